This is an optimization exercise on Yosys and OpenROAD, whose aim is a short achievable clock period and few clock cycles, not a production implementation.
Only simulation tests tie the RTL to the original design; equivalence was not proved.
Order is by start time. A run may have started before the one above it ended, and the first run may already hold edits.
Not every run is shown, and edits may drop behaviour that the tests do not exercise.

==> design.v <==
module reuleaux(input logic clk, input logic rst_n, input logic [2:0] colour,
                input logic [7:0] centre_x, input logic [6:0] centre_y, input logic [7:0] diameter,
                input logic start, output logic done,
                output logic [7:0] vga_x, output logic [6:0] vga_y,
                output logic [2:0] vga_colour, output logic vga_plot);
     localparam int F = 8;    
     logic [7:0] p_cx, p_d;
     logic [6:0] p_cy;
     logic [7:0] c_x1, c_x2, c_x3;
     logic [6:0] c_y1;
     logic [7:0] ox, oy;
     logic signed [10:0] crit;
     logic stepping;
     logic clearing, ld, busy;
     logic [7:0] clr_x;
     logic [6:0] clr_y;
     logic [7:0]  q_ox [F];
     logic [7:0]  q_oy [F];
     logic [23:0] q_m  [F];
     logic [3:0] q_n;
     logic [7:0] n_x1, n_x2;
     logic [6:0] n_y1;
     logic [23:0] m_first;
     reuleaux_vis u_vf (.cx1(n_x1), .cx2(n_x2), .cx3(p_cx), .cy1(n_y1), .ox(p_d), .oy(8'd0), .m(m_first));
     always_comb begin
          n_x1 = p_cx + 8'((9'(p_d) + 9'd1) >> 1);
          n_x2 = p_cx - (p_d >> 1);
          n_y1 = p_cy + 7'(p_d * 7'd74);
     end
     logic act, adv, push;
     logic [23:0] m_step;
     reuleaux_vis u_vs (.cx1(c_x1), .cx2(c_x2), .cx3(c_x3), .cy1(c_y1), .ox(ox), .oy(oy), .m(m_step));
     logic [7:0] oy_n, ox_n;
     logic signed [10:0] crit_n;
     always_comb begin
          act = stepping && (oy <= ox);
          adv = act && (q_n < F);
          oy_n = oy + 8'd1;
          if (crit <= 0) begin
               ox_n = ox;
               crit_n = crit + 11'(2 * oy_n) + 11'sd1;
          end else begin
               ox_n = ox - 8'd1;
               crit_n = crit + 11'(2 * oy_n) - 11'(2 * ox_n) + 11'sd1;
          end
     end
     logic [23:0] low, rest;
     logic pop, q_any;
     logic [23:0] push_m;
     logic [7:0] push_ox, push_oy;
     logic [7:0] e_x, e_y;
     logic [23:0][7:0] ex, ey;
     reuleaux_cands u_ec (.cx1(c_x1), .cx2(c_x2), .cx3(c_x3), .cy1(c_y1), .ox(q_ox[0]), .oy(q_oy[0]), .px(ex), .py(ey));
     always_comb begin
          q_any = (q_n != 0);
          low = q_m[0] & (~q_m[0] + 24'd1);
          rest = q_m[0] & ~low;
          pop = q_any && (rest == 24'd0);
          if (ld) begin
               push = (m_first != 24'd0); push_m = m_first; push_ox = p_d; push_oy = 8'd0;
          end else begin
               push = adv && (m_step != 24'd0); push_m = m_step; push_ox = ox; push_oy = oy;
          end
          e_x = 8'd0; e_y = 8'd0;
          for (int b = 0; b < 24; b++) begin
               e_x = e_x | (ex[b] & {8{low[b]}});
               e_y = e_y | (ey[b] & {8{low[b]}});
          end
     end
     always_ff @(posedge clk) begin
          if (clearing) begin
               p_cx <= 8'd80; p_cy <= 7'd60; p_d <= 8'd80;
          end else if (done) begin
               p_cx <= centre_x; p_cy <= centre_y; p_d <= diameter;
          end
     end
     always_ff @(posedge clk) begin
          if (ld) begin
               c_x1 <= n_x1; c_x2 <= n_x2; c_x3 <= p_cx; c_y1 <= n_y1;
               ox <= (p_d == 8'd0) ? 8'd255 : p_d;
               oy <= 8'd1;
               crit <= (p_d == 8'd0) ? -11'sd506 : 11'sd4 - 11'(p_d);
          end else if (adv) begin
               ox <= ox_n; oy <= oy_n; crit <= crit_n;
          end
     end
     logic [3:0] widx;
     always_comb widx = pop ? q_n - 1'b1 : q_n;
     always_ff @(posedge clk) begin
          for (int i = 0; i < F; i++) begin
               if (push && widx == i) begin
                    q_ox[i] <= push_ox; q_oy[i] <= push_oy; q_m[i] <= push_m;
               end else if (pop) begin
                    if (i < F - 1) begin
                         q_ox[i] <= q_ox[i+1]; q_oy[i] <= q_oy[i+1]; q_m[i] <= q_m[i+1];
                    end
               end else if (i == 0 && q_any) begin
                    q_m[0] <= rest;
               end
          end
     end
     always_ff @(posedge clk) begin
          vga_colour <= clearing ? 3'd0 : colour;
          if (clearing) begin
               vga_x <= clr_x; vga_y <= clr_y;
          end else begin
               vga_x <= e_x; vga_y <= e_y[6:0];
          end
     end
     always_ff @(posedge clk) begin
          if (!rst_n) begin
               done <= 1'b0;
               vga_plot <= 1'b0;
               clearing <= 1'b1;
               clr_x <= 8'd0;
               clr_y <= 7'd0;
               ld <= 1'b0;
               busy <= 1'b0;
               stepping <= 1'b0;
               q_n <= '0;
          end else begin
               vga_plot <= clearing || q_any;
               q_n <= q_n + push - pop;
               if (clearing) begin
                    if (clr_y == 7'd119) begin
                         clr_y <= 7'd0;
                         clr_x <= clr_x + 8'd1;
                         if (clr_x == 8'd159) begin
                              clearing <= 1'b0;
                              ld <= 1'b1;
                              busy <= 1'b1;
                         end
                    end else begin
                         clr_y <= clr_y + 7'd1;
                    end
               end
               if (done && start) begin
                    done <= 1'b0;
                    ld <= 1'b1;
                    busy <= 1'b1;
               end
               if (ld) begin
                    ld <= 1'b0;
                    stepping <= 1'b1;
               end else if (stepping && !act) begin
                    stepping <= 1'b0;
               end
               if (busy && !ld && !act && q_n == 0) begin
                    busy <= 1'b0;
                    done <= 1'b1;
               end
          end
     end
endmodule
module reuleaux_cands(input logic [7:0] cx1, input logic [7:0] cx2, input logic [7:0] cx3,
                      input logic [6:0] cy1, input logic [7:0] ox, input logic [7:0] oy,
                      output logic [23:0][7:0] px, output logic [23:0][7:0] py);
     logic [2:0][7:0] cx, cy;
     always_comb begin
          cx[0] = cx1; cx[1] = cx2; cx[2] = cx3;
          cy[0] = {1'b0, cy1}; cy[1] = {1'b0, cy1}; cy[2] = 8'd23;
          for (int k = 0; k < 3; k++) begin
               px[8*k+0] = cx[k] + ox; py[8*k+0] = cy[k] + oy;
               px[8*k+1] = cx[k] + oy; py[8*k+1] = cy[k] + ox;
               px[8*k+2] = cx[k] - oy; py[8*k+2] = cy[k] + ox;
               px[8*k+3] = cx[k] - ox; py[8*k+3] = cy[k] + oy;
               px[8*k+4] = cx[k] - ox; py[8*k+4] = cy[k] - oy;
               px[8*k+5] = cx[k] - oy; py[8*k+5] = cy[k] - ox;
               px[8*k+6] = cx[k] + oy; py[8*k+6] = cy[k] - ox;
               px[8*k+7] = cx[k] + ox; py[8*k+7] = cy[k] - oy;
          end
     end
endmodule
module reuleaux_vis(input logic [7:0] cx1, input logic [7:0] cx2, input logic [7:0] cx3,
                    input logic [6:0] cy1, input logic [7:0] ox, input logic [7:0] oy,
                    output logic [23:0] m);
     logic [23:0][7:0] px, py;
     logic [23:0] v;
     logic [7:0] dup;
     reuleaux_cands u_c (.cx1(cx1), .cx2(cx2), .cx3(cx3), .cy1(cy1), .ox(ox), .oy(oy), .px(px), .py(py));
     always_comb begin
          for (int o = 0; o < 8; o++) begin
               v[o]    = px[o] < 8'd160 && py[o] < 8'd120 && px[o] <= cx3 && px[o] >= cx2
                         && py[o] <= {1'b0, cy1} && py[o] >= 8'd23;
               v[8+o]  = px[8+o] < 8'd160 && py[8+o] < 8'd120 && px[8+o] <= cx1 && px[8+o] >= cx3
                         && py[8+o] <= {1'b0, cy1} && py[8+o] >= 8'd23;
               v[16+o] = px[16+o] < 8'd160 && py[16+o] < 8'd120 && px[16+o] <= cx1 && px[16+o] >= cx2
                         && py[16+o] >= {1'b0, cy1};
          end
          dup = 8'd0;
          if (oy == 8'd0) dup = dup | 8'b1101_0100;
          if (ox == oy)   dup = dup | 8'b1010_1010;
          m = v & ~{dup, dup, dup};
     end
endmodule
==> run.sh <==
#!/bin/bash
# synth_recipe.tcl (not shown) runs the flow's synth.tcl, then flattens the netlist and writes it again
# the make line also repeats each setting of config.mk as NAME=value (left out here)
make -C /OpenROAD-flow-scripts/flow DESIGN_CONFIG=/design/flow/config.mk WORK_HOME=/design/flow/orfs CLKGATE_MAP_FILE= SYNTH_SCRIPT=/design/flow/synth_recipe.tcl finish
==> config.mk <==
export PLATFORM = sky130hd
export DESIGN_NAME = reuleaux
export DESIGN_NICKNAME = reuleaux
export VERILOG_FILES = /design/flow/design.v
export SDC_FILE = /design/flow/constraint.sdc
export NUM_CORES = 4
export LEC_CHECK = 0
export CAP_MARGIN = 20
export CORE_MARGIN = 2
export CORE_UTILIZATION = 40
export SLEW_MARGIN = 20
==> constraint.sdc <==
create_clock -name core_clock -period 18.0 [get_ports {clk}]
set_input_delay 3.6000 -clock core_clock [delete_from_list [all_inputs] [get_ports {clk}]]
set_output_delay 3.6000 -clock core_clock [all_outputs]
set_load 0.01 [all_outputs]
==> impl_metrics.py, run 1 <==
metrics = {
    "placement": {
        "port_buffers": 48,
        "dpl.cell_count": 5993,
        "place_congestion": 0.994,
        "hpwlAfterDp_um": 109000,
    },
    "timing": {
        "tightest_slew_ns": 1.24,
        "fmax_mhz": 124,
        "period_needed_ns": 8.06,
        "max_slew_margin_pct": 17.3,
        "rsz0062_at_grt": "false",
        "finalHoldViolCount": 0,
        "setup_violations": 0,
        "finalClockSkew_ns": 0.0259,
        "tns_ns": 0,
        "period_share_pct": 44.8,
        "maxSlewViolCount": 0,
    },
    "synthesis": {
        "synth_seq_area_share_pct": 27.8,
        "syn_area_um2": 45200,
        "syn_inst": 4503,
        "synthArstFlopShare_pct": 0,
        "syn_avg_cell_area_um2": 10.0,
        "synth-edff-count": 370,
        "synth_ff_type": "edfxtp_1",
        "synth_warnings": 9,
        "ys_ff_latch": 444,
        "synth_nets": 5328,
        "ys_types": 106,
    },
    "clock_tree": {
        "cts-hold-fix-buffers": 0,
        "clk_latency_ns": 0.62,
        "cts_buffers": 49,
        "cts-htree-levels": 2,
        "clk_pin_slew_ns": 0.06,
        "ctsResizeCount": 0,
        "postCtsSetupBuffers": 0,
        "cts_max_path_buffers": 3,
        "cts-root-buf": "clkbuf_16",
        "clkSinkCount": 444,
        "cts_tree": "built",
    },
    "layout": {
        "nNetsFinal": 5369,
        "final_common_cell": "ha_1",
        "fin_cells": 6084,
        "final_cell_mix": "750 x ha_1, 370 x edfxtp_1, 320 x a21oi_1, 290 x inv_1, 281 x nor2_1",
        "syn2layout_area_growth_pct": 8.56,
        "final_util_pct": 43.7,
        "drive_gt1_share_pct": 11.1,
    },
    "critical_path": {
        "startpoint": "p_d[1]",
        "crit_path_max_incr_delay_ns": 0.88,
        "crit_required_ns": 18.23,
        "critPathArrivalTime_ns": 8.30,
        "cpMostUsedCell": "ha_1",
        "critical_path_class": "register to register",
        "reg2reg_from": "p_d[1]",
        "slowest_stage": "or2_1",
        "critPathCaptureType": "register",
        "crit_path_start_kind": "register",
        "worstPathMaxFanout": 42,
    },
    "global_routing": {
        "grt_max_degree": 80,
        "grt_pass1_vias": 33900,
        "track_usage_pct": 23.6,
        "antenna_found_initial": 0,
        "grt_pass1_wl_um": 211000,
        "grt_overflow_total": 0,
    },
    "drt": {
        "drc": 0,
        "viasPerCell": 5.83,
        "drtIter0Drc": 3233,
        "drt-wirelength-per-cell_um": 23.2,
        "wl_um": 141000,
        "antenna_left": 0,
        "num_vias": 35500,
        "first_pass_iters": 6,
    },
    "floorplanning": {
        "die_y_um": 340,
        "die-area_um2": 116000,
        "die_w_um": 340,
        "io_pins": 49,
        "initial_core_util_pct": 40.3,
        "rows": 123,
        "core-area_um2": 112000,
    },
    "status": {
        "status": "finished clean",
    },
    "hold_path": {
        "worstHoldStart": "p_cy[4]",
        "holdCritPathClass": "register to register",
    },
    "run": {
        "maxCapViolCount": 0,
    },
}
==> per-layer routing <==
layer	share of wire (%)	track usage, %	vias to the layer above	routed length [µm]
li1	-	-	17000	-
met1	47	33.9	17200	66900
met2	44	37.0	1074	61600
met3	5.4	2.24	220	7650
met4	3.5	8.07	0	4940
met5	0	0	-	0
==> logic make-up after synthesis <==
logic type      after synthesis  share of synthesized area (%)
compound gates             1226                           18.4
xor+xnor                    259                           5.05
fa+ha+maj                   799                           22.9
buf+inv                     431                           4.14
flops                       444                           27.8
mux                         309                           9.85
simple gates               1035                           11.9
==> critical path: cells and delay by family, from the launching register on <==
| family | cells | cell delay (ns) |
|---|---|---|
| xor+xnor | 2 | 0.92 |
| fa+ha+maj | 5 | 1.69 |
| flops | 1 | 0.56 |
| simple gates | 5 | 1.68 |
| buf+inv | 5 | 1.26 |
| compound gates | 10 | 1.51 |
==> stage by stage <==
stage               hold slack, ns  setup slack [ns]  instance area [µm²]
floorplan                    0.449             11.01                45200
global placement             0.478             10.21                47400
detailed placement           0.486             10.08                47400
CTS                          0.505             10.06                49100
global route                 0.540              9.50                49100
finish                       0.502              9.94                49100
==> cells in the mapped netlist, drive strengths merged, types with 55 or more instances <==
cell      n  area [µm²]
nand2   188         706
xor2     69         604
o21a     66         495
nor3     69         384
nor2    281        1050
nand2b   77         482
ha      750        9380
nand3    55         275
mux2    281        4170
edfxtp  370       11100
inv     291        1090
dfxtp    74        1480
o21bai   64         480
a21oi   320        1600
buf      65         499
o21ai   224        1200
nor2b    78         488
xnor2   189        1660
clkbuf   72         270
a21o     93         699
==> final timing paths <==
| kind | end | slack [ns] | cells past startpoint |
|---|---|---|---|
| min reg2reg | p_cy[4] | 0.50 | 2 |
| max | q_m[0][18] | 9.94 | 27 |
| max reg2reg | q_m[0][18] | 9.94 | 27 |
| min | p_cy[4] | 0.50 | 2 |
==> layout make-up <==
class	instances	area [µm²]
clock inverter	29	318
multi-input combinational	3628	30800
fill	10700	63200
antenna	1	2.50
timing repair buffer	127	1070
clock buffer	61	1330
inverter	294	1100
sequential	444	12600
tap	1500	1880
==> sequential cells by signal, summed over array words and instances (netlist names), 11 cells and up <==
signal / count
q_m: 192
crit: 11
q_oy: 64
q_ox: 64
Testbench counts, summed over its fixed seeds: cycles 25,345.
Power of run 1 is not shown: the default activity estimate is doubtful for this run.
==> run 2, diff against run 1 <==
==> design.v (replaced) <==
module reuleaux(input logic clk, input logic rst_n, input logic [2:0] colour,
                input logic [7:0] centre_x, input logic [6:0] centre_y, input logic [7:0] diameter,
                input logic start, output logic done,
                output logic [7:0] vga_x, output logic [6:0] vga_y,
                output logic [2:0] vga_colour, output logic vga_plot);
     localparam int F = 8;    
     logic [7:0] p_cx, p_d;
     logic [6:0] p_cy;
     logic [7:0] b_x1, b_x2, b_x3, b_y1;
     logic [7:0] ox, oy;
     logic signed [10:0] crit, c_a, c_b;
     logic stepping;
     logic [2:0][3:0][7:0] cx_r;
     logic [1:0][3:0][7:0] cy_r;
     logic clearing, ld, busy;
     logic [7:0] clr_x;
     logic [6:0] clr_y;
     logic [23:0] h_m;
     logic [7:0]  h_ox, h_oy;
     logic [23:0] f_m  [F];
     logic [7:0]  f_ox [F];
     logic [7:0]  f_oy [F];
     logic [2:0]  f_rd, f_wr;
     logic [3:0]  f_n;
     logic [7:0] n_x1, n_x2;
     logic [6:0] n_y1;
     always_comb begin
          n_x1 = p_cx + 8'((9'(p_d) + 9'd1) >> 1);
          n_x2 = p_cx - (p_d >> 1);
          n_y1 = p_cy + 7'(p_d * 7'd74);
     end
     logic act, adv, push, dec;
     logic [23:0] vis, m_step;
     logic [7:0] dup;
     always_comb begin
          act = stepping && (oy <= ox);
          adv = act && (f_n != 4'(F));
          dec = (crit > 0);
          for (int k = 0; k < 3; k++) begin
               logic [7:0] xs [8];
               logic [7:0] ys [8];
               logic [7:0] lo, hi;
               logic r;
               r = (k == 2);
               xs[0] = cx_r[k][0]; ys[0] = cy_r[r][0];
               xs[1] = cx_r[k][2]; ys[1] = cy_r[r][2];
               xs[2] = cx_r[k][3]; ys[2] = cy_r[r][2];
               xs[3] = cx_r[k][1]; ys[3] = cy_r[r][0];
               xs[4] = cx_r[k][1]; ys[4] = cy_r[r][1];
               xs[5] = cx_r[k][3]; ys[5] = cy_r[r][3];
               xs[6] = cx_r[k][2]; ys[6] = cy_r[r][3];
               xs[7] = cx_r[k][0]; ys[7] = cy_r[r][1];
               lo = (k == 1) ? b_x3 : b_x2;
               hi = (k == 0) ? b_x3 : b_x1;
               for (int o = 0; o < 8; o++) begin
                    if (k == 2)
                         vis[8*k+o] = xs[o] < 8'd160 && ys[o] < 8'd120 && xs[o] >= lo && xs[o] <= hi
                                      && ys[o] >= b_y1;
                    else
                         vis[8*k+o] = xs[o] < 8'd160 && ys[o] < 8'd120 && xs[o] >= lo && xs[o] <= hi
                                      && ys[o] <= b_y1 && ys[o] >= 8'd23;
               end
          end
          dup = 8'd0;
          if (oy == 8'd0) dup = dup | 8'b1101_0100;
          if (ox == oy)   dup = dup | 8'b1010_1010;
          m_step = vis & ~{dup, dup, dup};
          push = adv && (m_step != 24'd0);
     end
     always_ff @(posedge clk) begin
          if (ld) begin
               b_x1 <= n_x1; b_x2 <= n_x2; b_x3 <= p_cx; b_y1 <= {1'b0, n_y1};
               ox <= p_d;
               oy <= 8'd0;
               crit <= 11'sd1 - 11'(p_d);
               c_a <= 11'sd3;
               c_b <= (p_d == 8'd0) ? -11'sd507 : 11'sd5 - 11'(2 * p_d);
               cx_r[0] <= {n_x1, n_x1, n_x2, n_x1 + p_d};
               cx_r[1] <= {n_x2, n_x2, n_x2 - p_d, n_x1};
               cx_r[2] <= {p_cx, p_cx, p_cx - p_d, p_cx + p_d};
               cy_r[0] <= {{1'b0, n_y1} - p_d, {1'b0, n_y1} + p_d, {1'b0, n_y1}, {1'b0, n_y1}};
               cy_r[1] <= {8'd23 - p_d, 8'd23 + p_d, 8'd23, 8'd23};
          end else if (adv) begin
               ox <= ox - 8'(dec);
               oy <= oy + 8'd1;
               crit <= crit + (dec ? c_b : c_a);
               c_a <= c_a + 11'sd2;
               c_b <= c_b + (dec ? 11'sd4 : 11'sd2);
               for (int k = 0; k < 3; k++) begin
                    cx_r[k][0] <= cx_r[k][0] - 8'(dec);
                    cx_r[k][1] <= cx_r[k][1] + 8'(dec);
                    cx_r[k][2] <= cx_r[k][2] + 8'd1;
                    cx_r[k][3] <= cx_r[k][3] - 8'd1;
               end
               for (int r = 0; r < 2; r++) begin
                    cy_r[r][0] <= cy_r[r][0] + 8'd1;
                    cy_r[r][1] <= cy_r[r][1] - 8'd1;
                    cy_r[r][2] <= cy_r[r][2] - 8'(dec);
                    cy_r[r][3] <= cy_r[r][3] + 8'(dec);
               end
          end
     end
     logic [23:0] low, rest;
     logic take, f_any, byp;
     logic [7:0] e_x, e_y;
     always_comb begin
          low = h_m & (~h_m + 24'd1);
          rest = h_m & ~low;
          take = (rest == 24'd0);           
          f_any = (f_n != 4'd0);
          byp = take && !f_any;             
          e_x = 8'd0; e_y = 8'd0;
          for (int k = 0; k < 3; k++) begin
               logic [7:0] c, cy;
               logic [7:0] xa, xb, xc, xd, ya, yb, yc, yd;
               c = (k == 0) ? b_x1 : (k == 1) ? b_x2 : b_x3;
               cy = (k == 2) ? 8'd23 : b_y1;
               xa = c + h_ox; xb = c - h_ox; xc = c + h_oy; xd = c - h_oy;
               ya = cy + h_oy; yb = cy - h_oy; yc = cy + h_ox; yd = cy - h_ox;
               e_x = e_x | ({8{low[8*k+0] | low[8*k+7]}} & xa) | ({8{low[8*k+3] | low[8*k+4]}} & xb)
                         | ({8{low[8*k+1] | low[8*k+6]}} & xc) | ({8{low[8*k+2] | low[8*k+5]}} & xd);
               e_y = e_y | ({8{low[8*k+0] | low[8*k+3]}} & ya) | ({8{low[8*k+4] | low[8*k+7]}} & yb)
                         | ({8{low[8*k+1] | low[8*k+2]}} & yc) | ({8{low[8*k+5] | low[8*k+6]}} & yd);
          end
     end
     always_ff @(posedge clk) begin
          if (take) begin
               if (f_any) begin
                    h_m <= f_m[f_rd]; h_ox <= f_ox[f_rd]; h_oy <= f_oy[f_rd];
               end else begin
                    h_m <= push ? m_step : 24'd0; h_ox <= ox; h_oy <= oy;
               end
          end else begin
               h_m <= rest;
          end
          if (push && !byp) begin
               f_m[f_wr] <= m_step; f_ox[f_wr] <= ox; f_oy[f_wr] <= oy;
          end
          if (!rst_n) h_m <= 24'd0;
     end
     always_ff @(posedge clk) begin
          if (clearing) begin
               p_cx <= 8'd80; p_cy <= 7'd60; p_d <= 8'd80;
          end else if (done) begin
               p_cx <= centre_x; p_cy <= centre_y; p_d <= diameter;
          end
     end
     always_ff @(posedge clk) begin
          vga_colour <= clearing ? 3'd0 : colour;
          if (clearing) begin
               vga_x <= clr_x; vga_y <= clr_y;
          end else begin
               vga_x <= e_x; vga_y <= e_y[6:0];
          end
     end
     always_ff @(posedge clk) begin
          if (!rst_n) begin
               done <= 1'b0;
               vga_plot <= 1'b0;
               clearing <= 1'b1;
               clr_x <= 8'd0;
               clr_y <= 7'd0;
               ld <= 1'b0;
               busy <= 1'b0;
               stepping <= 1'b0;
               f_n <= 4'd0;
               f_rd <= 3'd0;
               f_wr <= 3'd0;
          end else begin
               vga_plot <= clearing || (h_m != 24'd0);
               f_n <= f_n + 4'(push && !byp) - 4'(take && f_any);
               if (push && !byp) f_wr <= f_wr + 3'd1;
               if (take && f_any) f_rd <= f_rd + 3'd1;
               if (clearing) begin
                    if (clr_y == 7'd119) begin
                         clr_y <= 7'd0;
                         clr_x <= clr_x + 8'd1;
                         if (clr_x == 8'd159) begin
                              clearing <= 1'b0;
                              ld <= 1'b1;
                              busy <= 1'b1;
                         end
                    end else begin
                         clr_y <= clr_y + 7'd1;
                    end
               end
               if (done && start) begin
                    done <= 1'b0;
                    ld <= 1'b1;
                    busy <= 1'b1;
               end
               if (ld) begin
                    ld <= 1'b0;
                    stepping <= 1'b1;
               end else if (stepping && !act) begin
                    stepping <= 1'b0;
               end
               if (busy && !ld && !act && f_n == 4'd0 && h_m == 24'd0) begin
                    busy <= 1'b0;
                    done <= 1'b1;
               end
          end
     end
endmodule
--- a/config.mk
+++ b/config.mk
@@ -5,6 +5,7 @@
 export SDC_FILE = /design/flow/constraint.sdc
 export NUM_CORES = 4
 export LEC_CHECK = 0
+export ABC_CLOCK_PERIOD_IN_PS = 4000
 export CAP_MARGIN = 20
 export CORE_MARGIN = 2
 export CORE_UTILIZATION = 40
==> run 2 against run 1 <==
Compared with the run above:
- still clean
- worst setup slack gained 2.1 ns
- first-iteration DRC count decreased by 7.4%
- hold slack worse by 0.016 ns
- non-clock buffer count fell by 39
- wire length fell by 14%
- synthesized area down 5.6%
- final cell count shrank 12%
- clock-buffer cell count grew 38
- core utilization grew 1.2 points
- flip-flop and latch count grew 229
- global-route usage decreased by 1.3 points
- synthesized cell count decreased by 14%
==> impl_metrics.py, run 2 <==
metrics = {
    "drt": {
        "wl_um": 122000,
        "drt-wirelength-per-cell_um": 22.6,
        "num_vias": 30900,
        "drc": 0,
        "first_pass_iters": 5,
        "viasPerCell": 5.73,
        "drtIter0Drc": 2995,
        "antenna_left": 0,
    },
    "synthesis": {
        "synth_top_family_by_area": "adder cells",
        "synthArstFlopShare_pct": 0,
        "synth-compound-area-share_pct": 13.2,
        "syn_area_um2": 42700,
        "yosys-top-cells-area": "edfxtp_1 38%, ha_1 15%, dfxtp_1 6.3%",
        "synth.most_common_cell": "edfxtp_1",
        "synth_mux_area_share_pct": 6.58,
        "synth_adder_area_share_pct": 16.2,
        "synth_top_area_cell": "edfxtp_1",
        "synth_seq_area_share_pct": 44.2,
        "synth_warnings": 7,
        "synth_top_area_share_pct": 37.9,
        "syn_avg_cell_area_um2": 11.0,
        "yosys-top-cells-count": "538 x edfxtp_1, 504 x ha_1, 306 x a21oi_1, 280 x nor2_1, 268 x nand2_1",
        "syn_inst": 3879,
        "synth-xor-area-share_pct": 6.05,
        "synth-edff-count": 538,
        "ys_ff_latch": 673,
        "yosys.area_share.simple_pct": 10.7,
        "synth_nets": 4440,
        "ys_types": 82,
        "synth_ff_type": "edfxtp_1",
    },
    "layout": {
        "largest_register_ffs": 192,
        "fin_cells": 5384,
        "multi_input_area_um2": 22600,
        "final_common_cell": "edfxtp_1",
        "fill_cells": 9725,
        "largestRegisters": "f_m x192, cx_r x96",
        "syn2layout_area_growth_pct": 11.2,
        "final_util_pct": 44.9,
        "seq_area_um2": 18900,
        "drive_gt1_share_pct": 7.54,
        "regMostFlops": "f_m",
        "n_antenna_cell": 0,
        "final_cell_mix": "538 x edfxtp_1, 504 x ha_1, 306 x a21oi_1, 280 x nor2_1, 267 x nand2_1",
        "nNetsFinal": 4491,
    },
    "clock_tree": {
        "cts_tree": "built",
        "cts-root-buf": "clkbuf_16",
        "cts-hold-fix-buffers": 0,
        "cts-htree-levels": 3,
        "ctsResizeCount": 0,
        "postCtsSetupBuffers": 0,
        "clk_latency_ns": 0.67,
        "clkSinkCount": 673,
        "cts_max_path_buffers": 3,
        "cts_buffers": 77,
        "clk_pin_slew_ns": 0.06,
    },
    "critical_path": {
        "r2r-end": "f_ox[6][0]",
        "crit_chain": "clkdlybuf4s50_1",
        "r2r_slack_ns": 12.08,
        "critPathCaptureType": "output port",
        "critPathArrivalTime_ns": 2.37,
        "slowest_stage": "dfxtp_2",
        "crit_family": "flip-flops",
        "worst_r2r_path_depth": 13,
        "reg2reg_from": "b_y1[1]",
        "crit_required_ns": 14.40,
        "critical_path_class": "register to output port",
        "crit_buf_inv": 1,
        "crit_path_max_incr_delay_ns": 0.99,
        "crit_path_start_kind": "register",
        "worstPathMaxFanout": 28,
    },
    "placement": {
        "place_congestion": 0.978,
        "dpl.cell_count": 5241,
        "port_buffers": 48,
        "hpwlAfterDp_um": 85800,
    },
    "floorplanning": {
        "initial_core_util_pct": 40.4,
        "io_pins": 49,
        "core-area_um2": 106000,
        "die-area_um2": 109000,
        "rows": 119,
        "die_y_um": 331,
        "die_w_um": 331,
    },
    "global_routing": {
        "grt_pass1_vias": 29800,
        "track_usage_pct": 22.3,
        "antenna_found_initial": 3,
        "grt_overflow_total": 0,
        "grt_pass1_wl_um": 185000,
        "grt_max_degree": 121,
    },
    "timing": {
        "tns_ns": 0,
        "finalClockSkew_ns": 0.0639,
        "rsz0062_at_grt": "false",
        "finalHoldViolCount": 0,
        "setup_violations": 0,
        "period_needed_ns": 5.97,
        "max_slew_margin_pct": 26.8,
        "fmax_mhz": 168,
        "maxSlewViolCount": 0,
        "tightest_slew_ns": 1.09,
        "period_share_pct": 33.1,
    },
    "hold_path": {
        "worstHoldStart": "clr_x[1]",
        "hold_end": "vga_x[1]",
        "holdCritPathClass": "register to register",
        "hold_depth": 2,
    },
    "run": {
        "maxCapViolCount": 0,
    },
    "status": {
        "status": "finished clean",
    },
}
-- run 2: cell count changes after synthesis, moves of 45 or more --
cell      before  now
mux2_4       269    0
nand2b_1      77   32
mux2i_1       28   79
o21a_1        66   12
edfxtp_1     370  538
ha_1         750  504
dfxtp_1       74  135
nand2_1      188  268
mux4_2         0   80
inv_1        290  225
-- run 2: worst reg2reg max path, cell delays in order (launching register included) --
cell and delay, ns:
edfxtp_1 0.66, inv_1 0.32, ha_1 0.39, nor2b_1 0.13, o211ai_1 0.15, a21oi_1 0.08
nor4_1 0.75, o21ai_0 0.48, and2_1 0.29, o2111ai_1 0.18, or4_1 0.22, nand2_1 0.34
nor3_2 0.93, buf_4 0.58
-- run 2: cell type report --
class,instances,share of cell area [%]
Multi-Input combinational cell,2862,47.6
Clock inverter,43,1.14
Inverter,228,1.81
Sequential cell,673,39.8
Tap cell,1391,3.67
Timing Repair Buffer,88,1.66
Clock buffer,99,4.34
-- run 2: cell families (layout without fill, tap and decap cells) --
| group | Yosys count | count (layout) |
|---|---|---|
| simple gates | 956 | 956 |
| flops | 673 | 673 |
| buf+inv | 344 | 458 |
| xor+xnor | 295 | 295 |
| compound gates | 897 | 897 |
| fa+ha+maj | 536 | 536 |
| mux | 178 | 178 |
-- run 2: worst max-delay path by stage --
stage | to | cells after the start | startpoint
after CTS | f_oy[7][1] | 13 | b_y1[1]
after global placement | f_oy[7][2] | 13 | b_y1[1]
after detailed placement | f_oy[7][2] | 13 | b_y1[1]
after floorplan | f_m[2][0] | 12 | b_x1[1]
after global routing | f_oy[6][1] | 13 | b_y1[1]
final | done | 1 | done
-- run 2: per-layer routing --
layer | GRT usage [%] | share of wire (%) | up-vias
li1 | - | - | 14500
met1 | 31.7 | 46 | 15100
met2 | 34.6 | 45 | 987
met3 | 3.59 | 6.5 | 172
met4 | 7.28 | 3.1 | 0
met5 | 0 | 0 | -
-- run 2: through the flow --
step	worst slack, ns	hold WS [ns]	cell area [µm²]
finish	12.03	0.486	47400
global route	11.52	0.518	47400
CTS	11.91	0.488	47400
detailed placement	11.97	0.477	44800
global placement	12.21	0.468	44800
floorplan	10.45	0.406	42700
Testbench counts for the RTL of run 2, summed over its fixed seeds: cycles 25,527.
Power of run 2 is not shown: the default activity estimate is doubtful for this run.
==> run 3, diff against run 2 <==
--- a/design.v
+++ b/design.v
@@ -10,6 +10,7 @@
      logic [7:0] ox, oy;
      logic signed [10:0] crit, c_a, c_b;
      logic stepping;
+     logic act_r, first_r, eq_r;    
      logic [2:0][3:0][7:0] cx_r;
      logic [1:0][3:0][7:0] cy_r;
      logic clearing, ld, busy;
@@ -32,10 +33,13 @@
      logic act, adv, push, dec;
      logic [23:0] vis, m_step;
      logic [7:0] dup;
+     logic [7:0] ox_n, oy_n;
      always_comb begin
-          act = stepping && (oy <= ox);
+          act = stepping && act_r;
           adv = act && (f_n != 4'(F));
           dec = (crit > 0);
+          ox_n = ox - 8'(dec);
+          oy_n = oy + 8'd1;
           for (int k = 0; k < 3; k++) begin
                logic [7:0] xs [8];
                logic [7:0] ys [8];
@@ -62,8 +66,8 @@
                end
           end
           dup = 8'd0;
-          if (oy == 8'd0) dup = dup | 8'b1101_0100;
-          if (ox == oy)   dup = dup | 8'b1010_1010;
+          if (first_r) dup = dup | 8'b1101_0100;
+          if (eq_r)    dup = dup | 8'b1010_1010;
           m_step = vis & ~{dup, dup, dup};
           push = adv && (m_step != 24'd0);
      end
@@ -72,6 +76,9 @@
                b_x1 <= n_x1; b_x2 <= n_x2; b_x3 <= p_cx; b_y1 <= {1'b0, n_y1};
                ox <= p_d;
                oy <= 8'd0;
+               act_r <= 1'b1;
+               first_r <= 1'b1;
+               eq_r <= (p_d == 8'd0);
                crit <= 11'sd1 - 11'(p_d);
                c_a <= 11'sd3;
                c_b <= (p_d == 8'd0) ? -11'sd507 : 11'sd5 - 11'(2 * p_d);
@@ -81,8 +88,11 @@
                cy_r[0] <= {{1'b0, n_y1} - p_d, {1'b0, n_y1} + p_d, {1'b0, n_y1}, {1'b0, n_y1}};
                cy_r[1] <= {8'd23 - p_d, 8'd23 + p_d, 8'd23, 8'd23};
           end else if (adv) begin
-               ox <= ox - 8'(dec);
-               oy <= oy + 8'd1;
+               ox <= ox_n;
+               oy <= oy_n;
+               act_r <= (oy_n <= ox_n);
+               first_r <= 1'b0;
+               eq_r <= (ox_n == oy_n);
                crit <= crit + (dec ? c_b : c_a);
                c_a <= c_a + 11'sd2;
                c_b <= c_b + (dec ? 11'sd4 : 11'sd2);
@@ -100,19 +110,23 @@
                end
           end
      end
-     logic [23:0] low, rest;
-     logic take, f_any, byp;
-     logic [7:0] e_x, e_y;
+     logic [23:0] pm, low, rest;
+     logic live, take, f_any, byp;
+     logic [7:0] e_x, e_y, l_x, l_y;
      always_comb begin
-          low = h_m & (~h_m + 24'd1);
-          rest = h_m & ~low;
+          f_any = (f_n != 4'd0);
+          live = (h_m == 24'd0) && !f_any;
+          pm = live ? (adv ? m_step : 24'd0) : h_m;
+          low = pm & (~pm + 24'd1);
+          rest = pm & ~low;
           take = (rest == 24'd0);           
-          f_any = (f_n != 4'd0);
-          byp = take && !f_any;             
-          e_x = 8'd0; e_y = 8'd0;
+          byp = !f_any && (live || take);   
+          e_x = 8'd0; e_y = 8'd0; l_x = 8'd0; l_y = 8'd0;
           for (int k = 0; k < 3; k++) begin
                logic [7:0] c, cy;
                logic [7:0] xa, xb, xc, xd, ya, yb, yc, yd;
+               logic r;
+               r = (k == 2);
                c = (k == 0) ? b_x1 : (k == 1) ? b_x2 : b_x3;
                cy = (k == 2) ? 8'd23 : b_y1;
                xa = c + h_ox; xb = c - h_ox; xc = c + h_oy; xd = c - h_oy;
@@ -121,27 +135,35 @@
                          | ({8{low[8*k+1] | low[8*k+6]}} & xc) | ({8{low[8*k+2] | low[8*k+5]}} & xd);
                e_y = e_y | ({8{low[8*k+0] | low[8*k+3]}} & ya) | ({8{low[8*k+4] | low[8*k+7]}} & yb)
                          | ({8{low[8*k+1] | low[8*k+2]}} & yc) | ({8{low[8*k+5] | low[8*k+6]}} & yd);
-          end
-     end
-     always_ff @(posedge clk) begin
-          if (take) begin
+               l_x = l_x | ({8{low[8*k+0] | low[8*k+7]}} & cx_r[k][0]) | ({8{low[8*k+3] | low[8*k+4]}} & cx_r[k][1])
+                         | ({8{low[8*k+1] | low[8*k+6]}} & cx_r[k][2]) | ({8{low[8*k+2] | low[8*k+5]}} & cx_r[k][3]);
+               l_y = l_y | ({8{low[8*k+0] | low[8*k+3]}} & cy_r[r][0]) | ({8{low[8*k+4] | low[8*k+7]}} & cy_r[r][1])
+                         | ({8{low[8*k+1] | low[8*k+2]}} & cy_r[r][2]) | ({8{low[8*k+5] | low[8*k+6]}} & cy_r[r][3]);
+          end
+          if (live) begin
+               e_x = l_x; e_y = l_y;
+          end
+     end
+     always_ff @(posedge clk) begin
+          if (live) begin
+               h_m <= rest; h_ox <= ox; h_oy <= oy;
+          end else if (take) begin
                if (f_any) begin
                     h_m <= f_m[f_rd]; h_ox <= f_ox[f_rd]; h_oy <= f_oy[f_rd];
                end else begin
-                    h_m <= push ? m_step : 24'd0; h_ox <= ox; h_oy <= oy;
+                    h_m <= adv ? m_step : 24'd0; h_ox <= ox; h_oy <= oy;
                end
           end else begin
                h_m <= rest;
           end
-          if (push && !byp) begin
+          if (adv) begin
                f_m[f_wr] <= m_step; f_ox[f_wr] <= ox; f_oy[f_wr] <= oy;
           end
-          if (!rst_n) h_m <= 24'd0;
      end
      always_ff @(posedge clk) begin
           if (clearing) begin
                p_cx <= 8'd80; p_cy <= 7'd60; p_d <= 8'd80;
-          end else if (done) begin
+          end else if (!busy_n) begin
                p_cx <= centre_x; p_cy <= centre_y; p_d <= diameter;
           end
      end
@@ -153,9 +175,24 @@
                vga_x <= e_x; vga_y <= e_y[6:0];
           end
      end
-     always_ff @(posedge clk) begin
-          if (!rst_n) begin
+     logic rst_q;
+     always_ff @(posedge clk) rst_q <= rst_n;
+     logic busy_n, fin;
+     always_comb fin = busy && !ld && !act && f_n == 4'd0 && h_m == 24'd0;
+     always_ff @(posedge clk) begin
+          if (!rst_n || !rst_q) begin
                done <= 1'b0;
+               busy_n <= 1'b1;
+          end else if (!busy_n && start) begin
+               done <= 1'b0;
+               busy_n <= 1'b1;
+          end else if (fin) begin
+               done <= 1'b1;
+               busy_n <= 1'b0;
+          end
+     end
+     always_ff @(posedge clk) begin
+          if (!rst_q) begin
                vga_plot <= 1'b0;
                clearing <= 1'b1;
                clr_x <= 8'd0;
@@ -167,7 +204,7 @@
                f_rd <= 3'd0;
                f_wr <= 3'd0;
           end else begin
-               vga_plot <= clearing || (h_m != 24'd0);
+               vga_plot <= clearing || (pm != 24'd0);
                f_n <= f_n + 4'(push && !byp) - 4'(take && f_any);
                if (push && !byp) f_wr <= f_wr + 3'd1;
                if (take && f_any) f_rd <= f_rd + 3'd1;
@@ -184,8 +221,7 @@
                          clr_y <= clr_y + 7'd1;
                     end
                end
-               if (done && start) begin
-                    done <= 1'b0;
+               if (!busy_n && start) begin
                     ld <= 1'b1;
                     busy <= 1'b1;
                end
@@ -195,10 +231,8 @@
                end else if (stepping && !act) begin
                     stepping <= 1'b0;
                end
-               if (busy && !ld && !act && f_n == 4'd0 && h_m == 24'd0) begin
+               if (fin)
                     busy <= 1'b0;
-                    done <= 1'b1;
-               end
           end
      end
 endmodule
==> flow/run.sh (new file) <==
#!/bin/bash
set -euo pipefail
MARGIN=$(cat flow/margin.txt 2>/dev/null || echo 14)
EXTRA=$(cat flow/extra.txt 2>/dev/null || true)
bash standard.sh SETUP_SLACK_MARGIN=$MARGIN $EXTRA finish > flow_make.log 2>&1
==> flow/margin.txt (new file) <==
14
==> standard.sh (new file) <==
#!/bin/bash
# synth_recipe.tcl (not shown) runs the flow's synth.tcl, then flattens the netlist and writes it again
# the make line also repeats each setting of config.mk as NAME=value (left out here)
make -C /OpenROAD-flow-scripts/flow DESIGN_CONFIG=/design/flow/config.mk WORK_HOME=/design/flow/orfs CLKGATE_MAP_FILE= SYNTH_SCRIPT=/design/flow/synth_recipe.tcl "${@:-finish}"
removed: run.sh
==> run 3 against run 2 <==
Compared with the run above:
- sequential share of layout area down 4.3 points
- via count up 16%
- flip-flop and latch count up 5
- critical path type is now register to register
- final area up 13%
- non-clock buffer count up 245
- core utilization up 3.5 points
- still clean
==> impl_metrics.py, run 3 <==
metrics = {
    "status": {
        "status": "finished clean",
    },
    "synthesis": {
        "yosys-top-cells-count": "539 x edfxtp_1, 503 x ha_1, 348 x nor2_1, 343 x a21oi_1, 235 x nand2_1",
        "yosys-top-cells-area": "edfxtp_1 36%, ha_1 14%, dfxtp_1 6.2%",
        "synth_top_area_share_pct": 36.2,
        "synth-edff-count": 539,
        "syn_avg_cell_area_um2": 10.8,
        "ys_ff_latch": 678,
        "synth_ff_type": "edfxtp_1",
        "synth_top_area_cell": "edfxtp_1",
        "syn_area_um2": 44800,
        "synth_seq_area_share_pct": 42.4,
        "ys_types": 111,
        "synth.most_common_cell": "edfxtp_1",
        "synth_warnings": 7,
        "synth_nets": 4690,
        "syn_inst": 4130,
        "synthArstFlopShare_pct": 0,
    },
    "layout": {
        "syn2layout_area_growth_pct": 19.9,
        "largest_register_ffs": 192,
        "nNetsFinal": 4967,
        "final_common_cell": "edfxtp_1",
        "fill_cells": 10200,
        "final_cell_mix": "539 x edfxtp_1, 476 x ha_1, 335 x nor2_1, 324 x a21oi_1, 237 x buf_4",
        "largestRegisters": "f_m x192, cx_r x96",
        "regMostFlops": "f_m",
        "drive_gt1_share_pct": 19.3,
    },
    "floorplanning": {
        "die_y_um": 339,
        "io_pins": 49,
        "die_w_um": 339,
        "die-area_um2": 115000,
        "rows": 122,
        "initial_core_util_pct": 40.4,
        "core-area_um2": 111000,
    },
    "timing": {
        "finalClockSkew_ns": 0.0522,
        "rsz0062_at_grt": "true",
        "max_slew_margin_pct": 28.4,
        "tightest_slew_ns": 1.07,
        "period_share_pct": 28.1,
        "fmax_mhz": 198,
        "maxSlewViolCount": 0,
        "tns_ns": 0,
        "setup_violations": 0,
        "period_needed_ns": 5.06,
        "finalHoldViolCount": 0,
    },
    "run": {
        "maxCapViolCount": 0,
    },
    "critical_path": {
        "crit_required_ns": 18.58,
        "crit_path_max_incr_delay_ns": 0.57,
        "critical_path_class": "register to register",
        "worstPathMaxFanout": 6,
        "r2r-end": "f_n[1]",
        "reg2reg_from": "cy_r[3]",
        "crit_path_start_kind": "register",
        "critPathCaptureType": "register",
        "worst_r2r_path_depth": 20,
        "crit_chain": "ha_1 -> nand4_1 -> a2bb2oi_1 -> a31o_1 -> nor4_2 -> buf_4 -> a22o_1 -> nor4b_4 -> buf_4 -> o21ai_4 -> nor4_4 -> o22ai_4 -> nor4_4 -> nand2_4 -> nor2_4 -> ha_4 -> inv_4 -> ha_4 -> fa_2 -> and2_4",
        "r2r_slack_ns": 12.94,
        "slowest_stage": "edfxtp_1",
        "critPathArrivalTime_ns": 5.63,
    },
    "clock_tree": {
        "cts-htree-levels": 3,
        "cts_tree": "built",
        "clk_latency_ns": 0.69,
        "clkSinkCount": 678,
        "cts-hold-fix-buffers": 0,
        "clk_pin_slew_ns": 0.06,
        "cts_max_path_buffers": 3,
        "cts_buffers": 78,
        "cts-root-buf": "clkbuf_16",
    },
    "global_routing": {
        "grt_pass1_vias": 33800,
        "antenna_found_initial": 7,
        "track_usage_pct": 26.4,
        "grt_pass1_wl_um": 227000,
        "grt_max_degree": 109,
        "grt_overflow_total": 0,
    },
    "drt": {
        "first_pass_iters": 10,
        "num_vias": 35700,
        "drc": 0,
        "antenna_left": 0,
        "wl_um": 156000,
        "drtIter0Drc": 4103,
        "viasPerCell": 6.00,
        "drt-wirelength-per-cell_um": 26.1,
    },
    "hold_path": {
        "hold_depth": 1,
        "worstHoldStart": "rst_q",
        "hold_end": "clearing",
        "holdCritPathClass": "register to register",
    },
    "placement": {
        "hpwlAfterDp_um": 110000,
        "port_buffers": 48,
        "place_congestion": 0.999,
    },
}
## run 3: cell types whose count changed in the layout (fill, tap and decap cells not counted), sizes merged, moves of 25 or more
cell / delta
inv: -45
a222oi: +25
o21ai: -31
nor2: +71
a21oi: +37
nand3: +34
buf: +264
nand2: -33
clkinvlp: +29
## run 3: cell type report
cell class | instances | area (µm²) | area share (%)
Multi-Input combinational cell | 3103 | 26200 | 48.9
Sequential cell | 678 | 19000 | 35.5
Timing Repair Buffer | 333 | 3000 | 5.59
Clock buffer | 112 | 2250 | 4.18
Tap cell | 1488 | 1860 | 3.47
Inverter | 213 | 910 | 1.69
Clock inverter | 32 | 380 | 0.709
Antenna cell | 1 | 2.50 | 0.00466
## run 3: worst max-delay path, delay by kind of cell, from the launching register on
family,cells,cell delay (ns)
compound gates,5,0.95
buf+inv,3,0.43
simple gates,8,1.82
fa+ha+maj,4,1.17
flops,1,0.57
## run 3: repair_timing
item	CTS	global route
pin swaps	48	67
setup endpoints to repair	123	103
setup buffers	151	73
gates cloned	2	2
gates resized for setup	296	149
endpoints found under the hold margin	0	0
## run 3: worst max-delay path by stage
stage,start,endpoint,cells past startpoint
after floorplan,f_n[2],f_m[5][0],6
after global placement,b_y1[1],vga_x[2],15
after detailed placement,b_y1[1],vga_x[2],15
after CTS,b_x3[7],f_n[1],20
after global routing,b_x3[7],f_n[1],21
final,cy_r[3],f_n[1],20
## run 3: per-stage QoR
| stage | hold WS [ns] | instance area (µm²) | utilization [%] | std cells | setup WS, ns |
|---|---|---|---|---|---|
| after CTS | 0.439 | 52200 | 47.1 | 5884 | 13.14 |
| after detailed placement | 0.419 | 47500 | 42.9 | 5587 | 12.17 |
| after floorplan | 0.406 | 45200 | - | 4130 | 13.03 |
| final | 0.431 | 53700 | 48.4 | 5960 | 12.94 |
| after global routing | 0.458 | 53700 | 48.4 | 5959 | 12.89 |
| after global placement | 0.422 | 47500 | 42.9 | 5587 | 12.20 |
## run 3: kinds of logic (layout without fill, tap and decap cells)
kind of cell / after synthesis / after routing / synth area share, %
AND/OR/NAND/NOR: 1075 / 1079 / 12.1
AO/OA/AOI/OAI: 1007 / 1007 / 14.9
flip-flops: 678 / 678 / 42.4
adder cells (fa/ha/maj): 531 / 531 / 15.3
buffers and inverters: 353 / 690 / 3.03
XOR/XNOR: 307 / 307 / 6.01
multiplexers: 179 / 179 / 6.28
other: 0 / 1 / 0
## run 3: routing by layer
metal	global-route usage, %	part of all wire (%)	up-vias
met5	0	0.017	-
met4	11.3	4.8	4
met3	5.59	9.8	395
met2	39.3	43	1683
met1	36.9	43	17500
li1	-	-	16200
Testbench counts for the RTL of run 3, summed over its fixed seeds: cycles 25,282.
Power of run 3 is not shown: the default activity estimate is doubtful for this run.
==> run 4, diff against run 3 <==
--- a/design.v
+++ b/design.v
@@ -110,17 +110,20 @@
                end
           end
      end
-     logic [23:0] pm, low, rest;
-     logic live, take, f_any, byp;
+     logic [23:0] ms, low_h, rest_h, low_l, rest_l;
+     logic live, take_h, f_any, pop, byp;
      logic [7:0] e_x, e_y, l_x, l_y;
      always_comb begin
           f_any = (f_n != 4'd0);
           live = (h_m == 24'd0) && !f_any;
-          pm = live ? (adv ? m_step : 24'd0) : h_m;
-          low = pm & (~pm + 24'd1);
-          rest = pm & ~low;
-          take = (rest == 24'd0);           
-          byp = !f_any && (live || take);   
+          low_h = h_m & (~h_m + 24'd1);
+          rest_h = h_m & ~low_h;
+          take_h = (rest_h == 24'd0);       
+          pop = take_h && f_any;
+          byp = take_h && !f_any;           
+          ms = adv ? m_step : 24'd0;
+          low_l = ms & (~ms + 24'd1);
+          rest_l = ms & ~low_l;
           e_x = 8'd0; e_y = 8'd0; l_x = 8'd0; l_y = 8'd0;
           for (int k = 0; k < 3; k++) begin
                logic [7:0] c, cy;
@@ -131,14 +134,14 @@
                cy = (k == 2) ? 8'd23 : b_y1;
                xa = c + h_ox; xb = c - h_ox; xc = c + h_oy; xd = c - h_oy;
                ya = cy + h_oy; yb = cy - h_oy; yc = cy + h_ox; yd = cy - h_ox;
-               e_x = e_x | ({8{low[8*k+0] | low[8*k+7]}} & xa) | ({8{low[8*k+3] | low[8*k+4]}} & xb)
-                         | ({8{low[8*k+1] | low[8*k+6]}} & xc) | ({8{low[8*k+2] | low[8*k+5]}} & xd);
-               e_y = e_y | ({8{low[8*k+0] | low[8*k+3]}} & ya) | ({8{low[8*k+4] | low[8*k+7]}} & yb)
-                         | ({8{low[8*k+1] | low[8*k+2]}} & yc) | ({8{low[8*k+5] | low[8*k+6]}} & yd);
-               l_x = l_x | ({8{low[8*k+0] | low[8*k+7]}} & cx_r[k][0]) | ({8{low[8*k+3] | low[8*k+4]}} & cx_r[k][1])
-                         | ({8{low[8*k+1] | low[8*k+6]}} & cx_r[k][2]) | ({8{low[8*k+2] | low[8*k+5]}} & cx_r[k][3]);
-               l_y = l_y | ({8{low[8*k+0] | low[8*k+3]}} & cy_r[r][0]) | ({8{low[8*k+4] | low[8*k+7]}} & cy_r[r][1])
-                         | ({8{low[8*k+1] | low[8*k+2]}} & cy_r[r][2]) | ({8{low[8*k+5] | low[8*k+6]}} & cy_r[r][3]);
+               e_x = e_x | ({8{low_h[8*k+0] | low_h[8*k+7]}} & xa) | ({8{low_h[8*k+3] | low_h[8*k+4]}} & xb)
+                         | ({8{low_h[8*k+1] | low_h[8*k+6]}} & xc) | ({8{low_h[8*k+2] | low_h[8*k+5]}} & xd);
+               e_y = e_y | ({8{low_h[8*k+0] | low_h[8*k+3]}} & ya) | ({8{low_h[8*k+4] | low_h[8*k+7]}} & yb)
+                         | ({8{low_h[8*k+1] | low_h[8*k+2]}} & yc) | ({8{low_h[8*k+5] | low_h[8*k+6]}} & yd);
+               l_x = l_x | ({8{low_l[8*k+0] | low_l[8*k+7]}} & cx_r[k][0]) | ({8{low_l[8*k+3] | low_l[8*k+4]}} & cx_r[k][1])
+                         | ({8{low_l[8*k+1] | low_l[8*k+6]}} & cx_r[k][2]) | ({8{low_l[8*k+2] | low_l[8*k+5]}} & cx_r[k][3]);
+               l_y = l_y | ({8{low_l[8*k+0] | low_l[8*k+3]}} & cy_r[r][0]) | ({8{low_l[8*k+4] | low_l[8*k+7]}} & cy_r[r][1])
+                         | ({8{low_l[8*k+1] | low_l[8*k+2]}} & cy_r[r][2]) | ({8{low_l[8*k+5] | low_l[8*k+6]}} & cy_r[r][3]);
           end
           if (live) begin
                e_x = l_x; e_y = l_y;
@@ -146,15 +149,15 @@
      end
      always_ff @(posedge clk) begin
           if (live) begin
-               h_m <= rest; h_ox <= ox; h_oy <= oy;
-          end else if (take) begin
+               h_m <= rest_l; h_ox <= ox; h_oy <= oy;
+          end else if (take_h) begin
                if (f_any) begin
                     h_m <= f_m[f_rd]; h_ox <= f_ox[f_rd]; h_oy <= f_oy[f_rd];
                end else begin
-                    h_m <= adv ? m_step : 24'd0; h_ox <= ox; h_oy <= oy;
+                    h_m <= ms; h_ox <= ox; h_oy <= oy;
                end
           end else begin
-               h_m <= rest;
+               h_m <= rest_h;
           end
           if (adv) begin
                f_m[f_wr] <= m_step; f_ox[f_wr] <= ox; f_oy[f_wr] <= oy;
@@ -204,10 +207,10 @@
                f_rd <= 3'd0;
                f_wr <= 3'd0;
           end else begin
-               vga_plot <= clearing || (pm != 24'd0);
-               f_n <= f_n + 4'(push && !byp) - 4'(take && f_any);
+               vga_plot <= clearing || (live ? (ms != 24'd0) : (h_m != 24'd0));
+               f_n <= f_n + 4'(push && !byp) - 4'(pop);
                if (push && !byp) f_wr <= f_wr + 3'd1;
-               if (take && f_any) f_rd <= f_rd + 3'd1;
+               if (pop) f_rd <= f_rd + 3'd1;
                if (clearing) begin
                     if (clr_y == 7'd119) begin
                          clr_y <= 7'd0;
==> flow/margin.txt (replaced) <==
13.5
==> run 4 against run 3 <==
Compared with the run above:
- synthesized area up 0.21%
- wire length is 1.7% lower
- sequential share of layout area increased by 1.3 points
- still clean
- synthesized cell count rose by 1.2%
- critical path depth down 19
- final area decreased by 3.5%
- final cell count shrank 0.64%
- global-route usage decreased by 0.41 points
- core utilization is 1.8 points lower
- clock skew down 0.023 ns
==> impl_metrics.py, run 4 <==
metrics = {
    "timing": {
        "tns_ns": 0,
        "rsz0062_at_grt": "true",
        "period_share_pct": 26.5,
        "setup_violations": 0,
        "period_needed_ns": 4.78,
        "max_slew_margin_pct": 15.5,
        "tightest_slew_ns": 1.26,
        "maxSlewViolCount": 0,
        "finalClockSkew_ns": 0.0291,
        "finalHoldViolCount": 0,
        "fmax_mhz": 209,
    },
    "layout": {
        "final_common_cell": "edfxtp_1",
        "regMostFlops": "f_m",
        "syn2layout_area_growth_pct": 15.4,
        "largest_register_ffs": 192,
        "fill_cells": 10300,
        "nNetsFinal": 4928,
        "final_cell_mix": "539 x edfxtp_1, 497 x ha_1, 339 x a21oi_1, 321 x nor2_1, 261 x nand2_1",
        "largestRegisters": "f_m x192, cx_r x96",
        "drive_gt1_share_pct": 14.4,
    },
    "critical_path": {
        "slowest_stage": "dfxtp_4",
        "reg2reg_from": "b_x2[2]",
        "crit_chain": "buf_6",
        "crit_family": "flip-flops",
        "worst_r2r_path_depth": 20,
        "crit_required_ns": 14.40,
        "critPathArrivalTime_ns": 1.18,
        "crit_path_max_incr_delay_ns": 0.39,
        "crit_cells": 1,
        "worstPathMaxFanout": 1,
        "crit_path_start_kind": "register",
        "critical_path_class": "register to output port",
        "crit_buf_inv": 1,
        "r2r_slack_ns": 13.51,
        "critPathCaptureType": "output port",
        "r2r-end": "f_n[2]",
    },
    "placement": {
        "place_congestion": 0.994,
        "hpwlAfterDp_um": 110000,
        "port_buffers": 48,
    },
    "synthesis": {
        "syn_avg_cell_area_um2": 10.7,
        "synth_ff_type": "edfxtp_1",
        "synth_top_area_share_pct": 36.1,
        "yosys-top-cells-count": "539 x edfxtp_1, 503 x ha_1, 344 x a21oi_1, 327 x nor2_1, 265 x nand2_1",
        "synth_nets": 4741,
        "synthArstFlopShare_pct": 0,
        "yosys-top-cells-area": "edfxtp_1 36%, ha_1 14%, dfxtp_1 6.2%",
        "synth-edff-count": 539,
        "synth_seq_area_share_pct": 42.3,
        "synth_top_area_cell": "edfxtp_1",
        "synth.most_common_cell": "edfxtp_1",
        "syn_inst": 4181,
        "ys_ff_latch": 678,
        "syn_area_um2": 44900,
        "synth_warnings": 7,
        "ys_types": 99,
    },
    "status": {
        "status": "finished clean",
    },
    "global_routing": {
        "antenna_found_initial": 10,
        "grt_max_degree": 113,
        "grt_pass1_vias": 34200,
        "track_usage_pct": 25.9,
        "grt_pass1_wl_um": 224000,
        "grt_overflow_total": 0,
    },
    "hold_path": {
        "holdCritPathClass": "register to register",
        "hold_end": "busy",
        "worstHoldStart": "busy",
        "hold_depth": 2,
    },
    "clock_tree": {
        "cts_max_path_buffers": 3,
        "clk_latency_ns": 0.68,
        "cts-root-buf": "clkbuf_16",
        "clk_pin_slew_ns": 0.06,
        "cts-hold-fix-buffers": 0,
        "cts_tree": "built",
        "clkSinkCount": 678,
        "cts_buffers": 77,
        "cts-htree-levels": 3,
    },
    "drt": {
        "first_pass_iters": 11,
        "drtIter0Drc": 3730,
        "drt-wirelength-per-cell_um": 25.8,
        "drc": 0,
        "viasPerCell": 6.07,
        "num_vias": 35900,
        "antenna_left": 0,
        "wl_um": 153000,
    },
    "floorplanning": {
        "die_w_um": 339,
        "io_pins": 49,
        "initial_core_util_pct": 40.4,
        "rows": 122,
        "die-area_um2": 115000,
        "die_y_um": 339,
        "core-area_um2": 111000,
    },
    "run": {
        "maxCapViolCount": 0,
    },
}
run 4: changes by cell type after synthesis, moves of 9 or more:
| cell | before | now |
|---|---|---|
| nand2_1 | 235 | 265 |
| a22o_1 | 3 | 25 |
| nor2_1 | 348 | 327 |
| o21ai_0 | 153 | 174 |
| a221oi_1 | 31 | 48 |
| nor3_1 | 47 | 61 |
| a222oi_1 | 26 | 13 |
| a22oi_1 | 30 | 18 |
| nand4_1 | 66 | 54 |
| o221ai_1 | 8 | 17 |
| or2_2 | 8 | 17 |
| or3_1 | 22 | 31 |
run 4: cells by family after synthesis:
kind of cell	share of synthesized area, %
and+or+nand+nor	12.0
AOI/OAI and AO/OA	15.1
DFF	42.3
adders and majority gates	15.3
buffers and inverters	3.02
xor gates and xnor gates	5.78
muxes	6.43
run 4: timing repair:
action / in CTS / in global routing
gates cloned: 0 / 0
pin swaps: 7 / 20
resized for setup: 185 / 90
hold endpoints to repair: 0 / 0
setup buffers: 76 / 58
endpoints found under the setup margin: 54 / 42
run 4: final cells by class:
type	count	area [µm²]	area share [%]
diodes	2	5.00	0.00967
multi-input cells	3149	25300	49.0
inverters	218	918	1.77
clock inverters	46	510	0.986
well taps	1488	1860	3.60
repair buffers	244	2050	3.96
clock buffers	97	2050	3.96
flip-flops and latches	678	19000	36.8
run 4: per-layer routing:
metal / up-vias / GRT usage (%) / part of all wire, %
met2: 1706 / 40.2 / 44
li1: 16200 / - / -
met3: 392 / 4.87 / 9.4
met4: 4 / 10.8 / 4.5
met5: - / 0 / 0.015
met1: 17600 / 35.5 / 42
run 4: through the flow:
stage / utilization (%) / hold WS (ns) / worst slack (ns) / cells / cell area, µm²
3_5_place_dp: 42.6 / 0.448 / 12.34 / 5643 / 47300
3_3_place_gp: 42.6 / 0.444 / 12.43 / 5643 / 47300
5_1_grt: 46.7 / 0.475 / 13.20 / 5920 / 51800
2_1_floorplan: - / 0.406 / 12.77 / 4181 / 44900
6_report: 46.7 / 0.458 / 13.22 / 5922 / 51800
4_1_cts: 45.8 / 0.458 / 13.20 / 5862 / 50800
run 4: worst max path at each step:
stage / startpoint / to / slack (ns)
final: vga_y[2] / vga_y[2] / 13.22
after global routing: vga_y[0] / vga_y[0] / 13.20
after CTS: vga_y[0] / vga_y[0] / 13.20
after detailed placement: b_y1[1] / f_n[2] / 12.34
after global placement: b_y1[1] / vga_y[1] / 12.43
after floorplan: f_n[2] / f_m[6][0] / 12.77
Testbench counts for the RTL of run 4, summed over its fixed seeds: cycles 25,282.
Power of run 4 is not shown: the default activity estimate is doubtful for this run.
==> run 5, diff against run 4 <==
--- a/design.v
+++ b/design.v
@@ -11,6 +11,7 @@
      logic signed [10:0] crit, c_a, c_b;
      logic stepping;
      logic act_r, first_r, eq_r;    
+     logic more_r;                  
      logic [2:0][3:0][7:0] cx_r;
      logic [1:0][3:0][7:0] cy_r;
      logic clearing, ld, busy;
@@ -35,7 +36,7 @@
      logic [7:0] dup;
      logic [7:0] ox_n, oy_n;
      always_comb begin
-          act = stepping && act_r;
+          act = stepping && act_r && more_r;
           adv = act && (f_n != 4'(F));
           dec = (crit > 0);
           ox_n = ox - 8'(dec);
@@ -71,6 +72,29 @@
           m_step = vis & ~{dup, dup, dup};
           push = adv && (m_step != 24'd0);
      end
+     function automatic logic run_hits(input logic [7:0] s, input logic [7:0] len1,
+                                       input logic [7:0] a, input logic [7:0] b);
+          logic [7:0] d;
+          d = a - s;
+          run_hits = (a <= b) && ((a <= s && s <= b) || d <= len1);
+     endfunction
+     logic maybe;
+     always_comb begin
+          logic [7:0] len1, x1h, x2h, y12h;
+          logic h0, h1, h2;
+          len1 = ox - oy;
+          x1h = (b_x3 < 8'd160) ? b_x3 : 8'd159;
+          x2h = (b_x1 < 8'd160) ? b_x1 : 8'd159;
+          y12h = (b_y1 < 8'd120) ? b_y1 : 8'd119;
+          h0 = (run_hits(cx_r[0][2], len1, b_x2, x1h) || run_hits(cx_r[0][1], len1, b_x2, x1h))
+               && (run_hits(cy_r[0][0], len1, 8'd23, y12h) || run_hits(cy_r[0][3], len1, 8'd23, y12h));
+          h1 = (run_hits(cx_r[1][2], len1, b_x3, x2h) || run_hits(cx_r[1][1], len1, b_x3, x2h))
+               && (run_hits(cy_r[0][0], len1, 8'd23, y12h) || run_hits(cy_r[0][3], len1, 8'd23, y12h));
+          h2 = (run_hits(cx_r[2][2], len1, b_x2, x2h) || run_hits(cx_r[2][1], len1, b_x2, x2h))
+               && (run_hits(cy_r[1][0], len1, b_y1, 8'd119) || run_hits(cy_r[1][3], len1, b_y1, 8'd119));
+          maybe = first_r || h0 || h1 || h2;
+     end
+     always_ff @(posedge clk) more_r <= ld || maybe;
      always_ff @(posedge clk) begin
           if (ld) begin
                b_x1 <= n_x1; b_x2 <= n_x2; b_x3 <= p_cx; b_y1 <= {1'b0, n_y1};
==> run 5 against run 4 <==
Compared with the run above:
- wire length is 28% higher
- largest cell class unchanged
- synthesized area rose by 14%
- critical path type unchanged
- critical endpoint is now vga_y[6]
- highest routed layer unchanged
- still clean
- flip-flop and latch count up 1
- hold slack better by 0.013 ns
- clock skew is 0.026 ns higher
- first-iteration DRC count increased by 35%
- core utilization fell by 1.0 points
==> impl_metrics.py, run 5 <==
metrics = {
    "synthesis": {
        "ys_ff_latch": 679,
        "synth_ff_type": "edfxtp_1",
        "synth_warnings": 7,
        "synth-edff-count": 539,
        "yosys-top-cells-count": "679 x ha_1, 539 x edfxtp_1, 453 x a21oi_1, 371 x nor2_1, 303 x inv_1",
        "syn_area_um2": 51000,
        "synth_adder_area_share_pct": 18.2,
        "ys_types": 106,
        "yosys-top-cells-area": "edfxtp_1 32%, ha_1 17%, dfxtp_1 5.5%",
        "synth_seq_area_share_pct": 37.2,
        "synth-compound-area-share_pct": 16.1,
        "synth-xor-area-share_pct": 6.16,
        "synthArstFlopShare_pct": 0,
        "synth_mux_area_share_pct": 5.64,
        "yosys.area_share.simple_pct": 13.2,
        "syn_inst": 5024,
        "synth_nets": 5769,
        "syn_avg_cell_area_um2": 10.2,
        "synth_top_family_by_area": "adder cells",
        "synth_top_area_cell": "edfxtp_1",
        "synth_top_area_share_pct": 31.7,
        "synth.most_common_cell": "ha_1",
    },
    "hold_path": {
        "holdCritPathClass": "register to register",
    },
    "floorplanning": {
        "die_w_um": 361,
        "die_y_um": 361,
        "initial_core_util_pct": 40.2,
        "core-area_um2": 127000,
        "io_pins": 49,
        "rows": 131,
        "die-area_um2": 130000,
    },
    "critical_path": {
        "r2r_slack_ns": 13.33,
        "critPathCaptureType": "output port",
        "startpoint": "vga_y[6]",
        "crit_buf_inv": 1,
        "reg2reg_from": "cx_r[23]",
        "crit_chain": "buf_6",
        "worst_r2r_path_depth": 13,
        "worstPathMaxFanout": 1,
        "critPathArrivalTime_ns": 1.25,
        "critical_path_class": "register to output port",
        "r2r-end": "vga_y[5]",
        "crit_path_max_incr_delay_ns": 0.41,
        "crit_family": "flip-flops",
        "crit_path_start_kind": "register",
        "slowest_stage": "dfxtp_4",
        "crit_cells": 1,
        "crit_required_ns": 14.40,
        "crit_end": "vga_y[6]",
    },
    "timing": {
        "finalHoldViolCount": 0,
        "period_needed_ns": 4.85,
        "maxSlewViolCount": 0,
        "rsz0062_at_grt": "true",
        "holdWs_ns": 0.471,
        "setup_violations": 0,
        "fmax_mhz": 206,
        "period_share_pct": 26.9,
        "max_slew_margin_pct": 24.0,
        "finalClockSkew_ns": 0.0551,
        "tns_ns": 0,
        "tightest_slew_ns": 1.14,
    },
    "placement": {
        "dpl_cell_area_um2": 53800,
        "port_buffers": 48,
        "hpwlAfterDp_um": 149000,
        "place_congestion": 1.04,
    },
    "global_routing": {
        "grt_pass1_vias": 40100,
        "grt_pass1_wl_um": 281000,
        "antenna_found_initial": 4,
        "track_usage_pct": 29.3,
        "grt_max_degree": 108,
        "grt_overflow_total": 0,
    },
    "layout": {
        "regMostFlops": "f_m",
        "nNetsFinal": 5953,
        "largestRegisters": "f_m x192, cx_r x96",
        "fin_area_um2": 58000,
        "multi_input_area_um2": 30900,
        "seq_area_um2": 19100,
        "syn2layout_area_growth_pct": 13.6,
        "fill_cells": 11900,
        "final_common_cell": "ha_1",
        "final_cell_mix": "678 x ha_1, 539 x edfxtp_1, 448 x a21oi_1, 363 x nor2_1, 290 x inv_1",
        "largest_register_ffs": 192,
        "drive_gt1_share_pct": 11.9,
    },
    "drt": {
        "drt-wirelength-per-cell_um": 28.2,
        "viasPerCell": 6.15,
        "num_vias": 42600,
        "antenna_left": 0,
        "drtIter0Drc": 5040,
        "drc": 0,
        "wl_um": 196000,
        "first_pass_iters": 10,
    },
    "clock_tree": {
        "clk_pin_slew_ns": 0.06,
        "cts_max_path_buffers": 3,
        "cts_buffers": 79,
        "cts_tree": "built",
        "clk_latency_ns": 0.72,
        "clkSinkCount": 679,
        "cts-htree-levels": 3,
        "cts-hold-fix-buffers": 0,
        "cts-root-buf": "clkbuf_16",
    },
    "run": {
        "maxCapViolCount": 0,
    },
    "status": {
        "status": "finished clean",
    },
}
run 5: cell types whose count changed after synthesis, moves of 33 or more:
cell	change
o21ai_0	+46
nor2_1	+44
xnor2_1	+58
o21a_1	+33
ha_1	+176
inv_1	+89
a21oi_1	+109
nand2b_1	+34
a21o_1	+44
nand4_1	+50
run 5: timing repair:
| action | 4_1_cts | 5_1_grt |
|---|---|---|
| endpoints found under the setup margin | 65 | 54 |
| endpoints found under the hold margin | 0 | 0 |
| resized for setup | 202 | 59 |
| buffers inserted | 70 | 45 |
| pin swaps | 7 | 15 |
run 5: worst min-delay path by stage:
stage	depth (start not counted)	slack (ns)	start	to
final	2	0.47	busy	busy
after global routing	2	0.48	busy	busy
after CTS	2	0.47	busy	busy
after detailed placement	2	0.46	busy	busy
after global placement	2	0.44	busy	busy
after floorplan	0	0.41	p_cx[7]	b_x3[7]
run 5: tightest hold or removal path, delay by kind of cell (launching register included):
kind / cells / cell delay (ns)
DFF: 1 / 0.31
AOI/OAI and AO/OA: 1 / 0.06
buffers and inverters: 1 / 0.05
run 5: cells by family after synthesis:
kind of cell | count (synthesis)
AND/OR/NAND/NOR | 1334
XOR/XNOR | 359
flip-flops | 679
multiplexers | 185
buffers and inverters | 461
AO/OA/AOI/OAI | 1286
adder cells (fa/ha/maj) | 720
run 5: cell type report:
type | instances | share of cell area [%]
clock buffer | 110 | 3.73
multi-input combinational | 3884 | 53.4
timing repair buffer | 258 | 3.69
sequential | 679 | 32.9
tap | 1662 | 3.59
clock inverter | 33 | 0.656
inverter | 306 | 2.06
antenna | 1 | 0.00432
run 5: stage by stage:
stage	utilization, %	worst slack (ns)	cells
after floorplan	-	12.96	5024
after global placement	42.4	12.10	6674
after detailed placement	42.4	12.15	6674
after CTS	45.2	13.13	6887
after global routing	45.6	13.11	6932
final	45.6	13.15	6933
run 5: routing by layer:
layer / vias up / track usage, % / wire length, µm
met1: 21000 / 40.8 / 84500
li1: 19200 / - / -
met4: 4 / 14.9 / 11500
met5: - / 0 / 26
met2: 2010 / 44.2 / 83600
met3: 438 / 4.51 / 16200
Testbench counts for the RTL of run 5, summed over its fixed seeds: cycles 24,895.
Power of run 5 is not shown: the default activity estimate is doubtful for this run.
==> run 6, diff against run 5 <==
--- a/design.v
+++ b/design.v
@@ -33,7 +33,10 @@
      end
      logic act, adv, push, dec;
      logic [23:0] vis, m_step;
-     logic [7:0] dup;
+     logic [7:0] dup, dup2;
+     logic [3:0][3:0] xeq, yeq;
+     localparam logic [15:0] XT = {2'd0, 2'd2, 2'd3, 2'd1, 2'd1, 2'd3, 2'd2, 2'd0};
+     localparam logic [15:0] YT = {2'd1, 2'd3, 2'd3, 2'd1, 2'd0, 2'd2, 2'd2, 2'd0};
      logic [7:0] ox_n, oy_n;
      always_comb begin
           act = stepping && act_r && more_r;
@@ -66,10 +69,22 @@
                                       && ys[o] <= b_y1 && ys[o] >= 8'd23;
                end
           end
+          for (int a = 0; a < 4; a++)
+               for (int b = 0; b < 4; b++) begin
+                    xeq[a][b] = (cx_r[0][a] == cx_r[1][b]);
+                    yeq[a][b] = (cy_r[0][a] == cy_r[0][b]);
+               end
+          for (int o2 = 0; o2 < 8; o2++) begin
+               logic any;
+               any = 1'b0;
+               for (int o1 = 0; o1 < 8; o1++)
+                    any = any | (xeq[XT[2*o1 +: 2]][XT[2*o2 +: 2]] & yeq[YT[2*o1 +: 2]][YT[2*o2 +: 2]]);
+               dup2[o2] = any && (cx_r[1][XT[2*o2 +: 2]] == b_x3) && (b_x2 <= b_x3);
+          end
           dup = 8'd0;
           if (first_r) dup = dup | 8'b1101_0100;
           if (eq_r)    dup = dup | 8'b1010_1010;
-          m_step = vis & ~{dup, dup, dup};
+          m_step = vis & ~{dup, dup | dup2, dup};
           push = adv && (m_step != 24'd0);
      end
      function automatic logic run_hits(input logic [7:0] s, input logic [7:0] len1,
==> run 6 against run 5 <==
Compared with the run above:
- still clean on timing, DRC and antenna
- die area is 4.6% higher
- fmax increased by 0.49%
- clock skew down 0.016 ns
- non-clock buffer count increased by 112
- worst setup slack better by 0.024 ns
- core utilization grew 0.51 points
- clock-buffer cell count down 9
- final cell count is 6.7% higher
- synthesized cell count increased by 6.4%
- critical endpoint is now vga_x[0]
- highest routed layer unchanged
==> impl_metrics.py, run 6 <==
metrics = {
    "clock_tree": {
        "clk_pin_slew_ns": 0.07,
        "cts-htree-levels": 3,
        "cts-hold-fix-buffers": 0,
        "cts_buffers": 76,
        "clkSinkCount": 679,
        "cts-root-buf": "clkbuf_16",
        "clk_latency_ns": 0.71,
        "cts_tree": "built",
        "cts_max_path_buffers": 3,
    },
    "critical_path": {
        "crit_chain": "buf_6",
        "crit_family": "flip-flops",
        "slowest_stage": "dfxtp_4",
        "critPathArrivalTime_ns": 1.23,
        "critPathCaptureType": "output port",
        "crit_required_ns": 14.40,
        "critical_path_class": "register to output port",
        "crit_path_start_kind": "register",
        "worstPathMaxFanout": 1,
        "crit_path_max_incr_delay_ns": 0.41,
        "crit_buf_inv": 1,
    },
    "layout": {
        "largest_register_ffs": 192,
        "regMostFlops": "f_m",
        "multi_input_area_um2": 33100,
        "seq_area_um2": 19100,
        "final_common_cell": "ha_1",
        "drive_gt1_share_pct": 14.2,
        "final_cell_mix": "687 x ha_1, 539 x edfxtp_1, 416 x a21oi_1, 355 x nor2_1, 310 x xnor2_1",
        "nNetsFinal": 6318,
        "largestRegisters": "f_m x192, cx_r x96",
        "fill_cells": 12400,
        "syn2layout_area_growth_pct": 14.9,
        "fin_area_um2": 61400,
    },
    "timing": {
        "tns_ns": 0,
        "period_needed_ns": 4.83,
        "maxSlewViolCount": 0,
        "max_slew_margin_pct": 20.3,
        "fmax_mhz": 207,
        "setup_violations": 0,
        "tightest_slew_ns": 1.18,
        "finalHoldViolCount": 0,
        "rsz0062_at_grt": "true",
        "holdWs_ns": 0.466,
        "period_share_pct": 26.8,
        "finalClockSkew_ns": 0.0396,
    },
    "placement": {
        "place_congestion": 1.06,
        "hpwlAfterDp_um": 153000,
        "dpl_cell_area_um2": 56100,
        "port_buffers": 48,
    },
    "synthesis": {
        "synth_top_area_cell": "edfxtp_1",
        "yosys-top-cells-area": "edfxtp_1 30%, ha_1 16%, dfxtp_1 5.3%",
        "syn_avg_cell_area_um2": 9.99,
        "yosys.area_share.simple_pct": 13.0,
        "yosys-top-cells-count": "689 x ha_1, 539 x edfxtp_1, 423 x a21oi_1, 368 x nor2_1",
        "syn_inst": 5346,
        "synth_nets": 6101,
        "syn_area_um2": 53400,
        "ys_types": 101,
        "synthArstFlopShare_pct": 0,
        "synth-edff-count": 539,
        "synth-compound-area-share_pct": 16.2,
        "synth_top_area_share_pct": 30.3,
        "synth_ff_type": "edfxtp_1",
        "synth_seq_area_share_pct": 35.6,
        "synth_adder_area_share_pct": 17.7,
        "ys_ff_latch": 679,
        "synth_mux_area_share_pct": 5.35,
        "synth_warnings": 7,
        "synth_top_family_by_area": "adder cells",
        "synth.most_common_cell": "ha_1",
        "synth-xor-area-share_pct": 8.22,
    },
    "drt": {
        "drt-wirelength-per-cell_um": 28.2,
        "antenna_left": 0,
        "wl_um": 208000,
        "drtIter0Drc": 5830,
        "viasPerCell": 6.22,
        "first_pass_iters": 8,
        "num_vias": 46000,
        "drc": 0,
    },
    "floorplanning": {
        "die_w_um": 369,
        "initial_core_util_pct": 40.2,
        "core-area_um2": 133000,
        "io_pins": 49,
        "die_y_um": 369,
        "rows": 134,
        "die-area_um2": 136000,
    },
    "status": {
        "status": "finished clean",
    },
    "hold_path": {
        "holdCritPathClass": "register to register",
    },
    "global_routing": {
        "grt_overflow_total": 0,
        "grt_pass1_wl_um": 297000,
        "grt_max_degree": 89,
        "track_usage_pct": 29.8,
        "antenna_found_initial": 11,
        "grt_pass1_vias": 42600,
    },
    "run": {
        "maxCapViolCount": 0,
    },
}
==> run 6: final cells by class <==
class                   count  share of cell area, %
diodes                      6                 0.0245
clock buffers             101                   3.47
clock inverters            40                  0.789
inverters                 314                   2.00
multi-input cells        4122                   54.0
flip-flops and latches    679                   31.1
well taps                1768                   3.61
repair buffers            370                   5.03
==> run 6: timing repair <==
action,CTS,global route
resized for setup,238,93
gates cloned,2,0
setup buffers,123,84
setup endpoints to repair,72,44
pin swaps,15,21
==> run 6: path summary, 6_finish.rpt <==
kind | start | end | slack (ns) | depth (start not counted)
setup / recovery | vga_x[0] | vga_x[0] | 13.17 | 1
hold / removal | busy | busy | 0.47 | 2
setup reg to reg | h_oy[2] | vga_x[6] | 13.52 | 12
hold reg to reg | busy | busy | 0.47 | 2
==> run 6: routing by layer <==
metal	part of all wire [%]	global-route usage [%]	vias up
met5	0.055	0	-
met4	6.2	16.3	10
met3	10	6.13	605
met2	43	44.8	2569
met1	41	39.9	22400
li1	-	-	20400
==> run 6: metrics by stage <==
step / setup WS (ns) / cells / utilization (%)
floorplan: 12.32 / 5346 / -
global placement: 12.29 / 7043 / 42.2
detailed placement: 12.13 / 7043 / 42.2
finish: 13.17 / 7400 / 46.1
CTS: 13.16 / 7309 / 45.3
global route: 13.17 / 7394 / 46.1
==> run 6: cell families after synthesis <==
logic type	Yosys count
and+or+nand+nor	1367
AOI/OAI and AO/OA	1338
adders and majority gates	732
DFF	679
buffers and inverters	547
xor gates and xnor gates	501
muxes	182
Testbench counts for the RTL of run 6, summed over its fixed seeds: cycles 24,845.
Power of run 6 is not shown: the default activity estimate is doubtful for this run.
==> run 7, diff against run 6 <==
==> flow/run.sh (replaced) <==
#!/bin/bash
set -euo pipefail
MARGIN=$(cat flow/margin.txt 2>/dev/null || echo 13.5)
bash standard.sh SETUP_SLACK_MARGIN=$MARGIN PRE_DETAIL_PLACE_TCL=$(pwd)/flow/outflops.tcl finish > flow_make.log 2>&1
==> flow/outflops.tcl (new file) <==
# Before detailed placement: move the flip-flop that drives each output port's
# buffer next to that buffer, so the flop's output wire is short. Detailed
# placement then legalizes the moved cells.
set block [ord::get_db_block]
set moved 0
foreach bterm [$block getBTerms] {
  if {[$bterm getIoType] != "OUTPUT"} { continue }
  set net [$bterm getNet]
  if {$net == "NULL"} { continue }
  set buf ""
  foreach it [$net getITerms] { if {[$it isOutputSignal]} { set buf [$it getInst] } }
  if {$buf == ""} { continue }
  set in_net ""
  foreach it [$buf getITerms] { if {[$it isInputSignal]} { set in_net [$it getNet] } }
  if {$in_net == "" || $in_net == "NULL"} { continue }
  set ff ""
  set nload 0
  foreach it [$in_net getITerms] {
    if {[$it isOutputSignal]} { set ff [$it getInst] } else { incr nload }
  }
  if {$ff == "" || $nload != 1} { continue }
  if {![[$ff getMaster] isSequential]} { continue }
  set loc [$buf getLocation]
  $ff setLocation [lindex $loc 0] [lindex $loc 1]
  incr moved
}
puts "outflops: moved $moved flip-flops next to their output buffers"
==> run 7 against run 6 <==
Compared with the run above:
- still clean on timing, DRC and antenna
- worst setup slack improved by 0.071 ns
- synthesized area did not move
- non-clock buffer count rose by 60
- flip-flop and latch count did not move
- final area rose by 1.6%
- fmax rose by 1.5%
- clock-buffer cell count rose by 7
- synthesized cell count did not move
- wire length rose by 1.1%
- critical path depth did not move
- die area did not move
- largest cell class unchanged
==> impl_metrics.py, run 7 <==
metrics = {
    "synthesis": {
        "synthArstFlopShare_pct": 0,
        "ys_ff_latch": 679,
        "synth-edff-count": 539,
        "synth_top_area_cell": "edfxtp_1",
        "synth_nets": 6101,
        "synth_warnings": 7,
        "synth_ff_type": "edfxtp_1",
        "synth.most_common_cell": "ha_1",
        "yosys-top-cells-area": "edfxtp_1 30%, ha_1 16%, dfxtp_1 5.3%",
        "synth_top_area_share_pct": 30.3,
        "yosys-top-cells-count": "689 x ha_1, 539 x edfxtp_1, 423 x a21oi_1, 368 x nor2_1",
        "ys_types": 101,
        "syn_area_um2": 53400,
        "syn_inst": 5346,
        "syn_avg_cell_area_um2": 9.99,
        "synth_seq_area_share_pct": 35.6,
    },
    "critical_path": {
        "crit_cells": 1,
        "crit_chain": "buf_6",
        "worstPathMaxFanout": 1,
        "slowest_stage": "dfxtp_2",
        "r2r_slack_ns": 13.49,
        "critical_path_class": "register to output port",
        "crit_path_max_incr_delay_ns": 0.32,
        "r2r-end": "vga_y[6]",
        "crit_path_start_kind": "register",
        "crit_required_ns": 14.40,
        "critPathCaptureType": "output port",
        "crit_buf_inv": 1,
        "crit_end": "vga_colour[0]",
        "reg2reg_from": "b_x2[5]",
        "worst_r2r_path_depth": 17,
        "critPathArrivalTime_ns": 1.16,
        "startpoint": "vga_colour[0]",
        "crit_family": "flip-flops",
    },
    "floorplanning": {
        "core-area_um2": 133000,
        "die_w_um": 369,
        "rows": 134,
        "io_pins": 49,
        "initial_core_util_pct": 40.2,
        "die-area_um2": 136000,
        "die_y_um": 369,
    },
    "run": {
        "maxCapViolCount": 0,
    },
    "layout": {
        "syn2layout_area_growth_pct": 16.7,
        "nNetsFinal": 6381,
        "drive_gt1_share_pct": 16.4,
        "final_util_pct": 46.9,
        "fill_cells": 12400,
        "final_cell_mix": "679 x ha_1, 539 x edfxtp_1, 410 x a21oi_1, 355 x buf_4, 354 x nor2_1",
        "fin_area_um2": 62300,
        "largest_register_ffs": 192,
        "largestRegisters": "f_m x192, cx_r x96",
        "regMostFlops": "f_m",
        "final_common_cell": "ha_1",
    },
    "clock_tree": {
        "cts-htree-levels": 3,
        "cts-hold-fix-buffers": 0,
        "clkSinkCount": 679,
        "cts_max_path_buffers": 3,
        "clk_pin_slew_ns": 0.06,
        "clk_latency_ns": 0.72,
        "cts-root-buf": "clkbuf_16",
        "cts_tree": "built",
        "cts_buffers": 79,
    },
    "hold_path": {
        "worstHoldStart": "busy",
        "holdCritPathClass": "register to register",
    },
    "placement": {
        "place_congestion": 1.06,
        "dpl_cell_area_um2": 56100,
        "port_buffers": 48,
        "hpwlAfterDp_um": 153000,
    },
    "drt": {
        "viasPerCell": 6.19,
        "first_pass_iters": 12,
        "wl_um": 211000,
        "drtIter0Drc": 5221,
        "drc": 0,
        "num_vias": 46200,
        "antenna_left": 0,
        "drt-wirelength-per-cell_um": 28.2,
    },
    "timing": {
        "rsz0062_at_grt": "true",
        "fmax_mhz": 210,
        "max_slew_margin_pct": 20.2,
        "tns_ns": 0,
        "period_share_pct": 26.4,
        "maxSlewViolCount": 0,
        "tightest_slew_ns": 1.19,
        "finalHoldViolCount": 0,
        "setup_violations": 0,
        "period_needed_ns": 4.76,
        "finalClockSkew_ns": 0.0488,
    },
    "global_routing": {
        "met2_usage_pct": 45.0,
        "grt.busiest_layer": "met2",
        "gr-usage-met1_pct": 39.7,
        "track_usage_pct": 30.0,
        "grt_pass1_vias": 43000,
        "grt_overflow_total": 0,
        "grt_max_degree": 89,
        "use_met3_pct": 6.96,
        "antenna_found_initial": 13,
        "grt_pass1_wl_um": 300000,
    },
    "status": {
        "status": "finished clean",
    },
}
run 7: cell types whose count changed in the layout (fill, tap and decap cells not counted), sizes merged:
cell and delta:
clkinvlp +3, o31ai -1, bufinv -2, buf +59
nor2 +1, diode +2, clkbuf +8, inv -6
run 7: how the worst min path moves through the flow:
| stage | slack (ns) | cells after the start | end |
|---|---|---|---|
| 6_report | 0.46 | 2 | busy |
| 5_1_grt | 0.50 | 2 | busy |
| 4_1_cts | 0.46 | 2 | busy |
| 3_5_place_dp | 0.45 | 2 | busy |
| 3_3_place_gp | 0.44 | 2 | busy |
| 2_1_floorplan | 0.41 | 0 | b_x3[7] |
run 7: area by class of cell:
| class | instances | area [µm²] | area share [%] |
|---|---|---|---|
| clock buffer | 108 | 2210 | 3.54 |
| antenna | 8 | 20.0 | 0.0321 |
| multi-input combinational | 4122 | 33600 | 53.9 |
| clock inverter | 35 | 414 | 0.665 |
| sequential | 679 | 19000 | 30.5 |
| inverter | 314 | 1250 | 2.01 |
| timing repair buffer | 430 | 3570 | 5.74 |
| tap | 1768 | 2210 | 3.55 |
run 7: cells by family (layout without fill, tap and decap cells):
| family | count (synthesis) | count (layout) | share of synthesized area, % |
|---|---|---|---|
| compound gates | 1338 | 1338 | 16.2 |
| xor+xnor | 501 | 501 | 8.22 |
| fa+ha+maj | 732 | 732 | 17.7 |
| buf+inv | 547 | 887 | 4.02 |
| flops | 679 | 679 | 35.6 |
| mux | 182 | 182 | 5.35 |
| other cells | 0 | 8 | 0 |
| simple gates | 1367 | 1369 | 13.0 |
run 7: routing by layer:
| layer | part of all wire [%] | wire length (µm) |
|---|---|---|
| met1 | 41 | 85500 |
| met2 | 42 | 89500 |
| met3 | 10 | 21700 |
| met4 | 6.7 | 14000 |
| met5 | 0.026 | 54 |
run 7: worst register-to-register path, stage by stage, from the launching register on:
cell and delay, ns:
edfxtp_1 0.37, buf_12 0.21, inv_1 0.15, ha_1 0.30
and3_1 0.19, nand2_1 0.09, o31ai_2 0.45, o2111ai_4 0.27
buf_4 0.20, buf_4 0.12, nor3_1 0.14, buf_4 0.26
a21oi_2 0.13, a21o_1 0.33, a21oi_2 0.25, nand2_1 0.19
a221oi_1 0.47, a31oi_2 0.24
run 7: through the flow:
stage          cells  hold WS [ns]  setup WS, ns
6_report        7464         0.461         13.24
5_1_grt         7456         0.504         13.22
4_1_cts         7372         0.461         13.21
3_5_place_dp    7043         0.453         11.95
3_3_place_gp    7043         0.444         12.29
2_1_floorplan   5346         0.406         12.32
run 7: repair_timing:
action / CTS / global route
pin swaps: 22 / 54
setup buffers: 185 / 82
endpoints found under the setup margin: 72 / 44
gates resized for setup: 260 / 159
gates cloned: 1 / 1
hold endpoints to repair: 0 / 0
Power of run 7 is not shown: the default activity estimate is doubtful for this run.
==> run 8, diff against run 7 <==
--- a/design.v
+++ b/design.v
@@ -3,7 +3,7 @@
                 input logic start, output logic done,
                 output logic [7:0] vga_x, output logic [6:0] vga_y,
                 output logic [2:0] vga_colour, output logic vga_plot);
-     localparam int F = 8;    
+     localparam int F = 2;    
      logic [7:0] p_cx, p_d;
      logic [6:0] p_cy;
      logic [7:0] b_x1, b_x2, b_x3, b_y1;
@@ -22,7 +22,7 @@
      logic [23:0] f_m  [F];
      logic [7:0]  f_ox [F];
      logic [7:0]  f_oy [F];
-     logic [2:0]  f_rd, f_wr;
+     logic [0:0]  f_rd, f_wr;
      logic [3:0]  f_n;
      logic [7:0] n_x1, n_x2;
      logic [6:0] n_y1;
@@ -243,13 +243,13 @@
                busy <= 1'b0;
                stepping <= 1'b0;
                f_n <= 4'd0;
-               f_rd <= 3'd0;
-               f_wr <= 3'd0;
+               f_rd <= 1'd0;
+               f_wr <= 1'd0;
           end else begin
                vga_plot <= clearing || (live ? (ms != 24'd0) : (h_m != 24'd0));
                f_n <= f_n + 4'(push && !byp) - 4'(pop);
-               if (push && !byp) f_wr <= f_wr + 3'd1;
-               if (pop) f_rd <= f_rd + 3'd1;
+               if (push && !byp) f_wr <= f_wr + 1'd1;
+               if (pop) f_rd <= f_rd + 1'd1;
                if (clearing) begin
                     if (clr_y == 7'd119) begin
                          clr_y <= 7'd0;
==> run 8 against run 7 <==
Compared with the run above:
- hold slack gained 0.0044 ns
- first-iteration DRC count shrank 17%
- clock skew shrank 0.0059 ns
- synthesized cell count shrank 7.5%
- highest routed layer unchanged
- via count shrank 11%
- non-clock buffer count shrank 108
- still clean on timing, DRC and antenna
- worst setup slack gained 0.027 ns
- wire length shrank 14%
- final cell count shrank 12%
- fmax grew 0.57%
==> impl_metrics.py, run 8 <==
metrics = {
    "floorplanning": {
        "die_y_um": 335,
        "initial_core_util_pct": 40.3,
        "die_w_um": 335,
        "die-area_um2": 112000,
        "rows": 121,
        "core-area_um2": 109000,
        "io_pins": 49,
    },
    "synthesis": {
        "ys_ff_latch": 433,
        "syn_inst": 4947,
        "synth_nets": 5698,
        "synth_warnings": 7,
        "yosys-top-cells-count": "685 x ha_1, 437 x a21oi_1, 375 x nor2_1, 321 x xnor2_1, 299 x edfxtp_1",
        "syn_area_um2": 43900,
        "synth_seq_area_share_pct": 26.6,
        "ys_types": 112,
        "synth-edff-count": 299,
        "synth.most_common_cell": "ha_1",
        "synth_top_area_share_pct": 20.5,
        "synth_top_area_cell": "edfxtp_1",
        "synthArstFlopShare_pct": 0,
        "syn_avg_cell_area_um2": 8.87,
        "yosys-top-cells-area": "edfxtp_1 20%, ha_1 20%, xnor2_1 6.4%",
        "synth_ff_type": "edfxtp_1",
    },
    "critical_path": {
        "crit_cells": 1,
        "slowest_stage": "dfxtp_2",
        "crit_end": "done",
        "crit_buf_inv": 1,
        "crit_chain": "buf_6",
        "r2r_slack_ns": 13.48,
        "crit_family": "flip-flops",
        "critPathCaptureType": "output port",
        "startpoint": "done",
        "r2r-end": "f_n[2]",
        "crit_required_ns": 14.40,
        "critical_path_class": "register to output port",
        "worst_r2r_path_depth": 17,
        "crit_path_start_kind": "register",
        "worstPathMaxFanout": 2,
        "critPathArrivalTime_ns": 1.13,
        "crit_path_max_incr_delay_ns": 0.35,
        "reg2reg_from": "cy_r[18]",
    },
    "layout": {
        "drive_gt1_share_pct": 11.9,
        "final_util_pct": 46.3,
        "regMostFlops": "cx_r",
        "fill_cells": 10400,
        "largest_register_ffs": 96,
        "final_common_cell": "ha_1",
        "nNetsFinal": 5868,
        "final_cell_mix": "682 x ha_1, 426 x a21oi_1, 372 x nor2_1, 320 x xnor2_1, 299 x edfxtp_1",
        "syn2layout_area_growth_pct": 14.9,
        "largestRegisters": "cx_r x96, cy_r x64, f_m x48",
    },
    "drt": {
        "viasPerCell": 6.22,
        "drc": 0,
        "drtIter0Drc": 4340,
        "num_vias": 40900,
        "drt-wirelength-per-cell_um": 27.5,
        "first_pass_iters": 8,
        "antenna_left": 0,
        "wl_um": 181000,
    },
    "timing": {
        "fmax_mhz": 211,
        "maxSlewViolCount": 0,
        "finalHoldViolCount": 0,
        "tns_ns": 0,
        "finalClockSkew_ns": 0.0429,
        "setup_violations": 0,
        "max_slew_margin_pct": 13.5,
        "rsz0062_at_grt": "true",
        "setup_slack_ns": 13.27,
        "period_share_pct": 26.3,
        "period_needed_ns": 4.73,
        "tightest_slew_ns": 1.29,
        "holdWs_ns": 0.465,
    },
    "global_routing": {
        "grt_pass1_vias": 38100,
        "antenna_found_initial": 9,
        "grt_max_degree": 101,
        "grt_pass1_wl_um": 259000,
        "track_usage_pct": 31.1,
        "grt_overflow_total": 0,
    },
    "clock_tree": {
        "cts_max_path_buffers": 3,
        "cts-root-buf": "clkbuf_16",
        "cts-htree-levels": 2,
        "cts-hold-fix-buffers": 0,
        "clk_pin_slew_ns": 0.06,
        "cts_tree": "built",
        "clkSinkCount": 433,
        "cts_buffers": 53,
        "clk_latency_ns": 0.67,
    },
    "status": {
        "status": "finished clean",
    },
    "hold_path": {
        "holdCritPathClass": "register to register",
    },
    "placement": {
        "place_ws_ns": 11.86,
        "place_congestion": 1.06,
        "hpwlAfterDp_um": 134000,
        "port_buffers": 48,
    },
    "run": {
        "maxCapViolCount": 0,
    },
}
-- run 8: cell types whose count changed in the layout (fill, tap and decap cells not counted), sizes merged, moves of 19 or more --
cell,delta
a21o,+29
mux4,-80
o21bai,-21
a221o,+24
edfxtp,-240
buf,-107
clkbuf,-35
o22ai,-19
-- run 8: through the flow --
| stage | std cells | area (µm²) |
|---|---|---|
| floorplan | 4947 | 43900 |
| global placement | 6293 | 46000 |
| detailed placement | 6293 | 46000 |
| CTS | 6494 | 49200 |
| global route | 6575 | 50400 |
| finish | 6576 | 50400 |
-- run 8: kinds of logic (layout without fill, tap and decap cells) --
group | count (synthesis) | count (layout) | share of synthesized area [%]
adders and majority gates | 726 | 726 | 21.3
xor gates and xnor gates | 512 | 512 | 10.2
DFF | 433 | 433 | 26.6
muxes | 101 | 101 | 2.35
other | 0 | 1 | 0
AOI/OAI and AO/OA | 1314 | 1314 | 19.4
buffers and inverters | 504 | 717 | 4.52
and+or+nand+nor | 1357 | 1358 | 15.7
-- run 8: layer usage --
layer	GRT usage (%)	wire, µm	vias to the layer above
met4	18.6	12000	8
met3	5.76	17300	522
met5	0	55	-
li1	-	-	18500
met1	41.4	75200	19700
met2	46.9	76500	2140
-- run 8: worst min-delay path by stage --
stage                       start  endpoint  cells after the start
after floorplan           p_cx[7]   b_x3[7]                      0
after global placement       busy      busy                      2
after detailed placement     busy      busy                      2
after CTS                    busy      busy                      2
after global routing         busy      busy                      2
final                        busy      busy                      2
-- run 8: area by class of cell --
cell class / count / area, µm² / share of cell area (%)
antenna: 1 / 2.50 / 0.00496
clock buffer: 74 / 1570 / 3.12
clock inverter: 25 / 246 / 0.489
inverter: 296 / 1150 / 2.29
multi-input combinational: 4011 / 31400 / 62.2
sequential: 433 / 11700 / 23.2
tap: 1414 / 1770 / 3.51
timing repair buffer: 322 / 2640 / 5.23
-- run 8: what timing repair did --
action | in CTS | in global routing
endpoints found under the setup margin | 54 | 43
setup buffers | 101 | 79
pin swaps | 19 | 40
gates resized for setup | 218 | 125
gates cloned | 1 | 2
Testbench counts for the RTL of run 8, summed over its fixed seeds: cycles 24,845.
Power of run 8 is not shown: the default activity estimate is doubtful for this run.
==> run 9, diff against run 8 <==
--- a/design.v
+++ b/design.v
@@ -234,8 +234,13 @@
           end
      end
      always_ff @(posedge clk) begin
+          if (!rst_n || !rst_q)
+               vga_plot <= 1'b0;
+          else
+               vga_plot <= clearing || (live ? (ms != 24'd0) : (h_m != 24'd0));
+     end
+     always_ff @(posedge clk) begin
           if (!rst_q) begin
-               vga_plot <= 1'b0;
                clearing <= 1'b1;
                clr_x <= 8'd0;
                clr_y <= 7'd0;
@@ -246,7 +251,6 @@
                f_rd <= 1'd0;
                f_wr <= 1'd0;
           end else begin
-               vga_plot <= clearing || (live ? (ms != 24'd0) : (h_m != 24'd0));
                f_n <= f_n + 4'(push && !byp) - 4'(pop);
                if (push && !byp) f_wr <= f_wr + 1'd1;
                if (pop) f_rd <= f_rd + 1'd1;
==> run 9 against run 8 <==
Compared with the run above:
- first-iteration DRC count fell by 5.5%
- core utilization rose by 0.41 points
- fmax up 0.16%
- global-route usage decreased by 0.31 points
- wire length shrank 2.7%
- clock skew fell by 0.017 ns
- non-clock buffer count is 42 higher
- critical path depth unchanged
==> impl_metrics.py, run 9 <==
metrics = {
    "critical_path": {
        "crit_path_max_incr_delay_ns": 0.36,
        "crit_required_ns": 14.40,
        "worstPathMaxFanout": 2,
        "crit_buf_inv": 1,
        "crit_chain": "buf_6",
        "worst_r2r_path_depth": 16,
        "critPathArrivalTime_ns": 1.12,
        "startpoint": "done",
        "critical_path_class": "register to output port",
        "crit_path_start_kind": "register",
        "reg2reg_from": "b_y1[6]",
        "slowest_stage": "dfxtp_2",
        "critPathCaptureType": "output port",
        "crit_cells": 1,
        "crit_family": "flip-flops",
    },
    "clock_tree": {
        "cts_buffers": 53,
        "cts_max_path_buffers": 3,
        "clk_pin_slew_ns": 0.06,
        "cts-root-buf": "clkbuf_16",
        "cts_tree": "built",
        "cts-htree-levels": 2,
        "clkSinkCount": 433,
        "clk_latency_ns": 0.67,
    },
    "floorplanning": {
        "die_y_um": 333,
        "initial_core_util_pct": 40.4,
        "rows": 120,
        "io_pins": 49,
        "die_w_um": 333,
        "core-area_um2": 107000,
        "die-area_um2": 111000,
    },
    "hold_path": {
        "holdCritPathClass": "register to register",
        "worstHoldStart": "p_cy[4]",
        "hold_depth": 2,
    },
    "layout": {
        "regMostFlops": "cx_r",
        "nNetsFinal": 5808,
        "largest_register_ffs": 96,
        "fin_cells": 6505,
        "drive_gt1_share_pct": 13.2,
        "final_cell_mix": "684 x ha_1, 426 x a21oi_1, 346 x xnor2_1, 338 x nor2_1, 299 x edfxtp_1",
        "final_common_cell": "ha_1",
        "syn2layout_area_growth_pct": 15.7,
        "final_util_pct": 46.7,
        "largestRegisters": "cx_r x96, cy_r x64, f_m x48",
    },
    "synthesis": {
        "synth-edff-count": 299,
        "synth_ff_type": "edfxtp_1",
        "yosys-top-cells-area": "edfxtp_1 21%, ha_1 20%, xnor2_1 7.0%",
        "synthArstFlopShare_pct": 0,
        "ys_types": 101,
        "syn_inst": 4844,
        "ys_ff_latch": 433,
        "synth_top_area_cell": "edfxtp_1",
        "synth.most_common_cell": "ha_1",
        "syn_avg_cell_area_um2": 8.95,
        "synth_seq_area_share_pct": 26.9,
        "synth_nets": 5596,
        "syn_area_um2": 43400,
        "synth_top_area_share_pct": 20.7,
        "yosys-top-cells-count": "686 x ha_1, 437 x a21oi_1, 350 x nor2_1, 346 x xnor2_1, 299 x edfxtp_1",
        "synth_warnings": 7,
    },
    "timing": {
        "period_needed_ns": 4.72,
        "tns_ns": 0,
        "period_share_pct": 26.2,
        "rsz0062_at_grt": "true",
        "setup_slack_ns": 13.28,
        "finalHoldViolCount": 0,
        "max_slew_margin_pct": 13.4,
        "tightest_slew_ns": 1.29,
        "finalClockSkew_ns": 0.0262,
        "setup_violations": 0,
        "fmax_mhz": 212,
        "maxSlewViolCount": 0,
    },
    "placement": {
        "place_ws_ns": 12.24,
        "hpwlAfterDp_um": 131000,
        "place_congestion": 0.991,
        "dpl.cell_count": 6161,
        "port_buffers": 48,
    },
    "drt": {
        "drc": 0,
        "viasPerCell": 6.08,
        "antenna_left": 0,
        "drtIter0Drc": 4101,
        "num_vias": 39500,
        "first_pass_iters": 6,
        "wl_um": 176000,
        "drt-wirelength-per-cell_um": 27.1,
    },
    "global_routing": {
        "antenna_found_initial": 15,
        "grt_max_degree": 94,
        "grt_pass1_vias": 37700,
        "grt_pass1_wl_um": 254000,
        "track_usage_pct": 30.8,
        "grt_overflow_total": 0,
    },
    "run": {
        "maxCapViolCount": 0,
    },
    "status": {
        "status": "finished clean",
    },
}
## run 9: cell count changes after synthesis, moves of 14 or more
| cell | change |
|---|---|
| buf_2 | +40 |
| nand2_1 | -37 |
| clkbuf_1 | -34 |
| nor3_1 | -27 |
| nor2_1 | -25 |
| xnor2_1 | +25 |
| xor2_1 | -25 |
| a21o_1 | +19 |
| or3_1 | -18 |
| o211ai_1 | -16 |
| nand3_1 | -14 |
## run 9: final timing paths
kind	endpoint	slack [ns]
setup / recovery	done	13.28
hold / removal	p_cy[4]	0.48
setup reg to reg	vga_x[7]	13.41
hold reg to reg	p_cy[4]	0.48
## run 9: routing by layer
| layer | global-route usage (%) | wire [µm] |
|---|---|---|
| met1 | 40.7 | 73600 |
| met2 | 47.8 | 76700 |
| met3 | 5.60 | 15300 |
| met4 | 16.2 | 10300 |
| met5 | 0 | 185 |
## run 9: layout make-up
class	count	area [µm²]
antenna	2	5.00
timing repair buffer	364	3020
inverter	296	1180
tap	1403	1760
clock buffer	67	1480
sequential	433	11700
multi-input combinational	3908	30700
clock inverter	32	353
fill	10400	57200
## run 9: cells by family after synthesis
family	synth area share, %
flops	26.9
fa+ha+maj	21.6
xor+xnor	10.3
simple gates	14.6
compound gates	19.6
mux	2.45
buf+inv	4.60
## run 9: what timing repair did
item | 4_1_cts | 5_1_grt
cloned | 0 | 1
gates resized for setup | 195 | 117
hold buffers | 0 | 0
pin swaps | 13 | 38
hold endpoints to repair | 0 | 0
setup endpoints to repair | 56 | 42
setup buffers | 150 | 92
## run 9: metrics by stage
stage	instance area (µm²)	hold WS, ns
floorplan	43400	0.406
global placement	45400	0.468
detailed placement	45400	0.473
CTS	48900	0.490
global route	50200	0.528
finish	50200	0.483
Testbench counts for the RTL of run 9, summed over its fixed seeds: cycles 24,845.
Power of run 9 is not shown: the default activity estimate is doubtful for this run.
==> run 10, diff against run 9 <==
--- a/flow/outflops.tcl
+++ b/flow/outflops.tcl
@@ -18,7 +18,8 @@
   foreach it [$in_net getITerms] {
     if {[$it isOutputSignal]} { set ff [$it getInst] } else { incr nload }
   }
-  if {$ff == "" || $nload != 1} { continue }
+  # the buffer, and at most one more load (a flop's own hold or enable mux)
+  if {$ff == "" || $nload > 2} { continue }
   if {![[$ff getMaster] isSequential]} { continue }
   set loc [$buf getLocation]
   $ff setLocation [lindex $loc 0] [lindex $loc 1]
==> run 10 against run 9 <==
Compared with the run above:
- worst setup slack gained 0.014 ns
- via count grew 0.20%
- register-to-register slack gained 0.11 ns
- final cell count shrank 0.11%
- global-route usage grew 0.15 points
- wire length grew 0.14%
- die area is the same
- flip-flop and latch count is the same
- hold slack gained 0.00089 ns
- clock skew grew 0.0098 ns
- synthesized area is the same
- final area shrank 0.23%
- largest cell class unchanged
- highest routed layer unchanged
==> impl_metrics.py, run 10 <==
metrics = {
    "status": {
        "status": "finished clean",
    },
    "critical_path": {
        "r2r-end": "vga_x[6]",
        "critPathArrivalTime_ns": 1.11,
        "crit_required_ns": 14.40,
        "crit_buf_inv": 1,
        "slowest_stage": "dfxtp_1",
        "crit_chain": "buf_2",
        "critPathCaptureType": "output port",
        "reg2reg_from": "cy_r[2]",
        "crit_path_start_kind": "register",
        "worst_r2r_path_depth": 14,
        "crit_path_max_incr_delay_ns": 0.31,
        "worstPathMaxFanout": 1,
        "r2r_slack_ns": 13.52,
        "critical_path_class": "register to output port",
        "crit_family": "flip-flops",
    },
    "synthesis": {
        "synth_seq_area_share_pct": 26.9,
        "syn_inst": 4844,
        "synth.most_common_cell": "ha_1",
        "ys_types": 101,
        "syn_area_um2": 43400,
        "synthArstFlopShare_pct": 0,
        "synth_warnings": 7,
        "synth_top_area_share_pct": 20.7,
        "synth_ff_type": "edfxtp_1",
        "synth_nets": 5596,
        "ys_ff_latch": 433,
        "syn_avg_cell_area_um2": 8.95,
        "yosys-top-cells-area": "edfxtp_1 21%, ha_1 20%, xnor2_1 7.0%",
        "synth_top_area_cell": "edfxtp_1",
        "synth-edff-count": 299,
        "yosys-top-cells-count": "686 x ha_1, 437 x a21oi_1, 350 x nor2_1, 346 x xnor2_1, 299 x edfxtp_1",
    },
    "drt": {
        "first_pass_iters": 6,
        "num_vias": 39600,
        "wl_um": 176000,
        "drc": 0,
        "viasPerCell": 6.09,
        "drtIter0Drc": 4133,
        "drt-wirelength-per-cell_um": 27.1,
        "antenna_left": 0,
    },
    "clock_tree": {
        "cts_tree": "built",
        "clk_latency_ns": 0.67,
        "cts_max_path_buffers": 3,
        "cts-htree-levels": 2,
        "cts-hold-fix-buffers": 0,
        "clk_pin_slew_ns": 0.07,
        "clkSinkCount": 433,
        "cts-root-buf": "clkbuf_16",
        "cts_buffers": 53,
    },
    "timing": {
        "period_share_pct": 26.2,
        "maxSlewViolCount": 0,
        "setup_violations": 0,
        "finalHoldViolCount": 0,
        "period_needed_ns": 4.71,
        "tightest_slew_ns": 1.20,
        "finalClockSkew_ns": 0.0361,
        "tns_ns": 0,
        "rsz0062_at_grt": "true",
        "max_slew_margin_pct": 19.4,
        "holdWs_ns": 0.484,
        "fmax_mhz": 212,
    },
    "run": {
        "maxCapViolCount": 0,
    },
    "global_routing": {
        "grt_pass1_wl_um": 256000,
        "antenna_found_initial": 15,
        "grt_pass1_vias": 37700,
        "grt_overflow_total": 0,
        "grt_max_degree": 94,
        "track_usage_pct": 31.0,
    },
    "hold_path": {
        "hold_depth": 2,
        "hold_end": "p_cy[4]",
        "holdCritPathClass": "register to register",
        "worstHoldStart": "p_cy[4]",
    },
    "floorplanning": {
        "core-area_um2": 107000,
        "initial_core_util_pct": 40.4,
        "rows": 120,
        "io_pins": 49,
        "die_w_um": 333,
        "die_y_um": 333,
        "die-area_um2": 111000,
    },
    "layout": {
        "largest_register_ffs": 96,
        "drive_gt1_share_pct": 12.9,
        "regMostFlops": "cx_r",
        "final_util_pct": 46.6,
        "final_cell_mix": "682 x ha_1, 428 x a21oi_1, 346 x xnor2_1, 340 x nor2_1, 299 x edfxtp_1",
        "nNetsFinal": 5801,
        "final_common_cell": "ha_1",
        "syn2layout_area_growth_pct": 15.4,
        "largestRegisters": "cx_r x96, cy_r x64, f_m x48",
    },
    "placement": {
        "hpwlAfterDp_um": 131000,
        "port_buffers": 48,
        "place_congestion": 0.991,
    },
}
-- run 10: cell counts after synthesis --
Identical to the previous run, type by type.
-- run 10: kinds of logic after synthesis --
logic type	Yosys count	synth area share (%)
and+or+nand+nor	1242	14.6
AOI/OAI and AO/OA	1322	19.6
DFF	433	26.9
muxes	104	2.45
buffers and inverters	504	4.60
adders and majority gates	727	21.6
xor gates and xnor gates	512	10.3
-- run 10: routing by layer --
layer / vias up / global-route usage, % / share of wire (%) / wire length [µm]
met3: 485 / 6.62 / 8.7 / 15400
met4: 10 / 15.0 / 5.7 / 9990
met1: 19100 / 40.4 / 42 / 73800
met5: - / 0 / 0.037 / 65
li1: 18200 / - / - / -
met2: 1758 / 48.6 / 44 / 77100
-- run 10: stage by stage --
step / area (µm²) / worst slack, ns / instances
5_1_grt: 50100 / 13.27 / 6498
2_1_floorplan: 43400 / 13.51 / 4844
4_1_cts: 49000 / 13.24 / 6432
3_3_place_gp: 45400 / 12.66 / 6161
6_report: 50100 / 13.29 / 6498
3_5_place_dp: 45400 / 12.22 / 6161
-- run 10: worst max-delay path by stage --
stage | slack, ns | startpoint | cells after the start | to
detailed placement | 12.22 | b_x2[0] | 16 | vga_x[3]
global placement | 12.66 | b_x2[5] | 16 | f_n[2]
global route | 13.27 | vga_x[4] | 1 | vga_x[4]
CTS | 13.24 | vga_x[2] | 1 | vga_x[2]
floorplan | 13.51 | b_x2[1] | 17 | f_n[2]
finish | 13.29 | vga_x[1] | 1 | vga_x[1]
-- run 10: timing repair --
action                                  4_1_cts  5_1_grt
pin swaps                                    14       34
buffers inserted                            171       65
resized for setup                           193      116
endpoints found under the setup margin       56       42
-- run 10: area by class of cell --
class | count | area (µm²)
Antenna cell | 1 | 2.50
Clock buffer | 71 | 1460
Clock inverter | 29 | 374
Fill cell | 10300 | 57300
Inverter | 296 | 1170
Multi-Input combinational cell | 3907 | 30700
Sequential cell | 433 | 11700
Tap cell | 1403 | 1760
Timing Repair Buffer | 358 | 2950
Power of run 10 is not shown: the default activity estimate is doubtful for this run.
==> run 11, diff against run 10 <==
==> flow/margin.txt (replaced) <==
13.8
==> run 11 against run 10 <==
Compared with the run above:
- synthesized cell count is the same
- hold slack gained 0.012 ns
- highest routed layer unchanged
- sequential share of layout area shrank 0.85 points
- critical path depth is the same
- final area grew 3.8%
- wire length grew 1.5%
- synthesized area is the same
==> impl_metrics.py, run 11 <==
metrics = {
    "timing": {
        "period_needed_ns": 4.71,
        "max_slew_margin_pct": 20.9,
        "tightest_slew_ns": 1.15,
        "finalClockSkew_ns": 0.0337,
        "finalHoldViolCount": 0,
        "fmax_mhz": 212,
        "setup_slack_ns": 13.29,
        "tns_ns": 0,
        "maxSlewViolCount": 0,
        "rsz0062_at_grt": "true",
        "setup_violations": 0,
        "period_share_pct": 26.2,
    },
    "status": {
        "status": "finished clean",
    },
    "drt": {
        "viasPerCell": 6.11,
        "wl_um": 179000,
        "antenna_left": 0,
        "num_vias": 40500,
        "first_pass_iters": 6,
        "drc": 0,
        "drtIter0Drc": 4266,
        "drt-wirelength-per-cell_um": 27.0,
    },
    "critical_path": {
        "crit_buf_inv": 1,
        "worstPathMaxFanout": 2,
        "worst_r2r_path_depth": 16,
        "critPathCaptureType": "output port",
        "crit_path_start_kind": "register",
        "critPathArrivalTime_ns": 1.11,
        "crit_path_max_incr_delay_ns": 0.35,
        "slowest_stage": "dfxtp_2",
        "critical_path_class": "register to output port",
        "crit_cells": 1,
        "crit_required_ns": 14.40,
        "crit_family": "flip-flops",
        "crit_chain": "buf_6",
    },
    "layout": {
        "final_common_cell": "ha_1",
        "final_util_pct": 48.4,
        "multi_input_area_um2": 31300,
        "seq_area_um2": 11700,
        "nNetsFinal": 5934,
        "syn2layout_area_growth_pct": 19.8,
        "regMostFlops": "cx_r",
        "final_cell_mix": "673 x ha_1, 414 x a21oi_1, 384 x buf_4, 343 x xnor2_1, 334 x nor2_1",
        "drive_gt1_share_pct": 16.7,
        "largestRegisters": "cx_r x96, cy_r x64, f_m x48",
        "fin_cells": 6633,
        "largest_register_ffs": 96,
        "fill_cells": 10100,
    },
    "synthesis": {
        "synth_ff_type": "edfxtp_1",
        "synth.most_common_cell": "ha_1",
        "syn_inst": 4844,
        "synth_seq_area_share_pct": 26.9,
        "yosys-top-cells-area": "edfxtp_1 21%, ha_1 20%, xnor2_1 7.0%",
        "synth_nets": 5596,
        "synth_top_area_share_pct": 20.7,
        "syn_area_um2": 43400,
        "syn_avg_cell_area_um2": 8.95,
        "yosys-top-cells-count": "686 x ha_1, 437 x a21oi_1, 350 x nor2_1, 346 x xnor2_1, 299 x edfxtp_1",
        "ys_types": 101,
        "synth-edff-count": 299,
        "synthArstFlopShare_pct": 0,
        "ys_ff_latch": 433,
        "synth_top_area_cell": "edfxtp_1",
        "synth_warnings": 7,
    },
    "placement": {
        "hpwlAfterDp_um": 130000,
        "port_buffers": 48,
        "place_congestion": 1.00,
        "dpl.cell_count": 6156,
        "place_ws_ns": 12.29,
    },
    "clock_tree": {
        "cts-htree-levels": 2,
        "cts_buffers": 54,
        "clk_latency_ns": 0.67,
        "cts-root-buf": "clkbuf_16",
        "cts_max_path_buffers": 3,
        "clkSinkCount": 433,
        "cts_tree": "built",
        "clk_pin_slew_ns": 0.06,
    },
    "floorplanning": {
        "io_pins": 49,
        "die-area_um2": 111000,
        "core-area_um2": 107000,
        "rows": 120,
        "initial_core_util_pct": 40.4,
        "die_w_um": 333,
        "die_y_um": 333,
    },
    "global_routing": {
        "track_usage_pct": 31.3,
        "grt_max_degree": 111,
        "grt_overflow_total": 0,
        "grt_pass1_vias": 38600,
        "antenna_found_initial": 16,
        "grt_pass1_wl_um": 259000,
    },
    "run": {
        "maxCapViolCount": 0,
    },
    "hold_path": {
        "hold_depth": 2,
        "holdCritPathClass": "register to register",
    },
}
==> run 11: changes by cell type in the layout (fill, tap and decap cells not counted), sizes merged <==
cell / before / now
diode: 1 / 2
inv: 288 / 282
clkbuf: 71 / 73
clkinv: 16 / 22
buf: 330 / 462
==> run 11: metal layers <==
layer  vias to the layer above  global-route usage (%)  routed length, µm
li1                      18500                       -                  -
met1                     19600                    41.0              73600
met2                      1951                    48.8              78100
met3                       500                    6.08              16400
met4                         6                    16.3              11100
met5                         -                       0                 34
==> run 11: timing repair <==
action / CTS / global route
hold buffers: 0 / 0
pin swaps: 55 / 97
endpoints found under the hold margin: 0 / 0
gates resized for setup: 314 / 163
setup endpoints to repair: 61 / 44
buffers inserted: 278 / 95
==> run 11: worst paths after layout <==
kind              startpoint  slack [ns]      end
hold reg to reg      p_cy[3]        0.50  p_cy[3]
setup / recovery        done       13.29     done
setup reg to reg     cx_r[8]       13.55   f_n[2]
hold / removal       p_cy[3]        0.50  p_cy[3]
==> run 11: layout make-up <==
class | instances | share of cell area, %
multi-input combinational | 3907 | 60.3
sequential | 433 | 22.5
timing repair buffer | 490 | 7.99
tap | 1403 | 3.38
clock buffer | 73 | 2.87
inverter | 296 | 2.28
clock inverter | 29 | 0.679
antenna | 2 | 0.00963
==> run 11: through the flow <==
step | instance area (µm²) | hold slack (ns)
CTS | 50400 | 0.499
global placement | 45300 | 0.471
finish | 52000 | 0.497
floorplan | 43400 | 0.406
global route | 52000 | 0.531
detailed placement | 45300 | 0.480
==> run 11: logic make-up (layout without fill, tap and decap cells) <==
family                     count (synthesis)  in the layout  share of synthesized area (%)
buffers and inverters                    504            888                           4.60
xor gates and xnor gates                 512            512                           10.3
muxes                                    104            104                           2.45
DFF                                      433            433                           26.9
and+or+nand+nor                         1242           1242                           14.6
AOI/OAI and AO/OA                       1322           1322                           19.6
other                                      0              2                              0
adders and majority gates                727            727                           21.6
Power of run 11 is not shown: the default activity estimate is doubtful for this run.

separate check: timing with driven ports:
How much do the figures lean on ideal ports? The routed layouts below were timed once more, with nothing changed but the port constraints.
Step 1 (the two cells are an assumption about what drives the block):
set clk [get_ports {clk}]
set_driving_cell -lib_cell sky130_fd_sc_hd__clkbuf_16 $clk
set_driving_cell -lib_cell sky130_fd_sc_hd__buf_2 [delete_from_list [all_inputs] $clk]
Step 2 also shifts input and output timing later by t, the mid clock arrival at the registers, as if the neighbouring blocks saw the same clock.
a / b / c = no drivers / after step 1 / after step 2; a / b = the first two.
| run | t (ns) | setup WS [ns] | worst setup path after step 2 | worst slew at a driven data input, ns | pins driven straight from the clock port |
|---|---|---|---|---|---|
| run 1 | 0.661 | 9.939 / 9.939 / 9.939 | register to register | 0.08 | 1 |
| run 2 | 0.713 | 12.033 / 11.963 / 12.076 | register to register | 0.04 | 1 |
| run 3 | 0.734 | 12.944 / 12.944 / 12.944 | register to register | 0.05 | 1 |
| run 4 | 0.742 | 13.223 / 13.149 / 13.151 | input to register | 0.05 | 1 |
| run 5 | 0.774 | 13.150 / 13.066 / 13.141 | input to register | 0.09 | 1 |
| run 6 | 0.764 | 13.174 / 13.104 / 13.332 | input to register | 0.06 | 1 |
| run 7 | 0.778 | 13.245 / 13.163 / 13.331 | input to register | 0.06 | 1 |
| run 8 | 0.728 | 13.272 / 13.196 / 13.200 | input to register | 0.05 | 1 |
| run 9 | 0.728 | 13.279 / 13.211 / 13.247 | input to register | 0.07 | 1 |
| run 10 | 0.726 | 13.293 / 13.224 / 13.212 | input to register | 0.08 | 1 |
| run 11 | 0.723 | 13.286 / 13.214 / 13.213 | input to register | 0.09 | 1 |
After both steps every run listed still meets setup and hold. The setup slack of run 10, which loses most, moves by -0.069 ns with the drivers and by -0.081 ns with both steps.
